Source: an optimization exercise on an open RTL-to-GDS flow (aim: small area). Production flows keep margins and buffers that such runs may drop.
Function was checked by simulation only, so behaviour that the tests miss may differ from the original.
Order is by start time. A run may have started before the one above it ended, and the first run may already hold edits.
Some runs may be left out. An edit can pass the tests and still lose a function that they never use.
In runs 8 to 16 the design's own scripts or RTL, not TritonCTS, make the clock network.
No driver is modelled on the clock port, so clock power and skew are understated where the tree is cut down; a real chip needs a root buffer or a tree.
Power is estimated from default activity; no workload was simulated.

`design/flow/design.v`:
```
`default_nettype none
module robot_eye (
  input  wire       clk,
  input  wire       rst,
  input  wire       move_en,
  input  wire       osc_reset,
  output wire       servo_a,
  output wire       servo_b,
  output wire       servo_lid_a,
  output wire       servo_lid_b,
  output wire [7:0] swing_count
);
  reg [12:0] p;
  always @(posedge clk)
    if (rst || p == 13'd7999) p <= 13'd0;
    else                      p <= p + 13'd1;
  wire stp  = (p == 13'd2049);    
  wire incr = (p == 13'd3074);    
  reg men_d, men_dd, osr_d, osr_dd;
  always @(posedge clk) begin
    men_d  <= move_en;
    men_dd <= men_d;
    osr_d  <= osc_reset;
    osr_dd <= osr_d;
  end
  reg started;
  always @(posedge clk)
    if (rst)      started <= 1'b0;
    else if (stp) started <= 1'b1;
  wire ors = ~started | osr_dd;
  reg [7:0] va;
  reg       cda, fa;
  reg [3:0] ca;
  always @(posedge clk)
    if (rst) begin
      va  <= 8'd127;
      cda <= 1'b0;
    end else if (stp) begin
      if (ors)                    va  <= 8'd127;
      else if (va >= 8'd200 && !cda) cda <= 1'b1;
      else if (va <= 8'd100 && cda)  cda <= 1'b0;
      else if (!cda)              va  <= va + {4'd0, ca} + 8'd1;
      else                        va  <= va - {4'd0, ca} - 8'd1;
    end
  always @(posedge clk)
    if (stp) fa <= ~ors & (va >= 8'd200) & ~cda;
  always @(posedge clk)
    if (rst || ca == 4'd15) ca <= 4'd0;
    else if (incr && fa)    ca <= ca + 4'd1;
  reg [7:0] vb;
  reg       cdb, fb;
  reg [2:0] cb;
  always @(posedge clk)
    if (rst) begin
      vb  <= 8'd163;
      cdb <= 1'b0;
    end else if (stp) begin
      if (ors)                    vb  <= 8'd163;
      else if (vb >= 8'd200 && !cdb) cdb <= 1'b1;
      else if (vb <= 8'd127 && cdb)  cdb <= 1'b0;
      else if (!cdb)              vb  <= vb + {5'd0, cb} + 8'd1;
      else                        vb  <= vb - {5'd0, cb} - 8'd1;
    end
  always @(posedge clk)
    if (stp) fb <= ~ors & (vb >= 8'd200) & ~cdb;
  always @(posedge clk)
    if (rst || cb == 3'd5) cb <= 3'd0;
    else if (incr && fb)   cb <= cb + 3'd1;
  reg [6:0]  d;
  reg [10:0] ang;
  wire tic = (d == 7'd93);
  always @(posedge clk)
    if (rst) begin
      d   <= 7'd93;
      ang <= 11'd2047;
    end else begin
      d <= tic ? 7'd0 : d + 7'd1;
      if (tic) ang <= ang + 11'd1;
    end
  wire [8:0] pa  = (men_dd ? {1'b0, va} : 9'd127) + 9'd46;
  wire [8:0] pb  = (men_dd ? {1'b0, vb} : 9'd163) + 9'd46;
  wire [8:0] pla = men_dd ? 9'd221 : 9'd173;
  wire [8:0] plb = men_dd ? 9'd201 : 9'd173;
  assign servo_a     = ang < {2'b00, pa};
  assign servo_b     = ang < {2'b00, pb};
  assign servo_lid_a = ang < {2'b00, pla};
  assign servo_lid_b = ang < {2'b00, plb};
  assign swing_count = {4'd0, ca};
endmodule
`default_nettype wire
```
`design/flow/run.sh`:
```
#!/bin/bash
# synth_recipe.tcl (not shown) runs the flow's synth.tcl, then flattens the netlist and writes it again
# the make line also repeats each setting of config.mk as NAME=value (left out here)
make -C /OpenROAD-flow-scripts/flow DESIGN_CONFIG=/design/flow/config.mk WORK_HOME=/design/flow/orfs CLKGATE_MAP_FILE= SYNTH_SCRIPT=/design/flow/synth_recipe.tcl finish
```
`design/flow/config.mk`:
```
export PLATFORM = sky130hd
export DESIGN_NAME = robot_eye
export DESIGN_NICKNAME = robot_eye
export VERILOG_FILES = /design/flow/design.v
export SDC_FILE = /design/flow/constraint.sdc
export NUM_CORES = 4
export LEC_CHECK = 0
export CAP_MARGIN = 20
export CORE_MARGIN = 2
export CORE_UTILIZATION = 40
export SLEW_MARGIN = 20
```
`design/flow/constraint.sdc`:
```
create_clock -name core_clock -period 10.0 [get_ports {clk}]
set_input_delay 2.0000 -clock core_clock [delete_from_list [all_inputs] [get_ports {clk}]]
set_output_delay 2.0000 -clock core_clock [all_outputs]
set_load 0.01 [all_outputs]
```
==> flow_summary.json, run 1 <==
{
  "antenna-diode-count": 0,
  "io_buffers": 11,
  "clkTransAtPathRegs_ps": 80,
  "grtUsageTotal_pct": 17.0,
  "insertion_delay_ps": 350,
  "fin_area_sq_mm": 0.00462,
  "worstMarginPinSlew_ps": 702,
  "cts_root_buf": "clkbuf_8",
  "core_region_area_sq_mm": 0.0103,
  "synth_seq_cells": 63,
  "cts_tree": "done",
  "cap_violations": 0,
  "hp-class": "flop to flop",
  "synth_commonest_cells": "61 x dfxtp_1, 43 x ha_1, 42 x nor2_1",
  "cts_hold_buf": 0,
  "numCtsBuffers": 9,
  "die_height_um": 107,
  "grt_pass1_wl_um": 15800,
  "post-dp-hpwl_um": 6630,
  "yosys-top-cells-area": "dfxtp_1 29%, ha_1 13%, xnor2_1 4.1%",
  "die_x_um": 107,
  "syn_avg_cell_area_sq_um": 8.38,
  "drc": 0,
  "period_share_pct": 51.5,
  "yosysMostFrequentCell": "dfxtp_1",
  "cp_slowest_cell": "clkdlybuf4s50_1",
  "async_reset_ff_share_pct": 0,
  "wl_per_cell_um": 13.9,
  "path_cells": "nor2_1, a21boi_0, o21ai_0, a21oi_1, ha_1, a21oi_1, nand2_1, o31ai_1, clkdlybuf4s50_1",
  "fmax_mhz": 194,
  "setup_viol": 0,
  "cpMostUsedCell": "a21oi_1",
  "cts_resized": 0,
  "die_area_sq_mm": 0.0115,
  "irDropWorstVdd_v": 0.0000992,
  "post_dp_cell_area_sq_mm": 0.00442,
  "rsz0062_at_grt": "false",
  "avgViaCountPerCell": 5.37,
  "hold_viol_final": 0,
  "max_stage_delay_ps": 580,
  "syn_to_final_growth_pct": 8.69,
  "synth_area_sq_mm": 0.00425,
  "yosys.area.top_type_share_pct": 28.7,
  "cp-start-kind": "flop",
  "yosysTopAreaCell": "dfxtp_1",
  "grt_overflow": 0,
  "wl_um": 9010,
  "rr_worst_depth": 8,
  "synth-edff-count": 2,
  "leakagePower_nw": 1.71,
  "power_density_mw_per_mm2": 166,
  "initial_core_util_pct": 41.2,
  "nNetsFinal": 560,
  "dominantRegCellSynth": "dfxtp_1",
  "gp_congestion": 0.836,
  "antenna_found_initial": 0,
  "clock-sinks": 63,
  "syn_inst": 507,
  "rows": 37,
  "final_layout_size_suffix_gt1_share_pct": 5.45,
  "hold_depth": 0,
  "slew_headroom_pct": 53.0,
  "synth_cell_types": 65,
  "cts_setup_buffers": 0,
  "period_needed_ps": 5150,
  "endpoint_kind": "output pin",
  "drv_slew": 0,
  "cts_max_level": 3,
  "skew_ps": 7.62,
  "grt_pass1_vias": 3352,
  "route.antenna.remaining_nets": 0,
  "dr_total_vias": 3488,
  "cp_data_arrival_time_ps": 3150,
  "status": "no timing/DRC/antenna violations",
  "clockBufferDepth": 2,
  "path_max_fanout": 9,
  "critical_path_class": "flop to output pin",
  "first_iter_violations": 193,
  "drt-pass1-iter-count": 4,
  "cp.required_ps": 8000,
  "yosys_warnings": 1,
  "synth_seq_area_share_pct": 30.2,
  "setup_tns_ps": 0,
  "grt_max_degree": 36,
  "io_pins": 16
}
[per-layer routing]
metal	up-vias	part of all wire, %	global-route usage [%]
li1	1782	-	-
met1	1647	49	22.6
met2	47	46	27.2
met3	12	3.5	4.32
met4	0	1.3	5.10
met5	-	0	0
[state kept, by name, indices dropped and copies added (netlist names)]
signal	flops
fb	1
d	7
vb	8
va	8
osr_dd	1
started	1
men_d	1
osr_d	1
ca	4
cda	1
fa	1
p	13
men_dd	1
ang	11
cb	3
cdb	1
[stage by stage]
step	hold slack (ps)	total power, W	std cells	worst slack (ps)	utilization (%)
global placement	311	0.000541	634	5220	42.8
global route	347	0.000832	650	4320	44.7
CTS	341	0.000778	650	4810	44.7
finish	333	0.000769	650	4850	44.7
detailed placement	321	0.000552	634	5210	42.8
floorplan	310	0.000497	510	5890	-
[placed cells by master, fill, tap and decap left out, types with 4 or more instances in the layout]
cell             netlist  layout
nor2b_1               14      14
nor3b_1                5       5
a211oi_1               5       5
and3_1                 6       6
or2_2                  4       4
o31ai_1                4       4
a21oi_1               27      27
clkdlybuf4s50_1        0      11
nor3_1                13      13
nand2_1               31      31
inv_1                 24      24
xor2_1                15      15
or3_1                 10      10
o21a_1                 5       5
nand3_1               27      27
xnor2_1               20      20
o21bai_1               7       7
fa_1                   4       4
conb_1                 1       4
dfxtp_1               61      61
nand4_1                8       8
clkbuf_8               0       9
and2_1                 5       5
o21ai_0               22      22
nor2_1                42      42
mux2i_1                7       7
a21o_1                 5       5
ha_1                  43      43
nor4_1                 4       4
nand2b_1              18      18
[path summary, 6_finish.rpt]
kind	start	end	slack, ps
max	vb[1]	servo_b	4850
min	osr_d	osr_dd	330
max reg2reg	ca[0]	va[6]	7390
min reg2reg	osr_d	osr_dd	330
[worst max-delay path: cells and delay by family (launching register included)]
| family | cells | cell delay [ps] |
|---|---|---|
| adders and majority gates | 1 | 270 |
| AOI/OAI and AO/OA | 5 | 1220 |
| and+or+nand+nor | 2 | 210 |
| DFF | 1 | 530 |
| buffers and inverters | 1 | 580 |
[power breakdown]
| part | internal [W] | total (W) | switching [W] |
|---|---|---|---|
| Combinational | 0.0000977 | 0.000209 | 0.000112 |
| Clock | 0.000115 | 0.000222 | 0.000106 |
| Sequential | 0.000284 | 0.000338 | 0.0000531 |
[final cells by class]
type                    count  area, sq um
multi-input cells         397         2760
inverters                  26         97.6
fillers                  1025         5710
flip-flops and latches     63         1280
clock inverters             7         72.6
well taps                 136          170
repair buffers             12          118
clock buffers               9          124
[logic make-up after synthesis]
group	share of synthesized area (%)
other	0.0883
and+or+nand+nor	24.6
buffers and inverters	5.27
DFF	30.2
xor gates and xnor gates	7.21
adders and majority gates	14.5
muxes	1.65
AOI/OAI and AO/OA	16.4
==> run 2, diff against run 1 <==
==> design/flow/design.v (replaced) <==
`default_nettype none
module robot_eye (
  input  wire       clk,
  input  wire       rst,
  input  wire       move_en,
  input  wire       osc_reset,
  output wire       servo_a,
  output wire       servo_b,
  output wire       servo_lid_a,
  output wire       servo_lid_b,
  output wire [7:0] swing_count
);
  genvar i;
  reg  [12:0] p;
  wire pstep = (p == 13'b1000010111111);
  wire pincr = (p == 13'b0110001010011);
  always @(posedge clk)
    if (rst)        p <= 13'b1011000101001;
    else if (pstep) p <= 13'b1011000101011;
    else            p <= {p[11:0], p[0] ^ p[1] ^ p[4] ^ p[12]};
  reg men_d, men_dd, osr_d, osr_dd;
  always @(posedge clk) begin
    men_d  <= move_en;
    men_dd <= men_d;
    osr_d  <= osc_reset;
    osr_dd <= osr_d;
  end
  reg started;
  always @(posedge clk)
    if (rst)        started <= 1'b0;
    else if (pstep) started <= 1'b1;
  wire ors = ~started | osr_dd;
  reg  [7:0] va;
  reg        cda, fa;
  reg  [3:0] ca;
  wire va_hi = va[7] & va[6] & (va[5] | va[4] | va[3]);                  
  wire va_lo = ~va[7] & (~va[6] | ~va[5] |
               (~va[4] & ~va[3] & (~va[2] | (~va[1] & ~va[0]))));        
  wire turn_a = cda ? va_lo : va_hi;
  wire [7:0] oa = {{4{cda}}, ca ^ {4{cda}}};
  wire [8:0] ka;
  wire [7:0] sa;
  assign ka[0] = ~cda;
  for (i = 0; i < 8; i = i + 1) begin : g_adda
    assign sa[i]   = va[i] ^ oa[i] ^ ka[i];
    assign ka[i+1] = (va[i] & oa[i]) | (ka[i] & (va[i] ^ oa[i]));
  end
  always @(posedge clk)
    if (rst) begin
      va  <= 8'd127;
      cda <= 1'b0;
    end else if (pstep) begin
      if (ors)         va  <= 8'd127;
      else if (turn_a) cda <= ~cda;
      else             va  <= sa;
    end
  always @(posedge clk)
    if (pstep) fa <= ~ors & ~cda & va_hi;
  wire [3:0] ca_inc = {ca[3] ^ (ca[2] & ca[1] & ca[0]), ca[2] ^ (ca[1] & ca[0]),
                       ca[1] ^ ca[0], ~ca[0]};
  always @(posedge clk)
    if (rst || (&ca))    ca <= 4'd0;
    else if (pincr & fa) ca <= ca_inc;
  reg  [7:0] vb;
  reg        cdb, fb;
  reg  [2:0] cb;
  wire vb_hi = vb[7] & vb[6] & (vb[5] | vb[4] | vb[3]);                  
  wire vb_lo = ~vb[7];                                                   
  wire turn_b = cdb ? vb_lo : vb_hi;
  wire [7:0] ob = {{5{cdb}}, cb ^ {3{cdb}}};
  wire [8:0] kb;
  wire [7:0] sb;
  assign kb[0] = ~cdb;
  for (i = 0; i < 8; i = i + 1) begin : g_addb
    assign sb[i]   = vb[i] ^ ob[i] ^ kb[i];
    assign kb[i+1] = (vb[i] & ob[i]) | (kb[i] & (vb[i] ^ ob[i]));
  end
  always @(posedge clk)
    if (rst) begin
      vb  <= 8'd163;
      cdb <= 1'b0;
    end else if (pstep) begin
      if (ors)         vb  <= 8'd163;
      else if (turn_b) cdb <= ~cdb;
      else             vb  <= sb;
    end
  always @(posedge clk)
    if (pstep) fb <= ~ors & ~cdb & vb_hi;
  wire [2:0] cb_inc = {cb[2] ^ (cb[1] & cb[0]), cb[1] ^ cb[0], ~cb[0]};
  always @(posedge clk)
    if (rst || (cb[2] & cb[0])) cb <= 3'd0;
    else if (pincr & fb)        cb <= cb_inc;
  reg  [6:0] d;
  wire tic = (d == 7'b1111011);
  always @(posedge clk)
    if (rst)      d <= 7'b1111011;
    else if (tic) d <= 7'b1111001;
    else          d <= {d[5:0], d[0] ^ d[6]};
  reg  [10:0] A;
  wire [11:0] ac;
  wire [10:0] an;
  assign ac[0] = tic;
  for (i = 0; i < 11; i = i + 1) begin : g_ang
    assign an[i]   = A[i] ^ ac[i];
    assign ac[i+1] = A[i] & ac[i];
  end
  always @(posedge clk)
    if (rst) A <= 11'd2001;      
    else     A <= an;
  wire az = (&A[10:6]) & (A[5] | (A[4] & (A[3] | A[2] | A[1])));
  wire ah = ~(A[10] | A[9] | A[8]);
  function lt8(input [7:0] x, input [7:0] y);    
    integer k;
    reg c;
    begin
      c = 1'b0;
      for (k = 0; k < 8; k = k + 1)
        c = (~x[k] & y[k]) | (~x[k] & c) | (y[k] & c);
      lt8 = c;
    end
  endfunction
  assign servo_a     = az | (ah & (men_dd ? lt8(A[7:0], va) : lt8(A[7:0], 8'd127)));
  assign servo_b     = az | (ah & (men_dd ? lt8(A[7:0], vb) : lt8(A[7:0], 8'd163)));
  assign servo_lid_a = az | (ah & (men_dd ? lt8(A[7:0], 8'd175) : lt8(A[7:0], 8'd127)));
  assign servo_lid_b = az | (ah & (men_dd ? lt8(A[7:0], 8'd155) : lt8(A[7:0], 8'd127)));
  assign swing_count = {4'd0, ca};
endmodule
`default_nettype wire
==> flow_summary.json, run 2 <==
{
  "status": "no timing/DRC/antenna violations",
  "insertion_delay_ps": 340,
  "die_x_um": 93.3,
  "synth_cell_types": 59,
  "cts_tree": "done",
  "cts_resized": 0,
  "worstMarginPinSlew_ps": 714,
  "grt_overflow": 0,
  "endpoint_kind": "output pin",
  "io_buffers": 11,
  "post-dp-hpwl_um": 4080,
  "yosys.area.top_type_share_pct": 38.3,
  "grtUsageTotal_pct": 15.4,
  "drv_slew": 0,
  "final_common_cell": "dfxtp_1",
  "yosysTopAreaCell": "dfxtp_1",
  "antenna-diode-count": 0,
  "top_regs": "p: 13 flops, A: 11 flops",
  "core_region_area_sq_mm": 0.00773,
  "critical_path_class": "flop to output pin",
  "period_share_pct": 46.4,
  "route.antenna.remaining_nets": 0,
  "grt_pass1_vias": 2376,
  "power_density_mw_per_mm2": 169,
  "fmax_mhz": 216,
  "rsz0062_at_grt": "false",
  "regMostFlops": "p",
  "io_pins": 16,
  "syn_to_final_growth_pct": 12.3,
  "synth_seq_area_share_pct": 40.2,
  "wl_per_cell_um": 13.0,
  "hold_viol_final": 0,
  "avgViaCountPerCell": 5.15,
  "cts_root_buf": "clkbuf_8",
  "p_comb_share_pct": 14.0,
  "reg2reg_from": "cdb",
  "cp-start-kind": "flop",
  "setup_tns_ps": 0,
  "rows": 32,
  "path_max_fanout": 10,
  "final_layout_size_suffix_gt1_share_pct": 10.5,
  "first_iter_violations": 120,
  "syn_avg_cell_area_sq_um": 9.44,
  "fin_area_sq_mm": 0.00358,
  "largest_reg_flops": 13,
  "cts_max_level": 3,
  "numCtsBuffers": 9,
  "drc": 0,
  "yosysMostFrequentCell": "dfxtp_1",
  "synth_area_sq_mm": 0.00319,
  "yosys-top-cells-area": "dfxtp_1 38%, fa_1 7.5%, ha_1 5.1%",
  "nNetsFinal": 378,
  "skew_ps": 6.90,
  "grt_pass1_wl_um": 10700,
  "leakagePower_nw": 1.41,
  "cts_setup_buffers": 0,
  "pwr-share-seq_pct": 47.4,
  "clockPowerShare_pct": 38.7,
  "antenna_found_initial": 0,
  "dr_total_vias": 2347,
  "p_sw_w": 0.000157,
  "final_cell_mix": "61 x dfxtp_1, 25 x inv_1, 20 x a21oi_1",
  "drt-pass1-iter-count": 4,
  "wl_um": 5950,
  "clockBufferDepth": 2,
  "period_needed_ps": 4640,
  "gp_congestion": 0.834,
  "synth-edff-count": 2,
  "cp.required_ps": 8000,
  "slew_headroom_pct": 52.3,
  "initial_core_util_pct": 41.3,
  "cts_hold_buf": 0,
  "post_dp_cell_area_sq_mm": 0.00337,
  "syn_inst": 338,
  "yosys_warnings": 1,
  "synth_seq_cells": 63,
  "synth_commonest_cells": "61 x dfxtp_1, 25 x inv_1, 20 x a21oi_1",
  "async_reset_ff_share_pct": 0,
  "dominantRegCellSynth": "dfxtp_1",
  "grt_max_degree": 53,
  "hp-class": "flop to flop",
  "setup_viol": 0,
  "die_area_sq_mm": 0.00870,
  "die_height_um": 93.3,
  "cap_violations": 0,
  "irDropWorstVdd_v": 0.0000968,
  "clkTransAtPathRegs_ps": 70,
  "p_sw_share_pct": 25.9,
  "startpoint": "A[4]",
  "cp_data_arrival_time_ps": 2640,
  "hold_path.startpoint": "men_d",
  "power.internal_w": 0.000449,
  "clock-sinks": 63
}
-- run 2: final cells by class --
class	count	area, sq um
flip-flops and latches	63	1280
well taps	102	128
multi-input cells	237	1740
clock inverters	5	62.6
inverters	25	93.8
clock buffers	11	153
repair buffers	13	125
fillers	744	4150
-- run 2: cells by family after synthesis --
| logic type | synth area share [%] |
|---|---|
| and+or+nand+nor | 22.0 |
| buffers and inverters | 5.65 |
| other | 0.118 |
| adders and majority gates | 14.6 |
| muxes | 0.942 |
| xor gates and xnor gates | 3.57 |
| DFF | 40.2 |
| AOI/OAI and AO/OA | 13.0 |
-- run 2: power groups by stage --
stage,Clock [W],Combinational [W],Sequential [W]
2_1_floorplan,0,0.0000599,0.000287
3_3_place_gp,0,0.0000838,0.000292
3_5_place_dp,0,0.0000855,0.000292
4_1_cts,0.000242,0.0000858,0.000287
5_1_grt,0.000254,0.0000978,0.000289
6_report,0.000234,0.0000847,0.000287
-- run 2: critical path: stages (launching register included) --
cell	delay, ps
dfxtp_1	510
nand2b_1	100
maj3_1	360
maj3_2	310
maj3_1	350
nand4_1	100
nand3_1	80
clkdlybuf4s50_1	480
-- run 2: final timing paths --
check | endpoint | slack [ps] | cells past startpoint
worst max-delay path | servo_a | 5360 | 7
worst min-delay path | men_dd | 330 | 0
worst max register to register | vb[6] | 6300 | 14
worst min register to register | men_dd | 330 | 0
-- run 2: per-layer routing --
metal / up-vias / routed length [um] / track usage [%]
met3: 5 / 239 / 4.83
met1: 1109 / 3000 / 20.1
met4: 0 / 62 / 4.53
met5: - / 0 / 0
met2: 42 / 2650 / 24.3
li1: 1191 / - / -
-- run 2: through the flow --
stage          setup WS (ps)  hold slack, ps  power, W  instances  util [%]
2_1_floorplan           6260             310  0.000347        341         -
3_3_place_gp            5780             315  0.000375        440      43.6
3_5_place_dp            5740             314  0.000378        440      43.6
4_1_cts                 5350             336  0.000615        456      46.4
5_1_grt                 5210             341  0.000641        456      46.4
6_report                5360             330  0.000606        456      46.4
==> run 3, diff against run 2 <==
--- a/design/flow/config.mk
+++ b/design/flow/config.mk
@@ -8,4 +8,6 @@
 export CAP_MARGIN = 20
 export CORE_MARGIN = 2
 export CORE_UTILIZATION = 40
+export CTS_BUF_LIST = sky130_fd_sc_hd__clkbuf_4
+export CTS_CLUSTER_SIZE = 20
 export SLEW_MARGIN = 20
==> flow_summary.json, run 3 <==
{
  "rr_worst_depth": 14,
  "status": "no timing/DRC/antenna violations",
  "async_reset_ff_share_pct": 0,
  "critical_path_class": "flop to output pin",
  "leakagePower_nw": 1.39,
  "cp-start-kind": "flop",
  "clockBufferDepth": 2,
  "setup_tns_ps": 0,
  "hold_viol_final": 0,
  "drc": 0,
  "worstMarginPinSlew_ps": 709,
  "yosys_warnings": 1,
  "clkTransAtPathRegs_ps": 120,
  "irDropWorstVdd_v": 0.0000856,
  "dominantRegCellSynth": "dfxtp_1",
  "final_common_cell": "dfxtp_1",
  "yosys-top-cells-area": "dfxtp_1 38%, fa_1 7.5%, ha_1 5.1%",
  "period_share_pct": 47.2,
  "synth_cell_types": 59,
  "avgViaCountPerCell": 5.10,
  "largest_reg_flops": 13,
  "post_dp_cell_area_sq_mm": 0.00337,
  "antenna-diode-count": 0,
  "synth_seq_area_share_pct": 40.2,
  "numCtsBuffers": 9,
  "cts_root_buf": "clkbuf_4",
  "synth_seq_cells": 63,
  "fin_area_sq_mm": 0.00353,
  "syn_inst": 338,
  "top_regs": "p: 13 flops, A: 11 flops",
  "yosysTopAreaCell": "dfxtp_1",
  "period_needed_ps": 4720,
  "die_x_um": 93.3,
  "regMostFlops": "p",
  "die_area_sq_mm": 0.00870,
  "rsz0062_at_grt": "false",
  "fin_total_pwr_w": 0.000574,
  "endpoint_kind": "output pin",
  "clock-sinks": 63,
  "synth-edff-count": 2,
  "io_buffers": 11,
  "rows": 32,
  "grt_overflow": 0,
  "grtUsageTotal_pct": 15.4,
  "syn_avg_cell_area_sq_um": 9.44,
  "slew_headroom_pct": 52.6,
  "io_pins": 16,
  "core_region_area_sq_mm": 0.00773,
  "gp_congestion": 0.834,
  "route.antenna.remaining_nets": 0,
  "cts_max_level": 3,
  "path_max_fanout": 10,
  "antenna_found_initial": 0,
  "initial_core_util_pct": 41.3,
  "drv_slew": 0,
  "yosys.area.top_type_share_pct": 38.3,
  "drt-pass1-iter-count": 5,
  "final_cell_mix": "61 x dfxtp_1, 25 x inv_1, 20 x a21oi_1",
  "wl_um": 5970,
  "setup_viol": 0,
  "nNetsFinal": 378,
  "skew_ps": 14.7,
  "cts_setup_buffers": 0,
  "cts_tree": "done",
  "final_layout_size_suffix_gt1_share_pct": 10.7,
  "insertion_delay_ps": 410,
  "synth_commonest_cells": "61 x dfxtp_1, 25 x inv_1, 20 x a21oi_1",
  "cap_violations": 0,
  "hold_depth": 0,
  "cp.required_ps": 8000,
  "grt_pass1_vias": 2383,
  "grt_max_degree": 53,
  "cts_resized": 0,
  "cts_hold_buf": 0,
  "first_iter_violations": 94,
  "dr_total_vias": 2326,
  "wl_per_cell_um": 13.1,
  "die_height_um": 93.3,
  "hp-class": "flop to flop",
  "yosysMostFrequentCell": "dfxtp_1",
  "power_density_mw_per_mm2": 162,
  "syn_to_final_growth_pct": 10.8,
  "post-dp-hpwl_um": 4080,
  "cp_data_arrival_time_ps": 2720,
  "grt_pass1_wl_um": 10700,
  "synth_area_sq_mm": 0.00319,
  "fmax_mhz": 212
}
## run 3: cell counts after synthesis
Identical to the previous run, type by type.
## run 3: cells by family after synthesis
logic type,count (synthesis),synth area share [%]
buf+inv,41,5.65
compound gates,66,13.0
other cells,1,0.118
mux,3,0.942
flops,63,40.2
fa+ha+maj,31,14.6
simple gates,120,22.0
xor+xnor,13,3.57
## run 3: power by group
group	internal, W	switching [W]	leakage, nW
clock	0.000106	0.0000974	0.0915
sequential	0.000271	0.0000152	0.521
combinational	0.0000455	0.0000388	0.777
## run 3: worst max-delay path, cell delays in order, from the launching register on
cell,delay [ps]
dfxtp_1,530
nand2b_1,100
maj3_1,360
maj3_2,310
maj3_1,350
nand4_1,100
nand3_1,70
clkdlybuf4s50_1,480
## run 3: stage by stage
| stage | setup slack [ps] | instances | util, % | hold slack, ps |
|---|---|---|---|---|
| global route | 5100 | 456 | 45.7 | 353 |
| detailed placement | 5740 | 440 | 43.6 | 314 |
| floorplan | 6260 | 341 | - | 310 |
| CTS | 5260 | 456 | 45.7 | 344 |
| global placement | 5780 | 440 | 43.6 | 315 |
| finish | 5280 | 456 | 45.7 | 338 |
## run 3: final timing paths
check	slack [ps]	start	end
worst min register to register	340	men_d	men_dd
worst max-delay path	5280	A[4]	servo_a
worst min-delay path	340	men_d	men_dd
worst max register to register	6310	cdb	vb[6]
## run 3: cell type report
class	count	area, sq um
Fill cell	737	4190
Multi-Input combinational cell	237	1740
Timing Repair Buffer	13	125
Inverter	25	93.8
Clock buffer	10	75.1
Clock inverter	6	92.6
Tap cell	102	128
Sequential cell	63	1280
## run 3: per-layer routing
layer | wire (um) | vias to the layer above | GRT usage, %
li1 | - | 1188 | -
met1 | 3040 | 1097 | 20.1
met2 | 2630 | 34 | 24.5
met3 | 237 | 7 | 4.83
met4 | 61 | 0 | 4.17
met5 | 0 | - | 0
==> run 4, diff against run 3 <==
--- a/design/flow/config.mk
+++ b/design/flow/config.mk
@@ -8,6 +8,7 @@
 export CAP_MARGIN = 20
 export CORE_MARGIN = 2
 export CORE_UTILIZATION = 40
-export CTS_BUF_LIST = sky130_fd_sc_hd__clkbuf_4
-export CTS_CLUSTER_SIZE = 20
+export CTS_BUF_LIST = sky130_fd_sc_hd__clkbuf_16
+export CTS_CLUSTER_DIAMETER = 200
+export CTS_CLUSTER_SIZE = 64
 export SLEW_MARGIN = 20
==> flow_summary.json, run 4 <==
{
  "rr_worst_depth": 14,
  "hold_depth": 0,
  "wl_met3_um": 242,
  "path_cells": "nand2b_1, maj3_1, maj3_2, maj3_1, nand4_1, nand3_1, clkdlybuf4s50_1",
  "synth_seq_cells": 63,
  "dpl.cell_count": 440,
  "synth-edff-count": 2,
  "period_share_pct": 46.3,
  "skew_ps": 4.24,
  "io_pins": 16,
  "die_area_sq_mm": 0.00870,
  "drv_slew": 0,
  "grt_pass1_wl_um": 10700,
  "core_region_area_sq_mm": 0.00773,
  "post-dp-hpwl_um": 4080,
  "avgViaCountPerCell": 5.09,
  "largest_reg_flops": 13,
  "setup_tns_ps": 0,
  "routed.top_layer": "met4",
  "grt_pass1_vias": 2365,
  "cp-start-kind": "flop",
  "synth_area_sq_mm": 0.00319,
  "nNetsFinal": 378,
  "setup_viol": 0,
  "clkTransAtPathRegs_ps": 60,
  "hp-class": "flop to flop",
  "reg2reg_from": "cdb",
  "path_max_fanout": 10,
  "fin_area_sq_mm": 0.00368,
  "syn_avg_cell_area_sq_um": 9.44,
  "cts_max_level": 3,
  "cp.buffers_inverters": 1,
  "cap_violations": 0,
  "regMostFlops": "p",
  "yosysMostFrequentCell": "dfxtp_1",
  "grtUsageTotal_pct": 15.5,
  "route.antenna.remaining_nets": 0,
  "power_density_mw_per_mm2": 189,
  "numCtsBuffers": 9,
  "worstMarginPinSlew_ps": 719,
  "cp_top_family": "adder cells",
  "antenna-diode-count": 0,
  "cts_resized": 0,
  "io_buffers": 11,
  "hold_path.startpoint": "men_d",
  "synth_cell_types": 59,
  "cts_hold_buf": 0,
  "max_stage_delay_ps": 510,
  "hold_viol_final": 0,
  "yosys_warnings": 1,
  "clock-sinks": 63,
  "cp_data_arrival_time_ps": 2630,
  "cpMostUsedCell": "maj3_1",
  "period_needed_ps": 4630,
  "critical_path_class": "flop to output pin",
  "grt_overflow": 0,
  "yosys-top-cells-area": "dfxtp_1 38%, fa_1 7.5%, ha_1 5.1%",
  "antenna_found_initial": 0,
  "clockBufferDepth": 2,
  "endpoint_kind": "output pin",
  "die_height_um": 93.3,
  "irDropWorstVdd_v": 0.000132,
  "rows": 32,
  "layout_setup_ws_ps": 5370,
  "wl_met1_um": 3080,
  "rrSetupSlack_ps": 6310,
  "insertion_delay_ps": 330,
  "timing.rr.end": "vb[6]",
  "async_reset_ff_share_pct": 0,
  "cts_setup_buffers": 0,
  "cp.required_ps": 8000,
  "final_cell_mix": "61 x dfxtp_1, 26 x inv_1, 20 x a21oi_1",
  "grt_max_degree": 53,
  "final_common_cell": "dfxtp_1",
  "syn_to_final_growth_pct": 15.5,
  "startpoint": "A[4]",
  "fmax_mhz": 216,
  "synth_commonest_cells": "61 x dfxtp_1, 25 x inv_1, 20 x a21oi_1",
  "yosysTopAreaCell": "dfxtp_1",
  "hold_path_end": "men_dd",
  "die_x_um": 93.3,
  "initial_core_util_pct": 41.3,
  "cts_root_buf": "clkbuf_16",
  "status": "no timing/DRC/antenna violations",
  "top_regs": "p: 13 flops, A: 11 flops",
  "syn_inst": 338,
  "synth_seq_area_share_pct": 40.2,
  "leakagePower_nw": 1.46,
  "drt-pass1-iter-count": 4,
  "yosys.area.top_type_share_pct": 38.3,
  "rsz0062_at_grt": "false",
  "dr_total_vias": 2323,
  "drc": 0,
  "first_iter_violations": 106,
  "wl_per_cell_um": 13.2,
  "wl_met2_um": 2630,
  "dominantRegCellSynth": "dfxtp_1",
  "timing.hold.ws_ps": 326,
  "wl_um": 6040,
  "slew_headroom_pct": 52.0,
  "cts_tree": "done",
  "cp_slowest_cell": "dfxtp_1",
  "final_layout_size_suffix_gt1_share_pct": 10.5,
  "post_dp_cell_area_sq_mm": 0.00337,
  "gp_congestion": 0.834,
  "place_ws_ps": 5740,
  "finalNonFillerCells": 456
}
## run 4: cell type report
class	count	area, sq um
Clock buffer	10	250
Clock inverter	6	66.3
Fill cell	729	4040
Inverter	25	93.8
Multi-Input combinational cell	237	1740
Sequential cell	63	1280
Tap cell	102	128
Timing Repair Buffer	13	125
## run 4: worst max-delay path by stage
stage,end,cells past startpoint
2_1_floorplan,servo_a,7
3_3_place_gp,servo_a,7
3_5_place_dp,servo_a,7
4_1_cts,servo_a,7
5_1_grt,servo_a,7
6_report,servo_a,7
## run 4: through the flow
stage / total power [W] / util, %
3_5_place_dp: 0.000378 / 43.6
2_1_floorplan: 0.000347 / -
5_1_grt: 0.000731 / 47.7
6_report: 0.000697 / 47.7
3_3_place_gp: 0.000375 / 43.6
4_1_cts: 0.000705 / 47.7
## run 4: routing by layer
metal	vias up	GRT usage, %
met1	1090	20.1
met5	-	0
met2	32	24.3
met4	0	6.00
li1	1192	-
met3	9	4.83
## run 4: kinds of logic after synthesis
group                      Yosys count  synth area share [%]
buffers and inverters               41                  5.65
xor gates and xnor gates            13                  3.57
other                                1                 0.118
DFF                                 63                  40.2
adders and majority gates           31                  14.6
AOI/OAI and AO/OA                   66                  13.0
and+or+nand+nor                    120                  22.0
muxes                                3                 0.942
## run 4: report_power, final
part           leakage, nW  switching (W)  internal (W)
sequential           0.521      0.0000155      0.000272
clock                0.160       0.000116      0.000209
combinational        0.777      0.0000392     0.0000455
==> run 5, diff against run 4 <==
==> design/flow/flow/run.sh (new file) <==
#!/bin/bash
# Own layout flow: the standard synthesis, then an area-oriented re-mapping
# of the combinational logic (registers untouched), then the standard
# layout with smaller port buffers and a clock tree without dummy loads.
set -euo pipefail
W=$(pwd)
R=$W/orfs/results/$FLOW_PLATFORM/robot_eye/base
LIB=$FLOW_HOME/platforms/$FLOW_PLATFORM/lib/sky130_fd_sc_hd__tt_025C_1v80.lib

bash standard.sh synth > $W/log_1_synth.txt 2>&1
cp $R/1_2_yosys.v $W/synth_standard.v

python3 flow/mkmodels.py $LIB $W/comb_models.v > $W/log_2_models.txt 2>&1
RESYN_LIB=$LIB RESYN_IN=$W/synth_standard.v RESYN_OUT=$W/synth_resyn.v \
RESYN_SCRIPT=$W/flow/area.script \
  yosys -c flow/resyn.tcl > $W/log_3_resyn.txt 2>&1
cp $W/synth_resyn.v $R/1_2_yosys.v
rm -f $R/1_synth.odb $R/1_synth.sdc

bash standard.sh \
  "BUFFER_PORTS_ARGS=-buffer_cell sky130_fd_sc_hd__buf_1" \
  "CTS_ARGS=-sink_clustering_enable -repair_clock_nets -dont_use_dummy_load" \
  finish > $W/log_4_layout.txt 2>&1
==> design/flow/flow/area.script (new file) <==
strash
&get -n
&deepsyn -T 20
&put
dch -f
amap
topo
==> design/flow/flow/dont_use.txt (new file) <==
sky130_fd_sc_hd__buf_12
sky130_fd_sc_hd__buf_16
sky130_fd_sc_hd__buf_2
sky130_fd_sc_hd__buf_4
sky130_fd_sc_hd__buf_6
sky130_fd_sc_hd__buf_8
sky130_fd_sc_hd__bufbuf_16
sky130_fd_sc_hd__bufbuf_8
sky130_fd_sc_hd__bufinv_16
sky130_fd_sc_hd__bufinv_8
sky130_fd_sc_hd__clkbuf_1
sky130_fd_sc_hd__clkbuf_16
sky130_fd_sc_hd__clkbuf_2
sky130_fd_sc_hd__clkbuf_4
sky130_fd_sc_hd__clkbuf_8
sky130_fd_sc_hd__clkdlybuf4s15_1
sky130_fd_sc_hd__clkdlybuf4s15_2
sky130_fd_sc_hd__clkdlybuf4s18_1
sky130_fd_sc_hd__clkdlybuf4s18_2
sky130_fd_sc_hd__clkdlybuf4s25_1
sky130_fd_sc_hd__clkdlybuf4s25_2
sky130_fd_sc_hd__clkdlybuf4s50_1
sky130_fd_sc_hd__clkdlybuf4s50_2
sky130_fd_sc_hd__clkinv_1
sky130_fd_sc_hd__clkinv_16
sky130_fd_sc_hd__clkinv_2
sky130_fd_sc_hd__clkinv_4
sky130_fd_sc_hd__clkinv_8
sky130_fd_sc_hd__clkinvlp_2
sky130_fd_sc_hd__clkinvlp_4
sky130_fd_sc_hd__conb_1
sky130_fd_sc_hd__decap_12
sky130_fd_sc_hd__decap_3
sky130_fd_sc_hd__decap_4
sky130_fd_sc_hd__decap_6
sky130_fd_sc_hd__decap_8
sky130_fd_sc_hd__diode_2
sky130_fd_sc_hd__dlygate4sd1_1
sky130_fd_sc_hd__dlygate4sd2_1
sky130_fd_sc_hd__dlygate4sd3_1
sky130_fd_sc_hd__dlymetal6s2s_1
sky130_fd_sc_hd__dlymetal6s4s_1
sky130_fd_sc_hd__dlymetal6s6s_1
sky130_fd_sc_hd__ebufn_1
sky130_fd_sc_hd__ebufn_2
sky130_fd_sc_hd__ebufn_4
sky130_fd_sc_hd__ebufn_8
sky130_fd_sc_hd__einvn_0
sky130_fd_sc_hd__einvn_1
sky130_fd_sc_hd__einvn_2
sky130_fd_sc_hd__einvn_4
sky130_fd_sc_hd__einvn_8
sky130_fd_sc_hd__einvp_1
sky130_fd_sc_hd__einvp_2
sky130_fd_sc_hd__einvp_4
sky130_fd_sc_hd__einvp_8
sky130_fd_sc_hd__lpflow_bleeder_1
sky130_fd_sc_hd__lpflow_clkbufkapwr_1
sky130_fd_sc_hd__lpflow_clkbufkapwr_16
sky130_fd_sc_hd__lpflow_clkbufkapwr_2
sky130_fd_sc_hd__lpflow_clkbufkapwr_4
sky130_fd_sc_hd__lpflow_clkbufkapwr_8
sky130_fd_sc_hd__lpflow_clkinvkapwr_1
sky130_fd_sc_hd__lpflow_clkinvkapwr_16
sky130_fd_sc_hd__lpflow_clkinvkapwr_2
sky130_fd_sc_hd__lpflow_clkinvkapwr_4
sky130_fd_sc_hd__lpflow_clkinvkapwr_8
sky130_fd_sc_hd__lpflow_decapkapwr_12
sky130_fd_sc_hd__lpflow_decapkapwr_3
sky130_fd_sc_hd__lpflow_decapkapwr_4
sky130_fd_sc_hd__lpflow_decapkapwr_6
sky130_fd_sc_hd__lpflow_decapkapwr_8
sky130_fd_sc_hd__lpflow_inputiso0n_1
sky130_fd_sc_hd__lpflow_inputiso0p_1
sky130_fd_sc_hd__lpflow_inputiso1n_1
sky130_fd_sc_hd__lpflow_inputiso1p_1
sky130_fd_sc_hd__lpflow_inputisolatch_1
sky130_fd_sc_hd__lpflow_isobufsrc_1
sky130_fd_sc_hd__lpflow_isobufsrc_16
sky130_fd_sc_hd__lpflow_isobufsrc_2
sky130_fd_sc_hd__lpflow_isobufsrc_4
sky130_fd_sc_hd__lpflow_isobufsrc_8
sky130_fd_sc_hd__lpflow_isobufsrckapwr_16
sky130_fd_sc_hd__lpflow_lsbuf_lh_hl_isowell_tap_1
sky130_fd_sc_hd__lpflow_lsbuf_lh_hl_isowell_tap_2
sky130_fd_sc_hd__lpflow_lsbuf_lh_hl_isowell_tap_4
sky130_fd_sc_hd__lpflow_lsbuf_lh_isowell_4
sky130_fd_sc_hd__lpflow_lsbuf_lh_isowell_tap_1
sky130_fd_sc_hd__lpflow_lsbuf_lh_isowell_tap_2
sky130_fd_sc_hd__lpflow_lsbuf_lh_isowell_tap_4
sky130_fd_sc_hd__macro_sparecell
sky130_fd_sc_hd__probe_p_8
sky130_fd_sc_hd__probec_p_8
==> design/flow/flow/mkmodels.py (new file) <==
import re,sys
lib=open(sys.argv[1]).read()
out=[]
for m in re.finditer(r'\n\s*cell \("(sky130_fd_sc_hd__\w+)"\) \{', lib):
    name=m.group(1); start=m.end()
    # find next cell start
    nxt=lib.find('\n    cell (', start)
    body=lib[start: nxt if nxt>0 else len(lib)]
    if re.search(r'\b(ff|latch|statetable)\s*\(', body): continue
    pins=[]
    for pm in re.finditer(r'\n\s*pin \("(\w+)"\) \{(.*?)\n\s{8}\}', body, re.S):
        pn, pb = pm.group(1), pm.group(2)
        d=re.search(r'direction : "(\w+)"', pb)
        f=re.search(r'function : "([^"]*)"', pb)
        pins.append((pn, d.group(1) if d else None, f.group(1) if f else None))
    outs=[p for p in pins if p[1]=='output']
    if not outs or any(o[2] is None for o in outs): continue
    ins=[p[0] for p in pins if p[1]=='input']
    if any(p[1] not in ('input','output') for p in pins): continue
    decl=', '.join(['input '+i for i in ins]+['output '+o[0] for o in outs])
    lines=['module %s(%s);'%(name,decl)]
    for o in outs:
        f=o[2].replace('!','~')
        f=re.sub(r'\)\s*\(', ')&(', f)
        f=re.sub(r'(\w)\s+(?=[\w(~])', r'\1&', f)
        lines.append('  assign %s = %s;'%(o[0],f))
    lines.append('endmodule')
    out.append('\n'.join(lines))
open(sys.argv[2],'w').write('\n'.join(out)+'\n')
print(len(out))
==> design/flow/flow/resyn.tcl (new file) <==
# Re-map the combinational logic of the standard synthesis with an
# area-oriented ABC script. Registers (instances, names, cell types) are kept.
yosys -import
set lib $::env(RESYN_LIB)
set du {}
foreach c [split [string trim [read [open flow/dont_use.txt]]] "\n"] { lappend du -dont_use $c }
read_liberty -lib $lib
read_verilog -overwrite comb_models.v
read_verilog $::env(RESYN_IN)
hierarchy -top $::env(FLOW_TOP)
flatten
opt_clean
read_liberty -lib -overwrite $lib
techmap
opt -fast
tee -o resyn_before.txt stat -liberty $lib
abc -liberty $lib {*}$du -script $::env(RESYN_SCRIPT)
opt_clean -purge
setundef -zero
hilomap -singleton -hicell sky130_fd_sc_hd__conb_1 HI -locell sky130_fd_sc_hd__conb_1 LO
insbuf -buf sky130_fd_sc_hd__buf_4 A X
splitnets
opt_clean -purge
tee -o resyn_after.txt stat -liberty $lib
check -assert -mapped
write_verilog -noattr -nohex -nodec $::env(RESYN_OUT)
==> design/flow/standard.sh (new file) <==
#!/bin/bash
# synth_recipe.tcl (not shown) runs the flow's synth.tcl, then flattens the netlist and writes it again
# the make line also repeats each setting of config.mk as NAME=value (left out here)
make -C /OpenROAD-flow-scripts/flow DESIGN_CONFIG=/design/flow/config.mk WORK_HOME=/design/flow/orfs CLKGATE_MAP_FILE= SYNTH_SCRIPT=/design/flow/synth_recipe.tcl "${@:-finish}"
--- a/design/flow/config.mk
+++ b/design/flow/config.mk
@@ -8,7 +8,4 @@
 export CAP_MARGIN = 20
 export CORE_MARGIN = 2
 export CORE_UTILIZATION = 40
-export CTS_BUF_LIST = sky130_fd_sc_hd__clkbuf_16
-export CTS_CLUSTER_DIAMETER = 200
-export CTS_CLUSTER_SIZE = 64
 export SLEW_MARGIN = 20
removed: design/flow/run.sh
==> flow_summary.json, run 5 <==
{
  "syn_to_final_growth_pct": 8.04,
  "p_sw_share_pct": 26.6,
  "top_regs": "p: 13 flops, A: 11 flops",
  "status": "no timing/DRC/antenna violations",
  "rsz0062_at_grt": "false",
  "dr_total_vias": 2395,
  "p_comb_share_pct": 12.9,
  "grtUsageTotal_pct": 17.5,
  "initial_core_util_pct": 41.2,
  "insertion_delay_ps": 340,
  "p_sw_w": 0.000136,
  "leakagePower_nw": 1.22,
  "final_common_cell": "dfxtp_1",
  "cp_data_arrival_time_ps": 2220,
  "slew_headroom_pct": 50.9,
  "path_max_fanout": 6,
  "cts_hold_buf": 0,
  "die_area_sq_mm": 0.00764,
  "fmax_mhz": 237,
  "cap_violations": 0,
  "endpoint_kind": "output pin",
  "max_stage_delay_ps": 340,
  "final_layout_size_suffix_gt1_share_pct": 2.72,
  "wl_um": 5920,
  "cp-start-kind": "flop",
  "clockPowerShare_pct": 32.2,
  "irDropWorstVdd_v": 0.0000933,
  "rows": 30,
  "cp_top_family": "compound AO/OA/AOI/OAI gates",
  "period_needed_ps": 4220,
  "syn_avg_cell_area_sq_um": 7.91,
  "fin_area_sq_mm": 0.00301,
  "cts_tree": "done",
  "grt_max_degree": 26,
  "antenna-diode-count": 0,
  "timing.hold.ws_ps": 327,
  "worstMarginPinSlew_ps": 730,
  "post_dp_cell_area_sq_mm": 0.00288,
  "post-dp-hpwl_um": 4320,
  "path_cells": "inv_1, nor2_1, o32ai_1, a222oi_1, o22ai_1, o21ai_0, o21ai_0, a222oi_1, o32a_1, o21ai_0, buf_1",
  "grt_pass1_wl_um": 10400,
  "synth_area_sq_mm": 0.00278,
  "power.internal_w": 0.000374,
  "core_region_area_sq_mm": 0.00676,
  "grt_overflow": 0,
  "die_height_um": 87.4,
  "setup_tns_ps": 0,
  "clkTransAtPathRegs_ps": 60,
  "cp.required_ps": 8000,
  "cts_setup_buffers": 0,
  "drt-pass1-iter-count": 4,
  "wl_per_cell_um": 13.2,
  "power_density_mw_per_mm2": 169,
  "cts_max_level": 3,
  "final_cell_mix": "61 x dfxtp_1, 60 x nor2_1, 52 x inv_1",
  "syn_inst": 352,
  "cts_root_buf": "clkbuf_8",
  "avgViaCountPerCell": 5.35,
  "setup_viol": 0,
  "cp.buffers_inverters": 2,
  "seq_area_sq_mm": 0.00128,
  "fillers": 682,
  "first_iter_violations": 234,
  "io_buffers": 11,
  "critical_path_class": "flop to output pin",
  "hp-class": "flop to flop",
  "hold_viol_final": 0,
  "largest_reg_flops": 13,
  "die_x_um": 87.4,
  "clockBufferDepth": 2,
  "period_share_pct": 42.2,
  "pwr-share-seq_pct": 54.9,
  "fin_total_pwr_w": 0.000510,
  "drv_slew": 0,
  "gp_congestion": 0.845,
  "numCtsBuffers": 9,
  "yosys_warnings": 1,
  "regMostFlops": "p",
  "nNetsFinal": 374,
  "skew_ps": 14.8,
  "io_pins": 16,
  "grt_pass1_vias": 2259,
  "clock-sinks": 63,
  "multi_input_area_sq_mm": 0.00126,
  "antenna_found_initial": 0,
  "cts_resized": 0,
  "drc": 0,
  "route.antenna.remaining_nets": 0,
  "cp_slowest_cell": "dfxtp_1",
  "cpMostUsedCell": "o21ai_0"
}
-- run 5: worst reg2reg max path, stage by stage (launching register included) --
cell	delay, ps
dfxtp_1	340
inv_1	60
or4_1	530
nor3_1	550
inv_1	210
or2_0	340
nor2_1	150
inv_1	80
or3_1	420
o21bai_1	200
nor2_1	140
inv_1	80
nor4_1	360
a31oi_1	130
nor2_1	120
a31oi_1	40
-- run 5: cell type report --
type                    count  share of cell area, %
well taps                  80                   3.33
inverters                  52                   6.49
flip-flops and latches     63                   42.6
repair buffers             12                   1.62
multi-input cells         232                   41.8
clock buffers               9                   4.12
-- run 5: metal layers --
metal | routed length, um | GRT usage [%]
met1 | 2960 | 23.6
met2 | 2530 | 26.0
met3 | 315 | 5.50
met4 | 116 | 6.99
met5 | 0 | 0
-- run 5: final timing paths --
path               from      end  slack (ps)  cells after the start
setup / recovery   A[1]  servo_b        5780                     11
hold / removal    osr_d   osr_dd         330                      0
setup reg to reg   p[4]    va[6]        6120                     15
hold reg to reg   osr_d   osr_dd         330                      0
-- run 5: through the flow --
step           std cells  setup slack [ps]  util [%]
6_report             448              5780      44.5
5_1_grt              448              5620      44.5
4_1_cts              448              5780      44.5
3_5_place_dp         439              5910      42.7
3_3_place_gp         439              5970      42.7
2_1_floorplan        355              6390         -
-- run 5: power groups by stage --
stage | Combinational, W | Sequential, W | Clock [W]
floorplan | 0.0000495 | 0.000282 | 0
global placement | 0.0000661 | 0.000285 | 0
detailed placement | 0.0000670 | 0.000285 | 0
CTS | 0.0000673 | 0.000280 | 0.000170
global route | 0.0000775 | 0.000282 | 0.000181
finish | 0.0000660 | 0.000280 | 0.000164
==> run 6, diff against run 5 <==
--- a/design/flow/flow/run.sh
+++ b/design/flow/flow/run.sh
@@ -17,7 +17,9 @@
 cp $W/synth_resyn.v $R/1_2_yosys.v
 rm -f $R/1_synth.odb $R/1_synth.sdc
 
+CTS="-sink_clustering_enable -repair_clock_nets -dont_use_dummy_load"
+if [[ -f flow/cts_args ]]; then CTS=$(cat flow/cts_args); fi
 bash standard.sh \
   "BUFFER_PORTS_ARGS=-buffer_cell sky130_fd_sc_hd__buf_1" \
-  "CTS_ARGS=-sink_clustering_enable -repair_clock_nets -dont_use_dummy_load" \
+  "CTS_ARGS=$CTS" \
   finish > $W/log_4_layout.txt 2>&1
==> design/flow/flow/cts_args (new file) <==
-repair_clock_nets -dont_use_dummy_load -buf_list sky130_fd_sc_hd__clkbuf_16
==> flow_summary.json, run 6 <==
{
  "antenna-diode-count": 0,
  "die_x_um": 87.4,
  "worstMarginPinSlew_ps": 737,
  "antenna_found_initial": 0,
  "io_pins": 16,
  "cpMostUsedCell": "o21ai_0",
  "rows": 30,
  "final_cell_mix": "61 x dfxtp_1, 60 x nor2_1, 52 x inv_1",
  "cp.required_ps": 8000,
  "max_stage_delay_ps": 340,
  "synth_area_sq_mm": 0.00278,
  "path_cells": "inv_1, nor2_1, o32ai_1, a222oi_1, o22ai_1, o21ai_0, o21ai_0, a222oi_1, o32a_1, o21ai_0, buf_1",
  "cp.buffers_inverters": 2,
  "final_layout_size_suffix_gt1_share_pct": 2.72,
  "slew_headroom_pct": 50.4,
  "cts_hold_buf": 0,
  "period_needed_ps": 4200,
  "gp_congestion": 0.845,
  "layout_setup_ws_ps": 5800,
  "critical_path_class": "flop to output pin",
  "cap_violations": 0,
  "initial_core_util_pct": 41.2,
  "status": "no timing/DRC/antenna violations",
  "grt_max_degree": 26,
  "endpoint_kind": "output pin",
  "cts_root_buf": "clkbuf_16",
  "setup_viol": 0,
  "clock-sinks": 63,
  "cp-start-kind": "flop",
  "fin_area_sq_mm": 0.00311,
  "die_area_sq_mm": 0.00764,
  "drc": 0,
  "rsz0062_at_grt": "false",
  "syn_to_final_growth_pct": 11.7,
  "leakagePower_nw": 1.27,
  "cts_max_level": 3,
  "regMostFlops": "p",
  "nNetsFinal": 374,
  "route.antenna.remaining_nets": 0,
  "syn_avg_cell_area_sq_um": 7.91,
  "power_density_mw_per_mm2": 192,
  "clkTransAtPathRegs_ps": 50,
  "top_regs": "p: 13 flops, A: 11 flops",
  "clockBufferDepth": 2,
  "insertion_delay_ps": 320,
  "core_region_area_sq_mm": 0.00676,
  "setup_tns_ps": 0,
  "drt-pass1-iter-count": 4,
  "grt_pass1_wl_um": 10400,
  "dr_total_vias": 2378,
  "cts_tree": "done",
  "path_max_fanout": 6,
  "fillers": 669,
  "post_dp_cell_area_sq_mm": 0.00288,
  "wl_per_cell_um": 13.1,
  "post-dp-hpwl_um": 4320,
  "drv_slew": 0,
  "numCtsBuffers": 9,
  "cp_top_family": "compound AO/OA/AOI/OAI gates",
  "hp-class": "flop to flop",
  "cp_data_arrival_time_ps": 2200,
  "cp_slowest_cell": "dfxtp_1",
  "place_ws_ps": 5910,
  "first_iter_violations": 154,
  "io_buffers": 11,
  "die_height_um": 87.4,
  "irDropWorstVdd_v": 0.000111,
  "cts_setup_buffers": 0,
  "grt_pass1_vias": 2254,
  "skew_ps": 10.9,
  "final_common_cell": "dfxtp_1",
  "largest_reg_flops": 13,
  "yosys_warnings": 1,
  "hold_viol_final": 0,
  "fmax_mhz": 238,
  "cts_resized": 0,
  "grt_overflow": 0,
  "grtUsageTotal_pct": 17.5,
  "syn_inst": 352,
  "avgViaCountPerCell": 5.31,
  "wl_um": 5890,
  "period_share_pct": 42.0
}
-- run 6: final cells by class --
| cell class | instances | area (sq um) | share of cell area [%] |
|---|---|---|---|
| sequential | 63 | 1280 | 41.2 |
| multi-input combinational | 232 | 1260 | 40.5 |
| clock buffer | 9 | 225 | 7.24 |
| inverter | 52 | 195 | 6.28 |
| tap | 80 | 100 | 3.22 |
| timing repair buffer | 12 | 48.8 | 1.57 |
-- run 6: final timing paths --
check	cells past startpoint	to	from	slack, ps
hold reg to reg	0	men_dd	men_d	330
setup reg to reg	15	va[6]	p[4]	6140
hold / removal	0	men_dd	men_d	330
setup / recovery	11	servo_b	A[1]	5800
-- run 6: power breakdown --
group          internal (W)  switching (W)
Clock              0.000157      0.0000948
Sequential         0.000269      0.0000110
Combinational     0.0000253      0.0000406
Total              0.000451       0.000146
-- run 6: worst reg2reg max path: cells and delay by family (launching register included) --
kind / cells / cell delay (ps)
flops: 1 / 340
simple gates: 8 / 2610
buf+inv: 4 / 430
compound gates: 3 / 360
-- run 6: stage by stage --
| step | power, W | hold slack [ps] | util, % | instances |
|---|---|---|---|---|
| 3_3_place_gp | 0.000351 | 311 | 42.7 | 439 |
| 3_5_place_dp | 0.000352 | 313 | 42.7 | 439 |
| 5_1_grt | 0.000628 | 333 | 46.0 | 448 |
| 4_1_cts | 0.000605 | 324 | 46.0 | 448 |
| 6_report | 0.000598 | 326 | 46.0 | 448 |
| 2_1_floorplan | 0.000332 | 310 | - | 355 |
-- run 6: routing by layer --
layer,vias to the layer above,global-route usage (%),part of all wire [%],routed length (um)
met3,9,5.40,4.7,279
met1,1063,23.7,51,3030
met2,53,26.0,42,2480
li1,1253,-,-,-
met4,0,6.85,1.7,100
met5,-,0,0,0
==> run 7, diff against run 6 <==
==> design/flow/flow/cts_args (replaced) <==
-sink_clustering_enable -sink_clustering_size 64 -sink_clustering_max_diameter 300 -repair_clock_nets -dont_use_dummy_load -buf_list sky130_fd_sc_hd__clkbuf_8
==> flow_summary.json, run 7 <==
{
  "status": "no timing/DRC/antenna violations",
  "clkTransAtPathRegs_ps": 60,
  "grt_overflow": 0,
  "p_sw_w": 0.000136,
  "hold_path.startpoint": "osr_d",
  "final_common_cell": "dfxtp_1",
  "die_area_sq_mm": 0.00764,
  "setup_viol": 0,
  "antenna_found_initial": 0,
  "cp.required_ps": 8000,
  "fmax_mhz": 237,
  "setup_tns_ps": 0,
  "grt_max_degree": 26,
  "die_x_um": 87.4,
  "power.internal_w": 0.000374,
  "fin_total_pwr_w": 0.000510,
  "max_stage_delay_ps": 340,
  "path_cells": "inv_1, nor2_1, o32ai_1, a222oi_1, o22ai_1, o21ai_0, o21ai_0, a222oi_1, o32a_1, o21ai_0, buf_1",
  "cts_root_buf": "clkbuf_8",
  "path_max_fanout": 6,
  "startpoint": "A[1]",
  "antenna-diode-count": 0,
  "wl_per_cell_um": 13.2,
  "finalNonFillerCells": 448,
  "critical_path_class": "flop to output pin",
  "regMostFlops": "p",
  "clock-sinks": 63,
  "rows": 30,
  "period_needed_ps": 4220,
  "route.antenna.remaining_nets": 0,
  "cp-start-kind": "flop",
  "syn_to_final_growth_pct": 8.04,
  "grt_pass1_vias": 2259,
  "cap_violations": 0,
  "io_buffers": 11,
  "skew_ps": 14.8,
  "numCtsBuffers": 9,
  "final_layout_size_suffix_gt1_share_pct": 2.72,
  "syn_inst": 352,
  "clockPowerShare_pct": 32.2,
  "clockBufferDepth": 2,
  "seq_area_sq_mm": 0.00128,
  "hp-class": "flop to flop",
  "irDropWorstVdd_v": 0.0000933,
  "grtUsageTotal_pct": 17.5,
  "cts_resized": 0,
  "wl_um": 5920,
  "pwr-share-seq_pct": 54.9,
  "largest_reg_flops": 13,
  "insertion_delay_ps": 340,
  "final_cell_mix": "61 x dfxtp_1, 60 x nor2_1, 52 x inv_1",
  "dr_total_vias": 2395,
  "multi_input_area_sq_mm": 0.00126,
  "worstMarginPinSlew_ps": 730,
  "io_pins": 16,
  "hold_viol_final": 0,
  "cpMostUsedCell": "o21ai_0",
  "cts_hold_buf": 0,
  "initial_core_util_pct": 41.2,
  "endpoint_kind": "output pin",
  "syn_avg_cell_area_sq_um": 7.91,
  "cts_max_level": 3,
  "cts_setup_buffers": 0,
  "rsz0062_at_grt": "false",
  "post-dp-hpwl_um": 4320,
  "power_density_mw_per_mm2": 169,
  "leakagePower_nw": 1.22,
  "top_regs": "p: 13 flops, A: 11 flops",
  "drc": 0,
  "p_sw_share_pct": 26.6,
  "synth_area_sq_mm": 0.00278,
  "core_region_area_sq_mm": 0.00676,
  "nNetsFinal": 374,
  "period_share_pct": 42.2,
  "drt-pass1-iter-count": 4,
  "p_comb_share_pct": 12.9,
  "die_height_um": 87.4,
  "cts_tree": "done",
  "drv_slew": 0,
  "avgViaCountPerCell": 5.35,
  "grt_pass1_wl_um": 10400,
  "cp_data_arrival_time_ps": 2220,
  "reg2reg_from": "p[4]",
  "yosys_warnings": 1,
  "gp_congestion": 0.845,
  "dpl.cell_count": 439,
  "slew_headroom_pct": 50.9,
  "cp_slowest_cell": "dfxtp_1",
  "first_iter_violations": 234,
  "fillers": 682
}
run 7: cell count changes in the layout (fill, tap and decap cells not counted):
cell,change
clkbuf_16,-9
clkbuf_8,+9
run 7: per-layer routing:
metal / routed length, um / global-route usage (%) / vias to the layer above
met5: 0 / 0 / -
met4: 116 / 6.99 / 0
met3: 315 / 5.50 / 12
met2: 2530 / 26.0 / 63
met1: 2960 / 23.6 / 1068
li1: - / - / 1252
run 7: cell type report:
class	count	area share (%)
tap	80	3.33
multi-input combinational	232	41.8
inverter	52	6.49
timing repair buffer	12	1.62
clock buffer	9	4.12
sequential	63	42.6
run 7: stage by stage:
step	instance area (sq um)	worst slack [ps]	hold slack, ps	util [%]
after floorplan	2800	6390	310	-
after global placement	2880	5970	311	42.7
after detailed placement	2880	5910	313	42.7
after CTS	3010	5780	328	44.5
after global routing	3010	5620	338	44.5
final	3010	5780	327	44.5
run 7: final timing paths:
path	to	slack, ps	cells past startpoint
max	servo_b	5780	11
min	osr_dd	330	0
max reg2reg	va[6]	6120	15
min reg2reg	osr_dd	330	0
run 7: power by group through the flow:
stage | combinational [W] | clock (W) | sequential, W
2_1_floorplan | 0.0000495 | 0 | 0.000282
3_3_place_gp | 0.0000661 | 0 | 0.000285
3_5_place_dp | 0.0000670 | 0 | 0.000285
4_1_cts | 0.0000673 | 0.000170 | 0.000280
5_1_grt | 0.0000775 | 0.000181 | 0.000282
6_report | 0.0000660 | 0.000164 | 0.000280
run 7: critical path, delay by kind of cell, from the launching register on:
kind | cells | cell delay [ps]
AO/OA/AOI/OAI | 8 | 1190
buffers and inverters | 2 | 260
flip-flops | 1 | 340
AND/OR/NAND/NOR | 1 | 100
==> run 8, diff against run 7 <==
--- a/design/flow/flow/run.sh
+++ b/design/flow/flow/run.sh
@@ -17,9 +17,16 @@
 cp $W/synth_resyn.v $R/1_2_yosys.v
 rm -f $R/1_synth.odb $R/1_synth.sdc
 
-CTS="-sink_clustering_enable -repair_clock_nets -dont_use_dummy_load"
-if [[ -f flow/cts_args ]]; then CTS=$(cat flow/cts_args); fi
+bash standard.sh "BUFFER_PORTS_ARGS=-buffer_cell sky130_fd_sc_hd__buf_1" place > $W/log_4_place.txt 2>&1
+
+CBUF=${CBUF:-sky130_fd_sc_hd__clkbuf_8}; NCL=${NCL:-4}
+if [[ -f flow/clk_cfg ]]; then read CBUF NCL < flow/clk_cfg; fi
+CBUF=$CBUF NCL=$NCL CTS_RESULTS=$R CTS_FLOWDIR=$W/flow \
+  openroad -no_init -exit flow/my_cts.tcl > $W/log_5_cts.txt 2>&1
+cp $R/4_1_cts.odb $R/4_cts.odb
+cp $R/3_place.sdc $R/4_cts.sdc
+echo 'set_propagated_clock [get_clocks {core_clock}]' >> $R/4_cts.sdc
+
 bash standard.sh \
   "BUFFER_PORTS_ARGS=-buffer_cell sky130_fd_sc_hd__buf_1" \
-  "CTS_ARGS=$CTS" \
-  finish > $W/log_4_layout.txt 2>&1
+  finish > $W/log_6_layout.txt 2>&1
==> design/flow/flow/clkbuf.tcl (new file) <==
set db [ord::get_db]
set block [ord::get_db_block]
set clknet [$block findNet clk]
set master [$db findMaster $::env(CBUF)]
set K $::env(NCL)
set its {}; set xs {}; set ys {}
foreach it [$clknet getITerms] {
  lappend its $it
  set bb [[$it getInst] getBBox]
  lappend xs [expr {([$bb xMin] + [$bb xMax]) / 2}]
  lappend ys [expr {([$bb yMin] + [$bb yMax]) / 2}]
}
set n [llength $its]
# k-means, init: spread by sorted x then y
set order [lsort -integer -indices $xs]
set cx {}; set cy {}
for {set k 0} {$k < $K} {incr k} {
  set i [lindex $order [expr {int(($k + 0.5) * $n / $K)}]]
  lappend cx [lindex $xs $i]; lappend cy [lindex $ys $i]
}
for {set iter 0} {$iter < 50} {incr iter} {
  set asg {}
  for {set i 0} {$i < $n} {incr i} {
    set best -1; set bd 1e30
    for {set k 0} {$k < $K} {incr k} {
      set dx [expr {[lindex $xs $i] - [lindex $cx $k]}]; set dy [expr {[lindex $ys $i] - [lindex $cy $k]}]
      set d [expr {abs($dx) + abs($dy)}]
      if {$d < $bd} { set bd $d; set best $k }
    }
    lappend asg $best
  }
  set ncx {}; set ncy {}
  for {set k 0} {$k < $K} {incr k} {
    set sx 0; set sy 0; set c 0
    for {set i 0} {$i < $n} {incr i} { if {[lindex $asg $i] == $k} { set sx [expr {$sx + [lindex $xs $i]}]; set sy [expr {$sy + [lindex $ys $i]}]; incr c } }
    if {$c > 0} { lappend ncx [expr {$sx / $c}]; lappend ncy [expr {$sy / $c}] } else { lappend ncx [lindex $cx $k]; lappend ncy [lindex $cy $k] }
  }
  set cx $ncx; set cy $ncy
}
for {set k 0} {$k < $K} {incr k} {
  set inst [odb::dbInst_create $block $master clkbuf_leaf_$k]
  set net [odb::dbNet_create $block clknet_leaf_$k]
  $net setSigType CLOCK
  for {set i 0} {$i < $n} {incr i} { if {[lindex $asg $i] == $k} { set it [lindex $its $i]; $it disconnect; $it connect $net } }
  [$inst findITerm A] connect $clknet
  [$inst findITerm X] connect $net
  $inst setLocation [lindex $cx $k] [lindex $cy $k]
  $inst setPlacementStatus PLACED
}
==> design/flow/flow/my_cts.tcl (new file) <==
# Clock buffering in place of ORFS's CTS step: the flip-flops are split into
# NCL clusters by position, each driven by one clock buffer fed from clk.
set P $::env(FLOW_HOME)/platforms/$::env(FLOW_PLATFORM)
set R $::env(CTS_RESULTS)
read_lef $P/lef/sky130_fd_sc_hd.tlef
read_lef $P/lef/sky130_fd_sc_hd_merged.lef
read_liberty $P/lib/sky130_fd_sc_hd__tt_025C_1v80.lib
read_db $R/3_place.odb
read_sdc $R/3_place.sdc
source $P/setRC.tcl
source $::env(CTS_FLOWDIR)/clkbuf.tcl
detailed_placement
check_placement -verbose
set_propagated_clock [all_clocks]
estimate_parasitics -placement
report_clock_skew
report_worst_slack -min
report_worst_slack -max
set worst 0
foreach pin [get_pins -hierarchical */CLK] {
  set s [get_property $pin slew_max]
  if {$s > $worst} { set worst $s }
}
puts "worst flip-flop clock slew (placement estimate): $worst"
write_db $R/4_1_cts.odb
removed: design/flow/flow/cts_args
==> flow_summary.json, run 8 <==
{
  "status": "no timing/DRC/antenna violations",
  "irDropWorstVdd_v": 0.000107,
  "rows": 30,
  "grt_pass1_wl_um": 10300,
  "die_area_sq_mm": 0.00764,
  "hold_depth": 0,
  "hold_viol_final": 0,
  "finalNonFillerCells": 443,
  "io_pins": 16,
  "largest_reg_flops": 13,
  "period_share_pct": 40.4,
  "nNetsFinal": 369,
  "wl_per_cell_um": 13.1,
  "cp.required_ps": 8000,
  "critical_path_class": "flop to output pin",
  "setup_viol": 0,
  "wl_um": 5790,
  "first_iter_violations": 182,
  "final_common_cell": "dfxtp_1",
  "period_needed_ps": 4040,
  "path_max_fanout": 6,
  "route.antenna.remaining_nets": 0,
  "drv_slew": 0,
  "core_region_area_sq_mm": 0.00676,
  "setup_tns_ps": 0,
  "slew_headroom_pct": 51.4,
  "regMostFlops": "p",
  "die_height_um": 87.4,
  "drt-pass1-iter-count": 4,
  "gp_congestion": 0.845,
  "timing.rr.end": "va[6]",
  "insertion_delay_ps": 160,
  "grt_pass1_vias": 2203,
  "antenna-diode-count": 0,
  "final_layout_size_suffix_gt1_share_pct": 1.38,
  "cp-start-kind": "flop",
  "initial_core_util_pct": 41.2,
  "seq_area_sq_mm": 0.00128,
  "leakagePower_nw": 1.18,
  "grt_overflow": 0,
  "worstMarginPinSlew_ps": 723,
  "yosys_warnings": 1,
  "antenna_found_initial": 0,
  "cp_data_arrival_time_ps": 2040,
  "final_cell_mix": "61 x dfxtp_1, 60 x nor2_1, 52 x inv_1",
  "rsz0062_at_grt": "false",
  "clkTransAtPathRegs_ps": 90,
  "syn_avg_cell_area_sq_um": 7.91,
  "fin_total_pwr_w": 0.000446,
  "syn_to_final_growth_pct": 5.57,
  "rrSetupSlack_ps": 6150,
  "io_buffers": 11,
  "fillers": 688,
  "multi_input_area_sq_mm": 0.00126,
  "die_x_um": 87.4,
  "post-dp-hpwl_um": 4320,
  "fmax_mhz": 247,
  "rr_worst_depth": 15,
  "hold_path_end": "osr_dd",
  "synth_area_sq_mm": 0.00278,
  "dpl.cell_count": 439,
  "skew_ps": 11.0,
  "grtUsageTotal_pct": 16.1,
  "endpoint_kind": "output pin",
  "startpoint": "A[1]",
  "dr_total_vias": 2363,
  "timing.hold.ws_ps": 335,
  "power_density_mw_per_mm2": 152,
  "hold_path.startpoint": "osr_d",
  "hp-class": "flop to flop",
  "drc": 0,
  "reg2reg_from": "p[4]",
  "avgViaCountPerCell": 5.33,
  "top_regs": "p: 13 flops, A: 11 flops",
  "grt_max_degree": 26,
  "cap_violations": 0,
  "syn_inst": 352
}
-- run 8: cell type report --
type                    count  area share [%]
plain buffers               4            1.87
repair buffers             12            1.66
well taps                  80            3.41
flip-flops and latches     63            43.6
multi-input cells         232            42.8
inverters                  52            6.64
-- run 8: metrics by stage --
stage	cell area (sq um)	worst slack [ps]	utilization, %
global route	2940	5680	43.5
detailed placement	2880	5910	42.7
global placement	2880	5970	42.7
floorplan	2800	6390	-
finish	2940	5960	43.5
-- run 8: power by group --
group / switching, W / leakage [nW] / total, W / internal, W
sequential: 0.0000109 / 0.514 / 0.000279 / 0.000268
clock: 0.0000636 / 0.0288 / 0.000101 / 0.0000371
combinational: 0.0000406 / 0.641 / 0.0000660 / 0.0000253
-- run 8: worst max-delay path by stage --
stage,to,cells after the start
finish,servo_b,11
global route,va[6],15
detailed placement,va[6],12
global placement,va[6],12
floorplan,va[6],10
-- run 8: layer usage --
metal	global-route usage (%)	routed length (um)	up-vias
met5	0	0	-
met4	2.10	105	0
met3	1.52	262	9
met2	26.3	2470	52
met1	23.6	2960	1057
li1	-	-	1245
-- run 8: worst max-delay path: stages, from the launching register on --
cell	delay, ps
dfxtp_1	360
inv_1	110
nor2_1	100
o32ai_1	80
a222oi_1	280
o22ai_1	130
o21ai_0	80
o21ai_0	100
a222oi_1	230
o32a_1	200
o21ai_0	70
buf_1	150
==> run 9, diff against run 8 <==
--- a/design/flow/flow/run.sh
+++ b/design/flow/flow/run.sh
@@ -11,9 +11,24 @@
 cp $R/1_2_yosys.v $W/synth_standard.v
 
 python3 flow/mkmodels.py $LIB $W/comb_models.v > $W/log_2_models.txt 2>&1
-RESYN_LIB=$LIB RESYN_IN=$W/synth_standard.v RESYN_OUT=$W/synth_resyn.v \
-RESYN_SCRIPT=$W/flow/area.script \
-  yosys -c flow/resyn.tcl > $W/log_3_resyn.txt 2>&1
+# Several seeds of the randomised AIG optimisation in parallel; keep the
+# smallest mapped netlist.
+for S in 1 2 3 4; do
+  sed "s/@SEED@/$S/" flow/area.script > $W/area_$S.script
+  RESYN_LIB=$LIB RESYN_IN=$W/synth_standard.v RESYN_OUT=$W/synth_resyn_$S.v \
+  RESYN_SCRIPT=$W/area_$S.script \
+    yosys -c flow/resyn.tcl > $W/log_3_resyn_$S.txt 2>&1 &
+done
+wait
+best=""; bestA=""
+for S in 1 2 3 4; do
+  [[ -s $W/synth_resyn_$S.v && -f $W/synth_resyn_$S.v.after.txt ]] || continue
+  a=$(awk '/Chip area/{print $NF}' $W/synth_resyn_$S.v.after.txt)
+  echo "seed $S: area $a" >> $W/log_3_resyn_pick.txt
+  if [[ -z "$best" ]] || awk -v a=$a -v b=$bestA 'BEGIN{exit !(a < b)}'; then best=$S; bestA=$a; fi
+done
+echo "picked seed $best ($bestA)" >> $W/log_3_resyn_pick.txt
+cp $W/synth_resyn_$best.v $W/synth_resyn.v
 cp $W/synth_resyn.v $R/1_2_yosys.v
 rm -f $R/1_synth.odb $R/1_synth.sdc
 
==> design/flow/flow/area.script (replaced) <==
strash
&get -n
&deepsyn -T 30 -S @SEED@
&put
dch -f
amap -F 10 -A 20 -C 1000
topo
--- a/design/flow/flow/resyn.tcl
+++ b/design/flow/flow/resyn.tcl
@@ -13,14 +13,14 @@
 read_liberty -lib -overwrite $lib
 techmap
 opt -fast
-tee -o resyn_before.txt stat -liberty $lib
+tee -o $::env(RESYN_OUT).before.txt stat -liberty $lib
 abc -liberty $lib {*}$du -script $::env(RESYN_SCRIPT)
 opt_clean -purge
 setundef -zero
 hilomap -singleton -hicell sky130_fd_sc_hd__conb_1 HI -locell sky130_fd_sc_hd__conb_1 LO
-insbuf -buf sky130_fd_sc_hd__buf_4 A X
+insbuf -buf sky130_fd_sc_hd__buf_1 A X
 splitnets
 opt_clean -purge
-tee -o resyn_after.txt stat -liberty $lib
+tee -o $::env(RESYN_OUT).after.txt stat -liberty $lib
 check -assert -mapped
 write_verilog -noattr -nohex -nodec $::env(RESYN_OUT)
==> flow_summary.json, run 9 <==
{
  "status": "no timing/DRC/antenna violations",
  "post-dp-hpwl_um": 4320,
  "avgViaCountPerCell": 5.45,
  "gp_congestion": 0.785,
  "syn_avg_cell_area_sq_um": 8.00,
  "initial_core_util_pct": 40.7,
  "multi_input_area_sq_mm": 0.00123,
  "grtUsageTotal_pct": 15.9,
  "skew_ps": 43.8,
  "antenna-diode-count": 0,
  "rows": 30,
  "dr_total_vias": 2360,
  "hold_viol_final": 0,
  "setup_viol": 0,
  "final_common_cell": "dfxtp_1",
  "cp.required_ps": 8000,
  "endpoint_kind": "output pin",
  "grt_max_degree": 26,
  "cp_slowest_cell": "dfxtp_1",
  "yosys_warnings": 1,
  "rsz0062_at_grt": "false",
  "cap_violations": 0,
  "worstMarginPinSlew_ps": 510,
  "wl_per_cell_um": 13.4,
  "die_height_um": 86.4,
  "leakagePower_nw": 1.20,
  "io_pins": 16,
  "clkTransAtPathRegs_ps": 100,
  "slew_headroom_pct": 65.7,
  "final_layout_size_suffix_gt1_share_pct": 1.98,
  "cp.buffers_inverters": 2,
  "fmax_mhz": 252,
  "power_density_mw_per_mm2": 153,
  "core_region_area_sq_mm": 0.00668,
  "grt_pass1_wl_um": 10000,
  "synth_area_sq_mm": 0.00272,
  "antenna_found_initial": 0,
  "cp_top_family": "compound AO/OA/AOI/OAI gates",
  "die_area_sq_mm": 0.00747,
  "drc": 0,
  "fillers": 684,
  "wl_um": 5790,
  "path_cells": "inv_1, o22ai_1, o221ai_1, o221ai_1, o221ai_1, a222oi_1, nor2_1, o31ai_1, buf_1",
  "regMostFlops": "p",
  "hp-class": "flop to flop",
  "utilization_pct": 43.7,
  "period_share_pct": 39.7,
  "final_cell_mix": "61 x dfxtp_1, 50 x inv_1, 43 x nor2_1",
  "first_iter_violations": 142,
  "syn_inst": 340,
  "period_needed_ps": 3970,
  "setup_tns_ps": 0,
  "cp_data_arrival_time_ps": 1970,
  "nNetsFinal": 359,
  "grt_pass1_vias": 2149,
  "grt_overflow": 0,
  "cpMostUsedCell": "o221ai_1",
  "syn_to_final_growth_pct": 7.36,
  "largest_reg_flops": 13,
  "drt-pass1-iter-count": 5,
  "critical_path_class": "flop to output pin",
  "top_regs": "p: 13 flops, A: 11 flops",
  "max_stage_delay_ps": 400,
  "die_x_um": 86.4,
  "cp-start-kind": "flop",
  "seq_area_sq_mm": 0.00128,
  "drv_slew": 0,
  "route.antenna.remaining_nets": 0,
  "insertion_delay_ps": 180,
  "path_max_fanout": 5,
  "io_buffers": 11,
  "irDropWorstVdd_v": 0.000118
}
==> run 9: cell types whose count changed in the layout (fill, tap and decap cells not counted), sizes merged, moves of 4 or more <==
cell	previous run	this run
o21ai	30	36
or3	10	6
o221ai	3	8
nor3	8	14
a21oi	9	17
nand2	23	17
nor2	60	43
==> run 9: final timing paths <==
path,slack [ps],cells past startpoint,startpoint,to
hold reg to reg,340,0,men_d,men_dd
hold / removal,340,0,men_d,men_dd
setup / recovery,6030,9,va[1],servo_a
setup reg to reg,6780,11,p[10],vb[6]
==> run 9: stage by stage <==
step,instances,hold WS [ps],worst slack (ps),area (sq um),total power [W]
after detailed placement,429,314,6230,2860,0.000352
after global routing,433,345,5790,2920,0.000472
final,433,336,6030,2920,0.000446
after global placement,429,310,6250,2860,0.000351
after floorplan,343,310,6400,2730,0.000332
==> run 9: cell type report <==
cell class | count | area share (%)
plain buffers | 4 | 1.89
well taps | 80 | 3.43
repair buffers | 14 | 2.19
inverters | 50 | 6.43
multi-input cells | 222 | 42.2
flip-flops and latches | 63 | 43.9
==> run 9: per-layer routing <==
metal / vias to the layer above / wire length, um / GRT usage [%]
met5: - / 0 / 0
met4: 0 / 75 / 2.98
met3: 4 / 210 / 2.19
met2: 37 / 2480 / 24.6
met1: 1094 / 3020 / 23.7
li1: 1225 / - / -
==> run 9: where the power goes <==
part	internal (W)	leakage [nW]	switching, W	total, W
Combinational	0.0000266	0.649	0.0000395	0.0000662
Clock	0.0000371	0.0288	0.0000627	0.0000998
Sequential	0.000268	0.518	0.0000115	0.000280
Total	0.000332	1.20	0.000114	0.000446
==> run 10, diff against run 9 <==
--- a/design/flow/design.v
+++ b/design/flow/design.v
@@ -11,13 +11,15 @@
   output wire [7:0] swing_count
 );
   genvar i;
-  reg  [12:0] p;
+  localparam [12:0] PPOL = 13'b0101010101010;
+  reg  [12:0] pq;
+  wire [12:0] p = pq ^ PPOL;
   wire pstep = (p == 13'b1000010111111);
   wire pincr = (p == 13'b0110001010011);
   always @(posedge clk)
-    if (rst)        p <= 13'b1011000101001;
-    else if (pstep) p <= 13'b1011000101011;
-    else            p <= {p[11:0], p[0] ^ p[1] ^ p[4] ^ p[12]};
+    if (rst)        pq <= 13'b1011000101001 ^ PPOL;
+    else if (pstep) pq <= 13'b1011000101011 ^ PPOL;
+    else            pq <= {p[11:0], p[0] ^ p[1] ^ p[4] ^ p[12]} ^ PPOL;
   reg men_d, men_dd, osr_d, osr_dd;
   always @(posedge clk) begin
     men_d  <= move_en;
@@ -90,12 +92,14 @@
   always @(posedge clk)
     if (rst || (cb[2] & cb[0])) cb <= 3'd0;
     else if (pincr & fb)        cb <= cb_inc;
-  reg  [6:0] d;
+  localparam [6:0] DPOL = 7'b0101010;
+  reg  [6:0] dq;
+  wire [6:0] d = dq ^ DPOL;
   wire tic = (d == 7'b1111011);
   always @(posedge clk)
-    if (rst)      d <= 7'b1111011;
-    else if (tic) d <= 7'b1111001;
-    else          d <= {d[5:0], d[0] ^ d[6]};
+    if (rst)      dq <= 7'b1111011 ^ DPOL;
+    else if (tic) dq <= 7'b1111001 ^ DPOL;
+    else          dq <= {d[5:0], d[0] ^ d[6]} ^ DPOL;
   reg  [10:0] A;
   wire [11:0] ac;
   wire [10:0] an;
--- a/design/flow/config.mk
+++ b/design/flow/config.mk
@@ -7,5 +7,5 @@
 export LEC_CHECK = 0
 export CAP_MARGIN = 20
 export CORE_MARGIN = 2
-export CORE_UTILIZATION = 40
+export CORE_UTILIZATION = 65
 export SLEW_MARGIN = 20
==> flow_summary.json, run 10 <==
{
  "status": "no timing/DRC/antenna violations",
  "io_pins": 16,
  "irDropWorstVdd_v": 0.000201,
  "dpl.cell_count": 406,
  "syn_avg_cell_area_sq_um": 7.88,
  "avgViaCountPerCell": 5.79,
  "path_cells": "inv_1, o221ai_1, o221ai_1, o221ai_1, o221ai_1, a222oi_1, o31ai_1, buf_1",
  "grt_overflow": 0,
  "nNetsFinal": 366,
  "final_layout_size_suffix_gt1_share_pct": 1.39,
  "reg2reg_from": "dq[6]",
  "rsz0062_at_grt": "false",
  "cp_slowest_cell": "dfxtp_1",
  "io_buffers": 11,
  "cp_top_family": "compound AO/OA/AOI/OAI gates",
  "endpoint_kind": "output pin",
  "setup_viol": 0,
  "hold_path.startpoint": "men_d",
  "power_density_mw_per_mm2": 153,
  "skew_ps": 40.9,
  "wl_per_cell_um": 13.5,
  "first_iter_violations": 121,
  "max_stage_delay_ps": 400,
  "hold_viol_final": 0,
  "core_region_area_sq_mm": 0.00403,
  "largest_reg_flops": 13,
  "critical_path_class": "flop to output pin",
  "dr_total_vias": 2375,
  "drv_slew": 0,
  "timing.hold.ws_ps": 335,
  "grt_pass1_vias": 2190,
  "hold_depth": 0,
  "grtUsageTotal_pct": 22.9,
  "period_needed_ps": 3800,
  "synth_area_sq_mm": 0.00275,
  "cp-start-kind": "flop",
  "timing.rr.end": "A[10]",
  "wl_um": 5520,
  "cp.buffers_inverters": 2,
  "post-dp-hpwl_um": 4170,
  "top_regs": "pq: 13 flops, A: 11 flops",
  "place_ws_ps": 6370,
  "drc": 0,
  "gp_congestion": 0.821,
  "setup_tns_ps": 0,
  "final_cell_mix": "61 x dfxtp_1, 55 x nor2_1, 50 x inv_1",
  "yosys_warnings": 1,
  "syn_to_final_growth_pct": 5.37,
  "regMostFlops": "pq",
  "syn_inst": 349,
  "cp.required_ps": 8000,
  "antenna-diode-count": 0,
  "die_area_sq_mm": 0.00477,
  "cpMostUsedCell": "o221ai_1",
  "route.antenna.remaining_nets": 0,
  "hp-class": "flop to flop",
  "path_max_fanout": 5,
  "slew_headroom_pct": 40.1,
  "clkTransAtPathRegs_ps": 90,
  "drt-pass1-iter-count": 4,
  "leakagePower_nw": 1.19,
  "layout_setup_ws_ps": 6200,
  "cap_violations": 0,
  "antenna_found_initial": 0,
  "worstMarginPinSlew_ps": 899,
  "period_share_pct": 38.0,
  "die_x_um": 69.0,
  "rrSetupSlack_ps": 6290,
  "rr_worst_depth": 15,
  "grt_max_degree": 25,
  "rows": 23,
  "final_common_cell": "dfxtp_1",
  "hold_path_end": "men_dd",
  "cp_data_arrival_time_ps": 1800,
  "fmax_mhz": 263,
  "initial_core_util_pct": 68.3,
  "insertion_delay_ps": 170,
  "finalNonFillerCells": 410,
  "utilization_pct": 71.9,
  "die_height_um": 69.0,
  "grt_pass1_wl_um": 9470
}
run 10: where the power goes:
part           internal [W]   total, W  switching [W]  leakage [nW]
logic             0.0000268  0.0000679      0.0000412         0.646
registers          0.000268   0.000279      0.0000107         0.518
clock network     0.0000370  0.0000963      0.0000593        0.0288
total              0.000332   0.000443       0.000111          1.19
run 10: area by class of cell:
cell class / instances / area, sq um
Sequential cell: 63 / 1280
Tap cell: 50 / 62.6
Timing Repair Buffer: 12 / 48.8
Multi-Input combinational cell: 231 / 1260
Fill cell: 340 / 1130
Buffer: 4 / 55.1
Inverter: 50 / 188
run 10: metal layers:
layer	up-vias	global-route usage, %	part of all wire (%)
li1	1241	-	-
met2	36	42.3	49
met3	4	2.05	3.6
met1	1094	30.4	46
met4	0	1.74	0.69
met5	-	0	0
run 10: how the worst max path moves through the flow:
stage                     startpoint       to  depth (start not counted)
after floorplan                vb[1]  servo_b                          9
after global placement          A[1]  servo_b                          9
after detailed placement        A[2]  servo_a                          8
after global routing           dq[6]    A[10]                         15
final                           A[2]  servo_a                          8
run 10: stage by stage:
| stage | total power (W) | area, sq um |
|---|---|---|
| 2_1_floorplan | 0.000333 | 2760 |
| 3_3_place_gp | 0.000351 | 2840 |
| 3_5_place_dp | 0.000353 | 2840 |
| 5_1_grt | 0.000466 | 2900 |
| 6_report | 0.000443 | 2900 |
run 10: worst register-to-register path, stage by stage, from the launching register on:
cell and delay (ps):
dfxtp_1 360, inv_1 50, or4_1 510, nor4b_1 730, nand2_1 220, nor2_1 170
inv_1 70, nor2_1 120, inv_1 70, nor2_1 160, nand2_1 150, nor3_1 280
and3_1 240, and2_0 190, a21oi_1 80, or2_0 190
==> run 11, diff against run 10 <==
--- a/design/flow/flow/run.sh
+++ b/design/flow/flow/run.sh
@@ -36,7 +36,7 @@
 
 CBUF=${CBUF:-sky130_fd_sc_hd__clkbuf_8}; NCL=${NCL:-4}
 if [[ -f flow/clk_cfg ]]; then read CBUF NCL < flow/clk_cfg; fi
-CBUF=$CBUF NCL=$NCL CTS_RESULTS=$R CTS_FLOWDIR=$W/flow \
+CBUF=$CBUF NCL=$NCL CBUF_BIG=sky130_fd_sc_hd__clkbuf_16 CTS_SLEW_LIMIT=0.110 CTS_RESULTS=$R CTS_FLOWDIR=$W/flow \
   openroad -no_init -exit flow/my_cts.tcl > $W/log_5_cts.txt 2>&1
 cp $R/4_1_cts.odb $R/4_cts.odb
 cp $R/3_place.sdc $R/4_cts.sdc
--- a/design/flow/flow/clkbuf.tcl
+++ b/design/flow/flow/clkbuf.tcl
@@ -18,16 +18,21 @@
   set i [lindex $order [expr {int(($k + 0.5) * $n / $K)}]]
   lappend cx [lindex $xs $i]; lappend cy [lindex $ys $i]
 }
-for {set iter 0} {$iter < 50} {incr iter} {
-  set asg {}
+for {set iter 0} {$iter < 30} {incr iter} {
+  set cap [expr {int(ceil(double($n) / $K)) + 1}]
+  set pairs {}
   for {set i 0} {$i < $n} {incr i} {
-    set best -1; set bd 1e30
     for {set k 0} {$k < $K} {incr k} {
-      set dx [expr {[lindex $xs $i] - [lindex $cx $k]}]; set dy [expr {[lindex $ys $i] - [lindex $cy $k]}]
-      set d [expr {abs($dx) + abs($dy)}]
-      if {$d < $bd} { set bd $d; set best $k }
+      set d [expr {abs([lindex $xs $i] - [lindex $cx $k]) + abs([lindex $ys $i] - [lindex $cy $k])}]
+      lappend pairs [list $d $i $k]
     }
-    lappend asg $best
+  }
+  set pairs [lsort -real -index 0 $pairs]
+  set asg [lrepeat $n -1]; set cnt [lrepeat $K 0]
+  foreach pr $pairs {
+    lassign $pr d i k
+    if {[lindex $asg $i] >= 0 || [lindex $cnt $k] >= $cap} continue
+    lset asg $i $k; lset cnt $k [expr {[lindex $cnt $k] + 1}]
   }
   set ncx {}; set ncy {}
   for {set k 0} {$k < $K} {incr k} {
--- a/design/flow/flow/my_cts.tcl
+++ b/design/flow/flow/my_cts.tcl
@@ -16,6 +16,22 @@
 report_clock_skew
 report_worst_slack -min
 report_worst_slack -max
+# Upsize a leaf buffer whose flip-flops see a slow clock edge.
+foreach inst [get_cells clkbuf_leaf_*] {
+  set net [get_nets -of_objects [get_pins -of_objects $inst -filter "direction==output"]]
+  set w 0
+  foreach p [get_pins -of_objects $net -filter "direction==input"] {
+    set s [get_property $p slew_max]; if {$s > $w} { set w $s }
+  }
+  puts "[get_full_name $inst]: worst sink slew $w"
+  if {$w > $::env(CTS_SLEW_LIMIT)} {
+    replace_cell $inst [get_lib_cells */$::env(CBUF_BIG)]
+    puts "  upsized to $::env(CBUF_BIG)"
+  }
+}
+detailed_placement
+check_placement -verbose
+estimate_parasitics -placement
 set worst 0
 foreach pin [get_pins -hierarchical */CLK] {
   set s [get_property $pin slew_max]
--- a/design/flow/config.mk
+++ b/design/flow/config.mk
@@ -7,5 +7,5 @@
 export LEC_CHECK = 0
 export CAP_MARGIN = 20
 export CORE_MARGIN = 2
-export CORE_UTILIZATION = 65
+export CORE_UTILIZATION = 40
 export SLEW_MARGIN = 20
==> flow_summary.json, run 11 <==
{
  "avgViaCountPerCell": 5.40,
  "max_stage_delay_ps": 330,
  "largest_reg_flops": 13,
  "antenna-diode-count": 0,
  "layout_setup_ws_ps": 5990,
  "grt_max_degree": 19,
  "hold_viol_final": 0,
  "cp_slowest_cell": "dfxtp_1",
  "hold_depth": 0,
  "rows": 29,
  "irDropWorstVdd_v": 0.0000997,
  "top_regs": "pq: 13 flops, A: 11 flops",
  "post-dp-hpwl_um": 4440,
  "cp_top_family": "compound AO/OA/AOI/OAI gates",
  "wl_per_cell_um": 13.9,
  "syn_avg_cell_area_sq_um": 7.83,
  "rr_worst_depth": 15,
  "drc": 0,
  "grt_pass1_vias": 2251,
  "skew_ps": 12.4,
  "dpl.cell_count": 431,
  "p_sw_w": 0.000119,
  "grt_pass1_wl_um": 10500,
  "period_share_pct": 40.1,
  "cp.required_ps": 8000,
  "p_comb_share_pct": 15.0,
  "cp_data_arrival_time_ps": 2010,
  "gp_congestion": 0.840,
  "p_sw_share_pct": 26.0,
  "critical_path_class": "flop to output pin",
  "rrSetupSlack_ps": 6880,
  "first_iter_violations": 108,
  "clockPowerShare_pct": 24.1,
  "hp-class": "flop to flop",
  "cap_violations": 0,
  "clkTransAtPathRegs_ps": 90,
  "io_pins": 16,
  "power_density_mw_per_mm2": 158,
  "core_region_area_sq_mm": 0.00646,
  "drv_slew": 0,
  "grtUsageTotal_pct": 17.0,
  "rsz0062_at_grt": "false",
  "hold_path.startpoint": "osr_d",
  "place_ws_ps": 6220,
  "timing.rr.end": "va[6]",
  "hold_path_end": "osr_dd",
  "slew_headroom_pct": 60.7,
  "final_layout_size_suffix_gt1_share_pct": 1.68,
  "die_height_um": 86.3,
  "antenna_found_initial": 0,
  "die_area_sq_mm": 0.00745,
  "fillers": 678,
  "path_cells": "inv_1, a22oi_1, o22ai_1, o21ai_0, o211ai_1, o221ai_1, o21ai_0, a21oi_1, o221ai_1, nand2_1, nor2_1, nand2b_1, buf_1",
  "period_needed_ps": 4010,
  "insertion_delay_ps": 150,
  "syn_inst": 346,
  "grt_overflow": 0,
  "pwr-share-seq_pct": 60.9,
  "nNetsFinal": 364,
  "worstMarginPinSlew_ps": 588,
  "final_common_cell": "nor2_1",
  "fmax_mhz": 249,
  "syn_to_final_growth_pct": 7.39,
  "yosys_warnings": 1,
  "cp.buffers_inverters": 2,
  "dr_total_vias": 2347,
  "synth_area_sq_mm": 0.00271,
  "status": "no timing/DRC/antenna violations",
  "reg2reg_from": "pq[12]",
  "drt-pass1-iter-count": 4,
  "leakagePower_nw": 1.17,
  "die_x_um": 86.3,
  "power.internal_w": 0.000340,
  "regMostFlops": "pq",
  "route.antenna.remaining_nets": 0,
  "setup_tns_ps": 0,
  "setup_viol": 0,
  "path_max_fanout": 7,
  "endpoint_kind": "output pin",
  "wl_um": 6040,
  "cp-start-kind": "flop",
  "io_buffers": 11,
  "final_cell_mix": "66 x nor2_1, 61 x dfxtp_1, 45 x inv_1",
  "initial_core_util_pct": 42.0,
  "finalNonFillerCells": 435
}
==> run 11: layer usage <==
layer | share of wire [%] | vias to the layer above | GRT usage (%)
met1 | 49 | 1078 | 22.9
met3 | 3.6 | 6 | 1.62
met4 | 1.5 | 0 | 2.27
li1 | - | 1226 | -
met5 | 0 | - | 0
met2 | 46 | 37 | 30.2
==> run 11: area by class of cell <==
type,count,area [sq um],share of cell area [%]
inverters,45,169,5.80
repair buffers,13,56.3,1.93
well taps,77,96.3,3.31
multi-input cells,233,1240,42.6
flip-flops and latches,63,1280,44.0
plain buffers,4,66.3,2.28
==> run 11: worst max path at each step <==
| stage | from | cells past startpoint | slack, ps | end |
|---|---|---|---|---|
| floorplan | A[2] | 12 | 6490 | servo_b |
| global placement | A[1] | 13 | 6260 | servo_b |
| detailed placement | A[1] | 13 | 6220 | servo_b |
| global route | A[1] | 13 | 5810 | servo_b |
| finish | A[1] | 13 | 5990 | servo_b |
==> run 11: power by group through the flow <==
| stage | logic, W | clock network (W) | registers, W |
|---|---|---|---|
| finish | 0.0000690 | 0.000111 | 0.000279 |
| global route | 0.0000792 | 0.000123 | 0.000282 |
| detailed placement | 0.0000683 | 0 | 0.000285 |
| global placement | 0.0000681 | 0 | 0.000285 |
| floorplan | 0.0000505 | 0 | 0.000282 |
==> run 11: metrics by stage <==
| step | total power [W] | instance area [sq um] | utilization, % | hold slack (ps) |
|---|---|---|---|---|
| final | 0.000459 | 2910 | 45.1 | 335 |
| after global routing | 0.000484 | 2910 | 45.1 | 342 |
| after detailed placement | 0.000354 | 2840 | 44.0 | 315 |
| after global placement | 0.000353 | 2840 | 44.0 | 312 |
| after floorplan | 0.000333 | 2720 | - | 310 |
==> run 12, diff against run 11 <==
--- a/design/flow/flow/run.sh
+++ b/design/flow/flow/run.sh
@@ -34,9 +34,9 @@
 
 bash standard.sh "BUFFER_PORTS_ARGS=-buffer_cell sky130_fd_sc_hd__buf_1" place > $W/log_4_place.txt 2>&1
 
-CBUF=${CBUF:-sky130_fd_sc_hd__clkbuf_8}; NCL=${NCL:-4}
+CBUF=${CBUF:-sky130_fd_sc_hd__buf_6}; NCL=${NCL:-4}
 if [[ -f flow/clk_cfg ]]; then read CBUF NCL < flow/clk_cfg; fi
-CBUF=$CBUF NCL=$NCL CBUF_BIG=sky130_fd_sc_hd__clkbuf_16 CTS_SLEW_LIMIT=0.110 CTS_RESULTS=$R CTS_FLOWDIR=$W/flow \
+CBUF=$CBUF NCL=$NCL CBUF_UP="sky130_fd_sc_hd__clkbuf_8 sky130_fd_sc_hd__buf_8 sky130_fd_sc_hd__clkbuf_16" CTS_SLEW_LIMIT=0.110 CTS_RESULTS=$R CTS_FLOWDIR=$W/flow \
   openroad -no_init -exit flow/my_cts.tcl > $W/log_5_cts.txt 2>&1
 cp $R/4_1_cts.odb $R/4_cts.odb
 cp $R/3_place.sdc $R/4_cts.sdc
==> design/flow/flow/area.script (replaced) <==
strash
&get -n
&deepsyn -T 90 -S @SEED@
&put
dch -f
amap -F 10 -A 20 -C 1000
topo
--- a/design/flow/flow/my_cts.tcl
+++ b/design/flow/flow/my_cts.tcl
@@ -16,18 +16,25 @@
 report_clock_skew
 report_worst_slack -min
 report_worst_slack -max
-# Upsize a leaf buffer whose flip-flops see a slow clock edge.
-foreach inst [get_cells clkbuf_leaf_*] {
+# Upsize each leaf buffer, in steps, until its flip-flops see a clock edge
+# faster than CTS_SLEW_LIMIT.
+proc leaf_slew { inst } {
   set net [get_nets -of_objects [get_pins -of_objects $inst -filter "direction==output"]]
   set w 0
   foreach p [get_pins -of_objects $net -filter "direction==input"] {
     set s [get_property $p slew_max]; if {$s > $w} { set w $s }
   }
-  puts "[get_full_name $inst]: worst sink slew $w"
-  if {$w > $::env(CTS_SLEW_LIMIT)} {
-    replace_cell $inst [get_lib_cells */$::env(CBUF_BIG)]
-    puts "  upsized to $::env(CBUF_BIG)"
+  return $w
+}
+foreach inst [get_cells clkbuf_leaf_*] {
+  foreach up $::env(CBUF_UP) {
+    set w [leaf_slew $inst]
+    puts "[get_full_name $inst] [get_property $inst ref_name]: worst sink slew $w"
+    if {$w <= $::env(CTS_SLEW_LIMIT)} break
+    replace_cell $inst [get_lib_cells */$up]
+    estimate_parasitics -placement
   }
+  puts "[get_full_name $inst] [get_property $inst ref_name]: worst sink slew [leaf_slew $inst]"
 }
 detailed_placement
 check_placement -verbose
==> flow_summary.json, run 12 <==
{
  "status": "no timing/DRC/antenna violations",
  "slew_headroom_pct": 60.5,
  "final_common_cell": "nor2_1",
  "post-dp-hpwl_um": 4440,
  "period_needed_ps": 3990,
  "layout_setup_ws_ps": 6010,
  "skew_ps": 8.08,
  "irDropWorstVdd_v": 0.000100,
  "gp_congestion": 0.840,
  "grt_max_degree": 19,
  "syn_inst": 346,
  "io_pins": 16,
  "wl_met2_um": 2790,
  "io_buffers": 11,
  "regMostFlops": "pq",
  "antenna_found_initial": 0,
  "nNetsFinal": 364,
  "cp_top_family": "compound AO/OA/AOI/OAI gates",
  "antenna-diode-count": 0,
  "final_layout_size_suffix_gt1_share_pct": 1.68,
  "grtUsageTotal_pct": 16.9,
  "setup_viol": 0,
  "finalNonFillerCells": 435,
  "top_regs": "pq: 13 flops, A: 11 flops",
  "die_height_um": 86.3,
  "syn_to_final_growth_pct": 6.74,
  "clkTransAtPathRegs_ps": 110,
  "dr_total_vias": 2358,
  "setup_tns_ps": 0,
  "wl_per_cell_um": 13.9,
  "worstMarginPinSlew_ps": 591,
  "cap_violations": 0,
  "cp_slowest_cell": "dfxtp_1",
  "drv_slew": 0,
  "hold_viol_final": 0,
  "avgViaCountPerCell": 5.42,
  "largest_reg_flops": 13,
  "leakagePower_nw": 1.16,
  "first_iter_violations": 97,
  "insertion_delay_ps": 130,
  "grt_overflow": 0,
  "cp.required_ps": 8000,
  "rrSetupSlack_ps": 6880,
  "wl_met1_um": 3000,
  "grt_pass1_wl_um": 10500,
  "final_cell_mix": "66 x nor2_1, 61 x dfxtp_1, 45 x inv_1",
  "critical_path_class": "flop to output pin",
  "yosys_warnings": 1,
  "drt-pass1-iter-count": 4,
  "fillers": 679,
  "endpoint_kind": "output pin",
  "die_x_um": 86.3,
  "wl_met3_um": 176,
  "place_ws_ps": 6220,
  "cp_data_arrival_time_ps": 1990,
  "wl_um": 6040,
  "period_share_pct": 39.9,
  "core_region_area_sq_mm": 0.00646,
  "timing.hold.ws_ps": 337,
  "routed.top_layer": "met4",
  "rows": 29,
  "route.antenna.remaining_nets": 0,
  "fmax_mhz": 250,
  "path_cells": "inv_1, a22oi_1, o22ai_1, o21ai_0, o211ai_1, o221ai_1, o21ai_0, a21oi_1, o221ai_1, nand2_1, nor2_1, nand2b_1, buf_1",
  "grt_pass1_vias": 2247,
  "power_density_mw_per_mm2": 155,
  "drc": 0,
  "path_max_fanout": 7,
  "synth_area_sq_mm": 0.00271,
  "max_stage_delay_ps": 340,
  "die_area_sq_mm": 0.00745,
  "dpl.cell_count": 431,
  "cp-start-kind": "flop",
  "syn_avg_cell_area_sq_um": 7.83,
  "rsz0062_at_grt": "false",
  "initial_core_util_pct": 42.0,
  "cp.buffers_inverters": 2,
  "hp-class": "flop to flop"
}
## run 12: worst paths after layout
path | from | to | cells past startpoint
hold reg to reg | osr_d | osr_dd | 0
hold / removal | osr_d | osr_dd | 0
setup / recovery | A[1] | servo_b | 13
setup reg to reg | pq[12] | va[6] | 15
## run 12: layer usage
metal | GRT usage (%) | vias up
met5 | 0 | -
met4 | 1.99 | 0
met3 | 1.62 | 6
met2 | 30.0 | 35
met1 | 23.0 | 1088
li1 | - | 1229
## run 12: where the power goes
group / internal (W) / switching (W) / total (W)
combinational: 0.0000256 / 0.0000433 / 0.0000690
sequential: 0.000269 / 0.0000111 / 0.000280
clock: 0.0000357 / 0.0000651 / 0.000101
total: 0.000330 / 0.000120 / 0.000449
## run 12: final cells by class
cell class                 instances  area, sq um  area share [%]
tap                               77         96.3            3.33
sequential                        63         1280            44.3
multi-input combinational        233         1240            42.9
timing repair buffer              13         56.3            1.95
buffer                             4         48.8            1.69
inverter                          45          169            5.84
## run 12: worst register-to-register path, stage by stage (launching register included)
cell and delay (ps):
dfxtp_1 320, inv_1 70, or4_1 480, nor3_1 200
buf_4 190, nand2_1 110, a21oi_1 170, o21ai_0 130
o21a_1 140, a221oi_1 210, nor2_1 120, nor3_1 340
a22oi_1 180, nor2_1 150, a21oi_1 50, or2_0 190
## run 12: per-stage QoR
stage	cell area (sq um)	power (W)	utilization, %
2_1_floorplan	2720	0.000333	-
3_3_place_gp	2840	0.000353	44.0
3_5_place_dp	2840	0.000354	44.0
5_1_grt	2890	0.000473	44.8
6_report	2890	0.000449	44.8
==> run 13, diff against run 12 <==
--- a/design/flow/flow/run.sh
+++ b/design/flow/flow/run.sh
@@ -13,7 +13,9 @@
 python3 flow/mkmodels.py $LIB $W/comb_models.v > $W/log_2_models.txt 2>&1
 # Several seeds of the randomised AIG optimisation in parallel; keep the
 # smallest mapped netlist.
-for S in 1 2 3 4; do
+SEEDS="1 2 3 4 5 6 7 8"
+for S in $SEEDS; do
+  if (( S == 5 )); then wait; fi
   sed "s/@SEED@/$S/" flow/area.script > $W/area_$S.script
   RESYN_LIB=$LIB RESYN_IN=$W/synth_standard.v RESYN_OUT=$W/synth_resyn_$S.v \
   RESYN_SCRIPT=$W/area_$S.script \
@@ -21,7 +23,7 @@
 done
 wait
 best=""; bestA=""
-for S in 1 2 3 4; do
+for S in $SEEDS; do
   [[ -s $W/synth_resyn_$S.v && -f $W/synth_resyn_$S.v.after.txt ]] || continue
   a=$(awk '/Chip area/{print $NF}' $W/synth_resyn_$S.v.after.txt)
   echo "seed $S: area $a" >> $W/log_3_resyn_pick.txt
==> flow_summary.json, run 13 <==
{
  "route.antenna.remaining_nets": 0,
  "path_max_fanout": 5,
  "cp_num_cells": 13,
  "grt_pass1_wl_um": 9250,
  "setup_viol": 0,
  "grt_pass1_vias": 1989,
  "first_iter_violations": 155,
  "period_share_pct": 40.3,
  "dpl.cell_count": 426,
  "cp_top_family": "compound AO/OA/AOI/OAI gates",
  "slew_headroom_pct": 57.0,
  "status": "no timing/DRC/antenna violations",
  "irDropWorstVdd_v": 0.0000854,
  "fmax_mhz": 248,
  "grtUsageTotal_pct": 14.7,
  "worstMarginPinSlew_ps": 645,
  "cp-start-kind": "flop",
  "timing.rr.end": "va[6]",
  "max_stage_delay_ps": 380,
  "fillers": 662,
  "leakagePower_nw": 1.14,
  "critical_path_class": "flop to output pin",
  "largest_reg_flops": 13,
  "io_pins": 16,
  "dr_total_vias": 2308,
  "initial_core_util_pct": 41.9,
  "rrSetupSlack_ps": 6770,
  "setup_tns_ps": 0,
  "grt_max_degree": 21,
  "drc": 0,
  "post-dp-hpwl_um": 4180,
  "syn_inst": 342,
  "hold_viol_final": 0,
  "rsz0062_at_grt": "false",
  "syn_to_final_growth_pct": 6.57,
  "nNetsFinal": 359,
  "antenna_found_initial": 0,
  "hp-class": "flop to flop",
  "cp.required_ps": 8000,
  "regMostFlops": "pq",
  "syn_avg_cell_area_sq_um": 7.91,
  "final_cell_mix": "62 x nor2_1, 61 x dfxtp_1, 45 x inv_1",
  "io_buffers": 11,
  "rr_worst_depth": 16,
  "seq_area_sq_mm": 0.00128,
  "reg2reg_from": "pq[4]",
  "avgViaCountPerCell": 5.37,
  "wl_um": 5570,
  "drt-pass1-iter-count": 4,
  "period_needed_ps": 4030,
  "cap_violations": 0,
  "final_common_cell": "nor2_1",
  "die_height_um": 86.3,
  "startpoint": "A[1]",
  "synth_area_sq_mm": 0.00271,
  "multi_input_area_sq_mm": 0.00124,
  "die_area_sq_mm": 0.00744,
  "insertion_delay_ps": 160,
  "gp_congestion": 0.874,
  "cp.buffers_inverters": 2,
  "cp_data_arrival_time_ps": 2030,
  "finalNonFillerCells": 430,
  "endpoint_kind": "output pin",
  "cpMostUsedCell": "o221ai_1",
  "clkTransAtPathRegs_ps": 100,
  "die_x_um": 86.3,
  "skew_ps": 33.0,
  "final_layout_size_suffix_gt1_share_pct": 1.42,
  "wl_per_cell_um": 13.0,
  "top_regs": "pq: 13 flops, A: 11 flops",
  "antenna-diode-count": 0,
  "power_density_mw_per_mm2": 159,
  "core_region_area_sq_mm": 0.00646,
  "rows": 29,
  "path_cells": "inv_1, o211ai_1, o221ai_1, o221ai_1, o221ai_1, o221ai_1, o2111ai_1, o311ai_0, nor2_1, nor3_1, nand2b_1, nand2_1, buf_1",
  "grt_overflow": 0,
  "cp_slowest_cell": "dfxtp_1",
  "yosys_warnings": 1,
  "drv_slew": 0,
  "worstSetupEndpoint": "servo_b"
}
==> run 13: through the flow <==
step / power, W / util, % / instance area (sq um) / hold WS (ps) / setup WS [ps]
2_1_floorplan: 0.000340 / - / 2720 / 310 / 6430
3_3_place_gp: 0.000361 / 43.9 / 2830 / 312 / 6200
3_5_place_dp: 0.000362 / 43.9 / 2830 / 313 / 6140
5_1_grt: 0.000488 / 44.7 / 2880 / 349 / 5790
6_report: 0.000459 / 44.7 / 2880 / 336 / 5970
==> run 13: routing by layer <==
metal | part of all wire [%] | track usage (%)
met4 | 0.63 | 1.14
met3 | 3.9 | 1.14
met1 | 52 | 22.1
met2 | 44 | 24.2
met5 | 0 | 0
==> run 13: worst reg2reg max path, stage by stage (launching register included) <==
cell	delay [ps]
dfxtp_1	350
inv_1	60
or4b_1	520
nand4b_1	190
nor4_1	180
buf_4	200
nand2_1	130
nor2_1	110
o21ai_0	110
o21a_1	140
a221oi_1	200
nor2_1	110
nor3_1	280
a22oi_1	170
nor2_1	140
a21oi_1	50
or2_0	190
==> run 13: worst min path at each step <==
stage,startpoint,endpoint,slack [ps],cells after the start
after floorplan,men_d,men_dd,310,0
after global placement,men_d,men_dd,310,0
after detailed placement,osr_d,osr_dd,310,0
after global routing,men_d,men_dd,350,0
final,osr_d,osr_dd,340,0
==> run 13: cell type report <==
type | count | area share (%)
sequential | 63 | 44.4
multi-input combinational | 229 | 42.9
inverter | 45 | 5.86
tap | 77 | 3.34
buffer | 4 | 1.78
timing repair buffer | 12 | 1.69
==> run 13: where the power goes <==
group | switching [W] | internal, W
clock | 0.0000661 | 0.0000369
sequential | 0.0000113 | 0.000269
combinational | 0.0000460 | 0.0000301
total | 0.000123 | 0.000336
==> run 14, diff against run 13 <==
--- a/design/flow/flow/run.sh
+++ b/design/flow/flow/run.sh
@@ -34,7 +34,7 @@
 cp $W/synth_resyn.v $R/1_2_yosys.v
 rm -f $R/1_synth.odb $R/1_synth.sdc
 
-bash standard.sh "BUFFER_PORTS_ARGS=-buffer_cell sky130_fd_sc_hd__buf_1" place > $W/log_4_place.txt 2>&1
+bash standard.sh "BUFFER_PORTS_ARGS=-buffer_cell sky130_fd_sc_hd__buf_1" SKIP_REPAIR_TIE_FANOUT=1 place > $W/log_4_place.txt 2>&1
 
 CBUF=${CBUF:-sky130_fd_sc_hd__buf_6}; NCL=${NCL:-4}
 if [[ -f flow/clk_cfg ]]; then read CBUF NCL < flow/clk_cfg; fi
==> flow_summary.json, run 14 <==
{
  "yosys_warnings": 1,
  "nNetsFinal": 356,
  "insertion_delay_ps": 150,
  "antenna-diode-count": 0,
  "setup_tns_ps": 0,
  "largest_reg_flops": 13,
  "first_iter_violations": 109,
  "gp_congestion": 0.854,
  "drv_slew": 0,
  "initial_core_util_pct": 41.9,
  "syn_to_final_growth_pct": 6.42,
  "slew_headroom_pct": 47.2,
  "cp.required_ps": 8000,
  "grtUsageTotal_pct": 15.1,
  "die_x_um": 86.3,
  "rows": 29,
  "period_needed_ps": 4010,
  "worstMarginPinSlew_ps": 781,
  "io_buffers": 11,
  "regMostFlops": "pq",
  "syn_avg_cell_area_sq_um": 7.94,
  "grt_overflow": 0,
  "hold_viol_final": 0,
  "leakagePower_nw": 1.16,
  "drc": 0,
  "rsz0062_at_grt": "false",
  "dr_total_vias": 2311,
  "hp-class": "flop to flop",
  "use_met3_pct": 1.62,
  "skew_ps": 30.4,
  "wl_per_cell_um": 13.1,
  "final_cell_mix": "61 x dfxtp_1, 55 x nor2_1, 51 x inv_1",
  "critical_path_class": "flop to output pin",
  "top_usage_layer": "met2",
  "io_pins": 16,
  "grt_pass1_vias": 2054,
  "met1_usage_pct": 22.0,
  "met2_usage_pct": 25.2,
  "cap_violations": 0,
  "fillers": 679,
  "antenna_found_initial": 0,
  "core_region_area_sq_mm": 0.00646,
  "synth_area_sq_mm": 0.00271,
  "die_area_sq_mm": 0.00745,
  "path_max_fanout": 6,
  "clkTransAtPathRegs_ps": 100,
  "period_share_pct": 40.1,
  "route.antenna.remaining_nets": 0,
  "die_height_um": 86.3,
  "cp-start-kind": "flop",
  "syn_inst": 341,
  "grt_max_degree": 23,
  "wl_um": 5580,
  "avgViaCountPerCell": 5.41,
  "cp_data_arrival_time_ps": 2010,
  "status": "no timing/DRC/antenna violations",
  "utilization_pct": 44.6,
  "post-dp-hpwl_um": 4170,
  "irDropWorstVdd_v": 0.000123,
  "fmax_mhz": 250,
  "endpoint_kind": "output pin",
  "drt-pass1-iter-count": 4,
  "grt_pass1_wl_um": 9520,
  "setup_viol": 0,
  "top_regs": "pq: 13 flops, A: 11 flops",
  "power_density_mw_per_mm2": 156,
  "final_layout_size_suffix_gt1_share_pct": 1.71,
  "final_common_cell": "dfxtp_1"
}
==> run 14: cell count changes in the layout (fill, tap and decap cells not counted), sizes merged, moves of 2 or more <==
| cell | previous run | this run |
|---|---|---|
| nor2b | 4 | 6 |
| nand2 | 23 | 18 |
| nor3 | 13 | 17 |
| o21ai | 23 | 25 |
| nor2 | 62 | 55 |
| inv | 45 | 51 |
| conb | 4 | 1 |
| o32ai | 0 | 2 |
| and3 | 3 | 0 |
| a22oi | 4 | 6 |
| o2111ai | 3 | 1 |
==> run 14: where the power goes <==
group,switching (W),internal [W],total (W)
Clock,0.0000634,0.0000369,0.000100
Combinational,0.0000434,0.0000270,0.0000704
Sequential,0.0000110,0.000269,0.000280
==> run 14: worst paths after layout <==
kind / start / endpoint / slack, ps / cells past startpoint
worst min register to register: osr_d / osr_dd / 340 / 0
worst max register to register: dq[0] / A[9] / 6410 / 14
worst max-delay path: A[2] / servo_b / 5990 / 13
worst min-delay path: osr_d / osr_dd / 340 / 0
==> run 14: worst max-delay path, stage by stage, from the launching register on <==
cell and delay, ps:
dfxtp_1 350, inv_1 150, a22oi_1 110, a22oi_1 200
o21ai_0 110, o221ai_1 80, o221ai_1 130, o21ai_0 90
a21oi_1 60, o221ai_1 170, nand2_1 70, nor2_1 80
nand2b_1 100, buf_1 150
==> run 14: per-layer routing <==
metal,up-vias,share of wire [%]
met2,33,44
met3,4,4.2
met4,0,0.86
li1,1228,-
met5,-,0
met1,1046,51
==> run 14: metrics by stage <==
step / instance area (sq um) / total power (W) / hold slack (ps) / cells / setup slack [ps]
detailed placement: 2830 / 0.000356 / 313 / 423 / 6190
finish: 2880 / 0.000451 / 337 / 427 / 5990
global placement: 2830 / 0.000355 / 311 / 423 / 6230
floorplan: 2710 / 0.000335 / 310 / 341 / 6450
global route: 2880 / 0.000475 / 342 / 427 / 5700
==> run 14: cell type report <==
cell class | instances | area [sq um] | share of cell area (%)
Tap cell | 77 | 96.3 | 3.34
Timing Repair Buffer | 13 | 56.3 | 1.95
Buffer | 4 | 51.3 | 1.78
Multi-Input combinational cell | 219 | 1210 | 41.8
Inverter | 51 | 191 | 6.64
Sequential cell | 63 | 1280 | 44.4
==> run 15, diff against run 14 <==
--- a/design/flow/config.mk
+++ b/design/flow/config.mk
@@ -8,4 +8,5 @@
 export CAP_MARGIN = 20
 export CORE_MARGIN = 2
 export CORE_UTILIZATION = 40
+export GPL_TIMING_DRIVEN = 0
 export SLEW_MARGIN = 20
==> flow_summary.json, run 15 <==
{
  "layout_setup_ws_ps": 5970,
  "period_needed_ps": 4030,
  "grt_max_degree": 21,
  "top_regs": "pq: 13 flops, A: 11 flops",
  "slew_headroom_pct": 49.1,
  "p_sw_share_pct": 26.9,
  "grt_pass1_wl_um": 9610,
  "yosys_warnings": 1,
  "cap_violations": 0,
  "die_height_um": 86.3,
  "p_comb_share_pct": 17.1,
  "syn_inst": 342,
  "grt_pass1_vias": 2113,
  "dr_total_vias": 2356,
  "nNetsFinal": 363,
  "gp_congestion": 0.835,
  "route.antenna.remaining_nets": 0,
  "avgViaCountPerCell": 5.43,
  "final_cell_mix": "62 x nor2_1, 61 x dfxtp_1, 45 x inv_1",
  "hold_viol_final": 0,
  "core_region_area_sq_mm": 0.00646,
  "cp_data_arrival_time_ps": 2030,
  "finalNonFillerCells": 434,
  "clkTransAtPathRegs_ps": 90,
  "timing.hold.ws_ps": 335,
  "endpoint_kind": "output pin",
  "largest_reg_flops": 13,
  "insertion_delay_ps": 160,
  "clockPowerShare_pct": 21.4,
  "rrSetupSlack_ps": 6380,
  "grt_overflow": 0,
  "pwr-share-seq_pct": 61.5,
  "critical_path_class": "flop to output pin",
  "drc": 0,
  "path_max_fanout": 5,
  "io_buffers": 11,
  "synth_area_sq_mm": 0.00271,
  "io_pins": 16,
  "die_x_um": 86.3,
  "irDropWorstVdd_v": 0.000122,
  "fin_area_sq_mm": 0.00290,
  "drt-pass1-iter-count": 4,
  "post_dp_cell_area_sq_mm": 0.00285,
  "syn_to_final_growth_pct": 7.17,
  "dpl.cell_count": 430,
  "final_layout_size_suffix_gt1_share_pct": 1.40,
  "regMostFlops": "pq",
  "final_common_cell": "nor2_1",
  "post-dp-hpwl_um": 4210,
  "fmax_mhz": 248,
  "power.internal_w": 0.000334,
  "initial_core_util_pct": 41.9,
  "antenna_found_initial": 0,
  "status": "no timing/DRC/antenna violations",
  "drv_slew": 0,
  "antenna-diode-count": 0,
  "wl_um": 5750,
  "leakagePower_nw": 1.14,
  "cp-start-kind": "flop",
  "first_iter_violations": 153,
  "hp-class": "flop to flop",
  "setup_viol": 0,
  "syn_avg_cell_area_sq_um": 7.91,
  "rsz0062_at_grt": "false",
  "worstMarginPinSlew_ps": 758,
  "die_area_sq_mm": 0.00744,
  "setup_tns_ps": 0,
  "cp.required_ps": 8000,
  "p_sw_w": 0.000123,
  "grtUsageTotal_pct": 15.2,
  "place_ws_ps": 6130,
  "rows": 29,
  "period_share_pct": 40.3,
  "wl_per_cell_um": 13.2,
  "skew_ps": 42.3,
  "power_density_mw_per_mm2": 157
}
## run 15: changes by cell type in the layout (fill, tap and decap cells not counted), moves of 2 or more
cell	delta
and3_1	+3
nor2b_1	-2
inv_1	-6
nor3_1	-4
o32ai_1	-2
nand2_1	+5
a22oi_1	-2
o2111ai_1	+2
buf_1	+8
buf_4	-2
nor2_1	+7
o21ai_0	-2
## run 15: final timing paths
| path | startpoint | endpoint | depth (start not counted) |
|---|---|---|---|
| setup / recovery | A[1] | servo_b | 13 |
| hold / removal | osr_d | osr_dd | 0 |
| setup reg to reg | pq[4] | va[6] | 15 |
| hold reg to reg | osr_d | osr_dd | 0 |
## run 15: power groups by stage
stage | logic (W) | clock network (W) | registers [W]
after floorplan | 0.0000579 | 0 | 0.000283
after global placement | 0.0000775 | 0 | 0.000287
after detailed placement | 0.0000780 | 0 | 0.000286
after global routing | 0.0000891 | 0.000112 | 0.000282
final | 0.0000782 | 0.0000978 | 0.000281
## run 15: routing by layer
metal  share of wire, %  track usage, %  up-vias
li1                   -               -     1238
met1                 52            22.3     1070
met2                 43            25.4       42
met3                3.7            1.33        6
met4                1.1            1.56        0
met5                  0               0        -
## run 15: area by class of cell
class	instances	area (sq um)
timing repair buffer	11	41.3
multi-input combinational	226	1230
buffer	12	80.1
fill	658	3560
inverter	45	169
sequential	63	1280
tap	77	96.3
## run 15: through the flow
stage	utilization, %	total power, W
floorplan	-	0.000340
global placement	44.0	0.000364
detailed placement	44.1	0.000364
global route	44.9	0.000483
finish	44.9	0.000457
## run 15: worst max-delay path, stage by stage, from the launching register on
cell       delay, ps
dfxtp_1          400
inv_1            130
o211ai_1         180
o221ai_1         130
o221ai_1          90
o221ai_1         140
o221ai_1          90
o2111ai_1        120
o311ai_0         140
nor2_1            70
nor3_1           120
nand2b_1         120
nand2_1           50
buf_1            130
==> run 16, diff against run 15 <==
--- a/design/flow/flow/run.sh
+++ b/design/flow/flow/run.sh
@@ -13,9 +13,9 @@
 python3 flow/mkmodels.py $LIB $W/comb_models.v > $W/log_2_models.txt 2>&1
 # Several seeds of the randomised AIG optimisation in parallel; keep the
 # smallest mapped netlist.
-SEEDS="1 2 3 4 5 6 7 8"
+SEEDS="$(seq 1 16)"
 for S in $SEEDS; do
-  if (( S == 5 )); then wait; fi
+  if (( S > 1 && S % 4 == 1 )); then wait; fi
   sed "s/@SEED@/$S/" flow/area.script > $W/area_$S.script
   RESYN_LIB=$LIB RESYN_IN=$W/synth_standard.v RESYN_OUT=$W/synth_resyn_$S.v \
   RESYN_SCRIPT=$W/area_$S.script \
==> design/flow/flow/area.script (replaced) <==
strash
&get -n
&deepsyn -T 60 -S @SEED@
&put
dch -f
amap -F 10 -A 20 -C 1000
topo
--- a/design/flow/config.mk
+++ b/design/flow/config.mk
@@ -8,5 +8,4 @@
 export CAP_MARGIN = 20
 export CORE_MARGIN = 2
 export CORE_UTILIZATION = 40
-export GPL_TIMING_DRIVEN = 0
 export SLEW_MARGIN = 20
==> flow_summary.json, run 16 <==
{
  "status": "no timing/DRC/antenna violations",
  "seq_area_sq_mm": 0.00128,
  "clkTransAtPathRegs_ps": 100,
  "grtUsageTotal_pct": 15.2,
  "slew_headroom_pct": 51.7,
  "io_buffers": 11,
  "skew_ps": 29.3,
  "rows": 29,
  "grt_max_degree": 18,
  "io_pins": 16,
  "die_area_sq_mm": 0.00744,
  "initial_core_util_pct": 41.9,
  "cp-start-kind": "flop",
  "yosys_warnings": 1,
  "leakagePower_nw": 1.20,
  "path_max_fanout": 5,
  "hp-class": "flop to flop",
  "cp_data_arrival_time_ps": 1950,
  "syn_avg_cell_area_sq_um": 7.77,
  "syn_to_final_growth_pct": 6.57,
  "avgViaCountPerCell": 5.33,
  "syn_inst": 348,
  "cp.required_ps": 8000,
  "rrSetupSlack_ps": 7190,
  "endpoint_kind": "output pin",
  "timing.rr.end": "va[6]",
  "largest_reg_flops": 13,
  "irDropWorstVdd_v": 0.000115,
  "die_x_um": 86.2,
  "regMostFlops": "pq",
  "cpMostUsedCell": "o21ai_0",
  "wl_um": 5590,
  "die_height_um": 86.2,
  "cp_top_family": "compound AO/OA/AOI/OAI gates",
  "grt_pass1_wl_um": 9660,
  "worstMarginPinSlew_ps": 715,
  "antenna-diode-count": 0,
  "gp_congestion": 0.833,
  "cp_num_cells": 11,
  "power_density_mw_per_mm2": 155,
  "period_share_pct": 39.5,
  "utilization_pct": 44.6,
  "fillers": 657,
  "insertion_delay_ps": 160,
  "route.antenna.remaining_nets": 0,
  "path_cells": "inv_1, o21ai_0, a21oi_1, o22ai_1, o21ai_0, a222oi_1, o221ai_1, nand2_1, nor2_1, nand2b_1, buf_1",
  "top_regs": "pq: 13 flops, A: 11 flops",
  "synth_area_sq_mm": 0.00271,
  "cp_slowest_cell": "dfxtp_1",
  "final_common_cell": "nor2_1",
  "wl_per_cell_um": 12.9,
  "drv_slew": 0,
  "rr_worst_depth": 12,
  "final_layout_size_suffix_gt1_share_pct": 1.96,
  "dr_total_vias": 2320,
  "fmax_mhz": 253,
  "setup_viol": 0,
  "post-dp-hpwl_um": 4230,
  "drt-pass1-iter-count": 7,
  "period_needed_ps": 3950,
  "setup_tns_ps": 0,
  "core_region_area_sq_mm": 0.00646,
  "nNetsFinal": 364,
  "drc": 0,
  "startpoint": "A[1]",
  "max_stage_delay_ps": 400,
  "cp.buffers_inverters": 2,
  "cap_violations": 0,
  "hold_viol_final": 0,
  "first_iter_violations": 151,
  "worstSetupEndpoint": "servo_b",
  "reg2reg_from": "pq[7]",
  "grt_overflow": 0,
  "multi_input_area_sq_mm": 0.00119,
  "antenna_found_initial": 0,
  "critical_path_class": "flop to output pin",
  "final_cell_mix": "62 x nor2_1, 61 x dfxtp_1, 55 x inv_1",
  "rsz0062_at_grt": "false",
  "grt_pass1_vias": 2077
}
[run 16: worst min-delay path by stage]
stage          cells past startpoint   from  endpoint  slack [ps]
6_report                           0  men_d    men_dd         340
5_1_grt                            0  osr_d    osr_dd         350
3_5_place_dp                       0  osr_d    osr_dd         310
3_3_place_gp                       0  osr_d    osr_dd         310
2_1_floorplan                      0  men_d    men_dd         310
[run 16: layout make-up]
| type | instances | area share [%] |
|---|---|---|
| sequential | 63 | 44.4 |
| tap | 77 | 3.34 |
| timing repair buffer | 14 | 2.21 |
| multi-input combinational | 222 | 41.2 |
| inverter | 55 | 7.16 |
| buffer | 4 | 1.65 |
[run 16: per-stage QoR]
step / worst slack (ps) / hold slack (ps) / instances / total power, W / instance area [sq um]
global route: 5830 / 347 / 435 / 0.000476 / 2880
detailed placement: 6250 / 313 / 431 / 0.000357 / 2840
floorplan: 6500 / 310 / 348 / 0.000332 / 2710
global placement: 6260 / 314 / 431 / 0.000357 / 2840
finish: 6050 / 337 / 435 / 0.000447 / 2880
[run 16: where the power goes]
| part | total (W) | switching [W] | internal [W] |
|---|---|---|---|
| logic | 0.0000717 | 0.0000447 | 0.0000271 |
| clock network | 0.0000960 | 0.0000625 | 0.0000335 |
| registers | 0.000280 | 0.0000112 | 0.000268 |
| total | 0.000447 | 0.000118 | 0.000329 |
[run 16: routing by layer]
layer / up-vias / wire [um] / global-route usage [%]
met4: 0 / 76 / 1.85
met2: 28 / 2440 / 24.5
met3: 6 / 149 / 0.857
met5: - / 0 / 0
met1: 1048 / 2930 / 23.3
li1: 1238 / - / -

[re-timing with driven ports]
Ports are ideal in the flow. The routed layouts listed here were re-timed in OpenROAD. Step 1: set_driving_cell puts a clkbuf_16 on clk and a buf_2 on each other input, an assumption about the parent block. Step 2 moves the port delays by t, midway between the first and last clock arrival at a register: inputs arrive t later, outputs are due t later. That takes back most of the time a late clock gives input paths. a / b / c = ideal ports / drivers / drivers and shift; a / b = the first two.
| run | t (ns) | slack for setup (ns) | worst slew at a driven data input, ns |
|---|---|---|---|
| run 1 | 0.381 | 4.852 / 4.819 / 5.200 | 0.04 |
| run 2 | 0.366 | 5.363 / 5.332 / 5.699 | 0.03 |
| run 3 | 0.429 | 5.280 / 5.251 / 5.681 | 0.03 |
| run 4 | 0.363 | 5.365 / 5.330 / 5.693 | 0.03 |
| run 5 | 0.361 | 5.782 / 5.754 / 5.846 | 0.03 |
| run 6 | 0.352 | 5.803 / 5.770 / 5.856 | 0.03 |
| run 7 | 0.361 | 5.782 / 5.754 / 5.846 | 0.03 |
| run 8 | 0.211 | 5.959 / 5.901 / 5.877 | 0.03 |
| run 9 | 0.213 | 6.033 / 5.974 / 6.187 | 0.03 |
| run 10 | 0.210 | 6.202 / 6.146 / 6.285 | 0.03 |
| run 11 | 0.212 | 5.990 / 5.924 / 6.136 | 0.03 |
| run 12 | 0.196 | 6.006 / 5.940 / 6.136 | 0.03 |
| run 13 | 0.206 | 5.965 / 5.903 / 6.109 | 0.03 |
| run 14 | 0.205 | 5.993 / 5.927 / 6.132 | 0.03 |
| run 15 | 0.200 | 5.974 / 5.914 / 6.114 | 0.03 |
| run 16 | 0.203 | 6.053 / 5.992 / 6.195 | 0.03 |
After both steps setup and hold are still met in every run listed. For run 8, which loses most, drivers alone change the setup slack by -0.058 ns; drivers and shift together by -0.082 ns.
